Source: an optimization exercise on an open RTL-to-GDS flow (aim: small area). Production flows keep margins and buffers that such runs may drop. RTL that was checked went through simulation tests only; none was proved equivalent to the original. Order is by start time. A run may have started before the one above it ended, and the first run may already hold edits. Some runs may be left out. An edit can pass the tests and still lose a function that they never use. Function not checked in run 2: the RTL went through the layout flow alone. Power figures rest on the tool's default switching activity, not on a simulated workload.

$ cat constraint.sdc
create_clock -name core_clock -period 7.0 [get_ports {clock}]
set_input_delay 1.4000 -clock core_clock [delete_from_list [all_inputs] [get_ports {clock}]]
set_output_delay 1.4000 -clock core_clock [all_outputs]
set_load 0.01 [all_outputs]
$ cat design.v
module stack(d_in, d_out, push, pop, reset, empty, full, clock);
input [15:0]  d_in;
input push, pop, reset, clock;
output reg empty, full;  
output reg [15:0] d_out;
reg [15:0] stack_mem[0:63];  
reg  [6:0] SP;  
integer i;
always @ (posedge clock)
begin
    if (reset==1) begin
			SP       = 7'b1000000;  
			empty    = SP[6];  
			full     = 1'b0;  
			d_out  = 4'h0;
      for (i=0;i<64;i=i+1) begin
			stack_mem[i]= 0;  
      end
     end
  else if (reset==0) begin
			full = SP ? 0:1;
			empty  = SP[6];
			d_out = 16'h0000;
    if (full == 1'b0 && push == 1'b1) begin  
       SP            = SP-1'b1;  
       full          = SP ? 0:1;  
       empty         = SP[6];
       stack_mem[SP[5:0]] = d_in;  
     end
   else if (empty == 1'b0 && pop == 1'b1) begin  
       d_out  = stack_mem[SP[5:0]];  
       stack_mem[SP[5:0]] = 0;  
       SP  = SP+1;  
       full  = SP? 0:1;  
       empty  = SP[6];  
    end
   else;
  end
  else;
 end
endmodule
$ cat config.mk
export PLATFORM = sky130hd
export DESIGN_NAME = stack
export DESIGN_NICKNAME = stack
export VERILOG_FILES = /design/flow/design.v
export SDC_FILE = /design/flow/constraint.sdc
export NUM_CORES = 8
export LEC_CHECK = 0
export CAP_MARGIN = 30
export CORE_MARGIN = 2
export CORE_UTILIZATION = 40
export SLEW_MARGIN = 40
$ cat run.sh
#!/bin/bash
# synth_recipe.tcl (not shown) runs the flow's synth.tcl, then flattens the netlist and writes it again
# the make line also repeats each setting of config.mk as NAME=value (left out here)
make -C /OpenROAD-flow-scripts/flow DESIGN_CONFIG=/design/flow/config.mk WORK_HOME=/design/flow/orfs CLKGATE_MAP_FILE= SYNTH_SCRIPT=/design/flow/synth_recipe.tcl finish
==> results of run 1 <==
-- sequential cells by signal, indices dropped and copies added (netlist names) --
register	count
stack_mem	1024
d_out	16
SP	7
empty	1
full	1
-- worst paths after layout --
path | from | to | slack (ns) | cells past startpoint
setup / recovery | SP[1] | stack_mem[2][9] | 1.42 | 12
hold / removal | stack_mem[43][7] | stack_mem[43][7] | 0.47 | 1
setup reg to reg | SP[1] | stack_mem[2][9] | 1.42 | 12
hold reg to reg | stack_mem[43][7] | stack_mem[43][7] | 0.47 | 1
-- layer usage --
metal / routed length [microns] / vias up / GRT usage
li1: - / 18000 / -
met1: 96100 / 21500 / 0.487
met2: 98700 / 2870 / 0.530
met3: 25800 / 790 / 0.0832
met4: 19300 / 18 / 0.240
met5: 117 / - / 0
-- area by class of cell --
| cell class | count | area (sq um) | share of cell area |
|---|---|---|---|
| Sequential cell | 1049 | 21000 | 0.367 |
| Tap cell | 1637 | 2050 | 0.0358 |
| Timing Repair Buffer | 278 | 2600 | 0.0455 |
| Clock buffer | 154 | 3200 | 0.0559 |
| Inverter | 13 | 48.8 | 0.000853 |
| Multi-Input combinational cell | 3547 | 27600 | 0.482 |
| Clock inverter | 50 | 742 | 0.0130 |
| Antenna cell | 3 | 7.51 | 0.000131 |
-- placed cells by master (no fill, tap or decap), types with 60 or more instances in the layout --
master,netlist,final
clkbuf_16,0,111
dfxtp_1,1049,1045
nand2b_1,987,987
nand2_1,188,172
o21ai_0,63,60
a22oi_1,433,433
buf_4,28,199
a21oi_1,64,61
nand4_1,68,68
nor2_1,136,73
mux2i_1,979,979
-- cells by family (layout without fill, tap and decap cells) --
| kind of cell | count (synthesis) | count (layout) | share of synthesized area |
|---|---|---|---|
| adders and majority gates | 6 | 6 | 0.00150 |
| buffers and inverters | 471 | 495 | 0.0436 |
| other | 0 | 3 | 0 |
| xor gates and xnor gates | 10 | 10 | 0.00175 |
| DFF | 1049 | 1049 | 0.420 |
| muxes | 980 | 980 | 0.196 |
| and+or+nand+nor | 1700 | 1700 | 0.199 |
| AOI/OAI and AO/OA | 851 | 851 | 0.137 |
-- power by group --
group          switching, uW  internal (uW)  leakage [uW]  total (uW)
Clock                   2670           3750       0.00194        6420
Combinational           7660           3610        0.0125       11300
Sequential               743           7110       0.00851        7850
-- worst max-delay path, cell delays in order, from the launching register on --
cell       delay (ns)
dfxtp_1          0.74
inv_1            0.18
ha_1             0.23
buf_4            0.22
nor3_2           0.58
buf_4            0.35
o32a_1           0.21
nand4_1          0.29
or3_1            0.87
nor2_2           0.71
o2bb2ai_4        0.31
buf_4            0.55
mux2i_1          0.24
-- stage by stage --
step | cells | worst slack, ns | hold WS [ns] | cell area [sq um] | power, uW
detailed placement | 6520 | 1.49 | 0.447 | 53100 | 18700
global placement | 6496 | 1.32 | 0.445 | 52600 | 18400
finish | 6731 | 1.42 | 0.467 | 57200 | 25500
CTS | 6724 | 1.52 | 0.465 | 57100 | 25000
global route | 6728 | 1.30 | 0.476 | 57200 | 25700
floorplan | 5067 | 3.17 | 0.432 | 50000 | 13800
==> impl_metrics.env, run 1 <==
export IMPL_yosysWarnings=2
export IMPL_nets=5026
export IMPL_finalHoldViolations=0
export IMPL_synth_edf_count=0
export IMPL_leakage_uw=0.0229
export IMPL_drt_iter0_drc=6901
export IMPL_final_util=0.462
export IMPL_worstPathRequired_ns=7.66
export IMPL_fmax_mhz=179
export IMPL_post_drt_wl_per_cell_microns=35.7
export IMPL_power_density_nw_per_um2=447
export IMPL_netlist_instances=5067
export IMPL_ant_nets=0
export IMPL_drv_cap=0
export IMPL_grt_max_degree=171
export IMPL_cts_clk_slew_worst_paths_ns=0.06
export IMPL_synth_commonest_cells="1049 x dfxtp_1, 987 x nand2b_1, 979 x mux2i_1"
export IMPL_synthMostInstantiatedCell="dfxtp_1"
export IMPL_num_fill_cells=11600
export IMPL_endpoint_kind="flop"
export IMPL_portBuffers=37
export IMPL_num_io_pins=38
export IMPL_antenna_found_initial=22
export IMPL_grtUsageTotal=0.366
export IMPL_skew_ns=0.0723
export IMPL_relSlewSlack=0.357
export IMPL_place_detailed_hpwl_mm=152
export IMPL_yosys_register_bits=1049
export IMPL_synth_area_sq_um=50000
export IMPL_initial_core_util=0.404
export IMPL_die_w_microns=357
export IMPL_worst_ep_arrival_time_ns=6.24
export IMPL_ys_seq_area_frac=0.420
export IMPL_crit_type="reg -> reg"
export IMPL_period_needed_ns=5.58
export IMPL_crit_fanout=22
export IMPL_post_route_cells_drive_above_1_share=0.124
export IMPL_die_h_microns=357
export IMPL_dr_pass1_iters=7
export IMPL_place_congestion=0.981
export IMPL_clk_latency_ns=0.77
export IMPL_start_kind="flop"
export IMPL_tightestPinTransition_ns=0.964
export IMPL_min_path_type="reg -> reg"
export IMPL_routed_wl_mm=240
export IMPL_synth_fp_nets=5093
export IMPL_cts_hold_buffers=0
export IMPL_post_cts_buffers=0
export IMPL_synth_top_area_share=0.420
export IMPL_synth_area_leaders="dfxtp_1 42%, mux2i_1 20%, nand2b_1 12%"
export IMPL_rsz0062_at_grt="no"
export IMPL_ir_drop_mv=0.294
export IMPL_cts_tree="yes"
export IMPL_yosysTopAreaCell="dfxtp_1"
export IMPL_synth_cell_type_count=106
export IMPL_ctsResizeCount=0
export IMPL_synth_area_per_cell_sq_um=9.86
export IMPL_ctsRootBufferMaster="clkbuf_16"
export IMPL_finalCritPeriodShare=0.797
export IMPL_final_max_slew_violation_count=0
export IMPL_grt_overflow_total=0
export IMPL_cts_sinks=1049
export IMPL_async_reset_ff_frac=0
export IMPL_cts_max_path_buffers=3
export IMPL_fin_setup_tns_ns=0
export IMPL_vias=43200
export IMPL_dieArea_sq_um=128000
export IMPL_coreArea_sq_um=124000
export IMPL_first_global_vias=40800
export IMPL_rows=129
export IMPL_cts_buffers=111
export IMPL_syn2layout_area_growth_pct=14.5
export IMPL_status="timing/DRC/antenna clean"
export IMPL_h_tree_depth=3
export IMPL_routed_via_density=6.42
export IMPL_drc=0
export IMPL_setup_viol=0
export IMPL_grt_pass1_wl_mm=329
export IMPL_synthFlopType="dfxtp_1"
==> inputs of run 2 (changes only) <==
==> design.v (replaced) <==
module stack(d_in, d_out, push, pop, reset, empty, full, clock);
input  [15:0] d_in;
input         push, pop, reset, clock;
output reg    empty, full;
output reg [15:0] d_out;
reg  [6:0]    n;           
reg           ph;          
reg  [1023:0] st;          
wire push_ok = push & ~full & ~reset;
wire pop_ok  = pop & ~empty & ~push_ok;
wire [6:0] m = reset ? 7'd0 : n - {6'd0, pop_ok};
wire [15:0] wdat = ~(d_in ^ {16{~ph}});
wire [15:0] c_even = (push_ok & ~n[0]) ? wdat : 16'hffff;
wire [15:0] c_odd  = (push_ok &  n[0]) ? wdat : 16'hffff;
wire [6:0] n_next = n + {6'd0, push_ok} - {6'd0, pop_ok};
integer j;
reg [15:0] rd;
always @(*) begin
    rd = 16'h0000;
    for (j = 0; j < 64; j = j + 1)
        if (m[5:0] == j) rd = st[16*j +: 16];
end
genvar g;
generate
    for (g = 0; g < 64; g = g + 1) begin : row
        wire r = ({1'b0, m} <= g);
        wire [15:0] c = (g % 2 == 0) ? c_even : c_odd;
        always @(posedge clock)
            st[16*g +: 16] <= ~(st[16*g +: 16] | ({16{r}} & c));
    end
endgenerate
always @(posedge clock) begin
    if (reset) begin
        n     <= 7'd0;
        ph    <= 1'b0;
        empty <= 1'b1;
        full  <= 1'b0;
        d_out <= 16'h0000;
    end else begin
        n     <= n_next;
        ph    <= ~ph;
        empty <= (n_next == 7'd0);
        full  <= n_next[6];
        d_out <= pop_ok ? (rd ^ {16{ph}}) : 16'h0000;
    end
end
endmodule
==> run 2 against run 1 <==
  * Critical path depth increased by 7
  * Routed wire length decreased by 17%
  * Still clean on timing, DRC and antenna
  * Clock skew decreased by 0.040 ns
  * Flip-flop and latch count unchanged
  * Highest routed layer unchanged
==> impl_metrics.env, run 2 <==
export IMPL_status="timing/DRC/antenna clean"
export IMPL_cp_num_buf_inv=5
export IMPL_synthMostInstantiatedCell="a21oi_1"
export IMPL_ir_drop_mv=0.271
export IMPL_cts_tree="yes"
export IMPL_antenna_found_initial=4
export IMPL_multi_input_area_sq_um=16400
export IMPL_largest_register_ffs=1024
export IMPL_synth_area_sq_um=38400
export IMPL_routed_via_density=6.77
export IMPL_critPathSlowestCell="a2111oi_1"
export IMPL_crit_path_max_incr_delay_ns=0.66
export IMPL_post_route_cells_drive_above_1_share=0.168
export IMPL_power_density_nw_per_um2=583
export IMPL_reg2reg_slack_ns=1.08
export IMPL_cp_depth=19
export IMPL_rows=113
export IMPL_post_cts_buffers=0
export IMPL_grt_pass1_wl_mm=277
export IMPL_crit_fanout=11
export IMPL_nets=4405
export IMPL_drt_iter0_drc=6562
export IMPL_rsz0062_at_grt="no"
export IMPL_cts_max_path_buffers=3
export IMPL_cts_hold_buffers=0
export IMPL_place_congestion=1.06
export IMPL_grtUsageTotal=0.390
export IMPL_seqCellArea_sq_um=21000
export IMPL_intPower_uw=15900
export IMPL_cts_clk_slew_worst_paths_ns=0.06
export IMPL_crit_family="compound AO/OA/AOI/OAI gates"
export IMPL_design_area_sq_um=46500
export IMPL_finalCritPeriodShare=0.944
export IMPL_ctsRootBufferMaster="clkbuf_16"
export IMPL_coreArea_sq_um=95200
export IMPL_r2r_cells=19
export IMPL_synth_edf_count=0
export IMPL_synth_commonest_cells="1190 x a21oi_1, 1049 x dfxtp_1, 260 x clkbuf_1"
export IMPL_pwr_share_clk=0.228
export IMPL_placed_cell_area_sq_um=42600
export IMPL_synth_top_area_share=0.547
export IMPL_ys_seq_area_frac=0.547
export IMPL_synth_cell_type_count=95
export IMPL_drv_cap=0
export IMPL_start_kind="input pin"
export IMPL_dr_pass1_iters=8
export IMPL_cts_buffers=110
export IMPL_fin_setup_tns_ns=0
export IMPL_die_w_microns=314
export IMPL_fmax_mhz=151
export IMPL_initial_core_util=0.404
export IMPL_relSlewSlack=0.361
export IMPL_instances_no_fill=5732
export IMPL_finalHoldViolations=0
export IMPL_clk_latency_ns=0.73
export IMPL_vias=38800
export IMPL_hold_ws_ns=0.401
export IMPL_die_h_microns=314
export IMPL_drc=0
export IMPL_leakage_uw=0.0182
export IMPL_portBuffers=37
export IMPL_place_inst=5520
export IMPL_grt_overflow_total=0
export IMPL_min_path_type="reg -> reg"
export IMPL_power_switching_uw=11200
export IMPL_ctsResizeCount=0
export IMPL_async_reset_ff_frac=0
export IMPL_num_io_pins=38
export IMPL_synth_area_leaders="dfxtp_1 55%, a21oi_1 16%, a221oi_1 2.6%"
export IMPL_setup_viol=0
export IMPL_skew_ns=0.0322
export IMPL_yosysWarnings=1
export IMPL_num_fill_cells=8881
export IMPL_netlist_instances=4128
export IMPL_routed_wl_mm=199
export IMPL_crit_chain="clkdlybuf4s50_1, nand2b_1, a21oi_1, ha_1, ha_1, buf_4, nor3b_2, o211ai_1, buf_4, nor4_2, buf_4, nand2_1, and3_1, a2111oi_1, buf_4, o21ai_0, a21oi_1, a22oi_1, mux2i_1"
export IMPL_p_seq_frac=0.376
export IMPL_synthFlopType="dfxtp_1"
export IMPL_startpoint="pop"
export IMPL_cts_sinks=1049
export IMPL_swShare=0.415
export IMPL_crit_type="in -> reg"
export IMPL_period_needed_ns=6.61
export IMPL_worstPathRequired_ns=7.60
export IMPL_yosysTopAreaCell="dfxtp_1"
export IMPL_grt_max_degree=55
export IMPL_dieArea_sq_um=98500
export IMPL_ant_nets=0
export IMPL_worst_ep_arrival_time_ns=7.21
export IMPL_post_drt_wl_per_cell_microns=34.7
export IMPL_yosys_register_bits=1049
export IMPL_final_max_slew_violation_count=0
export IMPL_place_detailed_hpwl_mm=135
export IMPL_reg2reg_to="d_out[4]"
export IMPL_tightestPinTransition_ns=0.954
export IMPL_h_tree_depth=3
export IMPL_reg2reg_from="full"
export IMPL_synth_fp_nets=4164
export IMPL_mostFrequentLayoutCells="1185 x a21oi_1, 1048 x dfxtp_1, 409 x buf_4, 215 x nor2_1, 147 x nand2_1"
export IMPL_final_common_cell="a21oi_1"
export IMPL_p_comb_frac=0.396
export IMPL_endpoint="d_out[4]"
export IMPL_first_global_vias=36000
export IMPL_power_uw=27100
export IMPL_holdPathStages=1
export IMPL_endpoint_kind="flop"
export IMPL_synth_area_per_cell_sq_um=9.31
export IMPL_syn2layout_area_growth_pct=21.1
export IMPL_cpMostUsedCell="buf_4"
-- run 2: worst min-delay path by stage --
stage          startpoint       to
6_report          st[418]  st[418]
5_1_grt           st[524]  st[524]
4_1_cts           st[418]  st[418]
3_5_place_dp      st[284]  st[284]
3_3_place_gp      st[166]  st[166]
2_1_floorplan     st[588]  st[588]
-- run 2: cell type report --
cell class	count	share of cell area
antenna	4	0.000215
clock buffer	159	0.0700
clock inverter	47	0.0125
inverter	21	0.00169
multi-input combinational	2731	0.353
sequential	1049	0.452
tap	1265	0.0340
timing repair buffer	456	0.0769
-- run 2: metrics by stage --
step / setup slack (ns) / utilization
after detailed placement: -0.190 / 0.448
final: 0.394 / 0.489
after floorplan: 0.962 / -
after global routing: 0.248 / 0.489
after global placement: -0.115 / 0.447
after CTS: 0.482 / 0.488
-- run 2: power groups by stage --
stage | sequential (uW) | combinational, uW | clock [uW]
after floorplan | 9810 | 5570 | 0
final | 10200 | 10700 | 6190
after detailed placement | 10200 | 10200 | 0
after CTS | 10100 | 10200 | 6190
after global placement | 10200 | 10000 | 0
after global routing | 10400 | 11100 | 6440
-- run 2: metal layers --
layer	up-vias	global-route usage	wire, microns
met2	3222	0.545	79900
met4	6	0.236	14200
li1	16100	-	-
met3	738	0.136	28700
met5	-	0	35
met1	18800	0.515	76000
-- run 2: cell families after synthesis --
| kind of cell | after synthesis | synth area share |
|---|---|---|
| compound gates | 1950 | 0.307 |
| flops | 1049 | 0.547 |
| simple gates | 719 | 0.0924 |
| buf+inv | 348 | 0.0366 |
| xor+xnor | 25 | 0.00638 |
| mux | 21 | 0.00547 |
| fa+ha+maj | 16 | 0.00541 |
==> inputs of run 3 (changes only) <==
==> design.v (replaced) <==
module stack(d_in, d_out, push, pop, reset, empty, full, clock);
input  [15:0] d_in;
input         push, pop, reset, clock;
output reg    empty, full;
output reg [15:0] d_out;
reg  [6:0]    n;           
reg           ph;          
reg  [1023:0] st;          
wire push_ok = push & ~full & ~reset;
wire pop_ok  = pop & ~empty & ~reset & (~push | full);
wire [6:0] n_next = n + {6'd0, push_ok} - {6'd0, pop_ok};
wire [6:0] m = n - {6'd0, pop_ok};
wire [8:0] m_hlt, m_heq;    
wire [7:0] m_lle;           
genvar k, l, g, b;
generate
    for (k = 0; k < 8; k = k + 1) begin : mh
        assign m_hlt[k] = reset | (~m[6] & (m[5:3] < k));
        assign m_heq[k] = ~m[6] & (m[5:3] == k);
    end
    for (l = 0; l < 8; l = l + 1) begin : ml
        assign m_lle[l] = (m[2:0] <= l);
    end
endgenerate
wire [8:0] n_hoh;           
wire [7:0] n_loh;           
generate
    for (k = 0; k < 8; k = k + 1) begin : nh
        assign n_hoh[k] = ~n[6] & (n[5:3] == k);
    end
    assign n_hoh[8] = n[6];
    for (l = 0; l < 8; l = l + 1) begin : nl
        assign n_loh[l] = (n[2:0] == l);
    end
endgenerate
wire [63:0] r, sel;
generate
    for (g = 0; g < 64; g = g + 1) begin : dec
        assign r[g]   = m_hlt[g / 8] | (m_heq[g / 8] & m_lle[g % 8]);
        assign sel[g] = n_hoh[(g + 1) / 8] & n_loh[(g + 1) % 8];
    end
endgenerate
wire [15:0] wdat = d_in ^ {16{ph}};
wire [15:0] c_even = ~{16{push_ok & ~n[0]}} | wdat;
wire [15:0] c_odd  = ~{16{push_ok &  n[0]}} | wdat;
generate
    for (g = 0; g < 64; g = g + 1) begin : row
        wire [15:0] c = (g % 2 == 0) ? c_even : c_odd;
        always @(posedge clock)
            st[16*g +: 16] <= ~(st[16*g +: 16] | ({16{r[g]}} & c));
    end
endgenerate
wire [15:0] rd;
generate
    for (b = 0; b < 16; b = b + 1) begin : rcol
        wire [21:0] grp;    
        for (k = 0; k < 21; k = k + 1) begin : rg
            assign grp[k] = ~((sel[3*k]   & st[16*(3*k)   + b]) |
                              (sel[3*k+1] & st[16*(3*k+1) + b]) |
                              (sel[3*k+2] & st[16*(3*k+2) + b]));
        end
        assign grp[21] = ~(sel[63] & st[16*63 + b]);
        assign rd[b] = ~&grp;
    end
endgenerate
always @(posedge clock) begin
    if (reset) begin
        n     <= 7'd0;
        ph    <= 1'b0;
        empty <= 1'b1;
        full  <= 1'b0;
        d_out <= 16'h0000;
    end else begin
        n     <= n_next;
        ph    <= ~ph;
        empty <= (n_next == 7'd0);
        full  <= n_next[6];
        d_out <= pop_ok ? (rd ^ {16{ph}}) : 16'h0000;
    end
end
endmodule
==> flow/run.sh (new file) <==
#!/bin/bash
# Own layout flow: the standard ORFS flow (standard.sh) with
#  - synthesis mapped by an area-oriented ABC script (registers unchanged:
#    same synth script, only the combinational mapping script differs),
#  - small port buffers, and a clock tree of small clock buffers without
#    dummy loads.
set -euo pipefail
W=$(pwd)
F=$W/flow

# synthesis script: the standard flow's synth_recipe.tcl, sourcing a copy of ORFS's
# synth.tcl whose abc call uses flow/abc_area.script
sed "s|log_cmd abc {\*}\$abc_args|set abc_args [lreplace \$abc_args 1 1 $F/abc_area.script]; log_cmd abc {*}\$abc_args|" \
    "$FLOW_HOME/scripts/synth.tcl" > "$W/own_synth.tcl"
grep -q "abc_area.script\]; log_cmd abc" "$W/own_synth.tcl"
sed "s|source \$::env(SCRIPTS_DIR)/synth.tcl|source $W/own_synth.tcl|" synth_recipe.tcl > "$W/own_synth_recipe.tcl"
grep -q "own_synth.tcl" "$W/own_synth_recipe.tcl"

CTS=$(cat "$F/cts_args.txt")

bash standard.sh \
    SYNTH_SCRIPT="$W/own_synth_recipe.tcl" \
    BUFFER_PORTS_ARGS="-buffer_cell sky130_fd_sc_hd__buf_1" \
    CTS_ARGS="$CTS" \
    finish > "$W/flow_make.log" 2>&1
==> flow/abc_area.script (new file) <==
&get -n
&st
&dch
&nf -R 1000
&put
topo
stime -c
==> flow/cts_args.txt (new file) <==
-sink_clustering_enable -repair_clock_nets -dont_use_dummy_load -buf_list sky130_fd_sc_hd__clkbuf_4 -sink_clustering_size 8 -sink_clustering_max_diameter 40
==> standard.sh (new file) <==
#!/bin/bash
# synth_recipe.tcl (not shown) runs the flow's synth.tcl, then flattens the netlist and writes it again
# the make line also repeats each setting of config.mk as NAME=value (left out here)
make -C /OpenROAD-flow-scripts/flow DESIGN_CONFIG=/design/flow/config.mk WORK_HOME=/design/flow/orfs CLKGATE_MAP_FILE= SYNTH_SCRIPT=/design/flow/synth_recipe.tcl "${@:-finish}"
==> config.mk (replaced) <==
export PLATFORM = sky130hd
export DESIGN_NAME = stack
export DESIGN_NICKNAME = stack
export VERILOG_FILES = /design/flow/design.v
export SDC_FILE = /design/flow/constraint.sdc
export NUM_CORES = 8
export LEC_CHECK = 0
export CAP_MARGIN = 20
export CORE_MARGIN = 2
export CORE_UTILIZATION = 60
export GPL_TIMING_DRIVEN = 0
export SLEW_MARGIN = 20
removed: run.sh
==> run 3 against run 2 <==
  * Clock-buffer cell count fell by 4
  * Total power fell by 31%
  * Setup slack got worse by 0.12 ns
  * Critical path depth fell by 3
  * Die area fell by 44%
  * First-iteration DRC count fell by 23%
  * Clock skew rose by 0.068 ns
  * Routed wire length fell by 43%
  * Final cell count fell by 33%
  * Core utilization rose by 20 points
  * Critical path type unchanged
  * Largest power group is now registers
==> impl_metrics.env, run 3 <==
export IMPL_worstPathRequired_ns=7.92
export IMPL_power_switching_uw=7130
export IMPL_tightestPinTransition_ns=1.18
export IMPL_ctsRootBufferMaster="clkbuf_4"
export IMPL_clk_latency_ns=1.07
export IMPL_num_fill_cells=3881
export IMPL_p_seq_frac=0.523
export IMPL_swShare=0.381
export IMPL_dr_pass1_iters=10
export IMPL_crit_fanout=19
export IMPL_antenna_found_initial=6
export IMPL_place_congestion=0.945
export IMPL_hold_ws_ns=0.409
export IMPL_synthMostInstantiatedCell="a21oi_1"
export IMPL_portBuffers=37
export IMPL_netlist_instances=2863
export IMPL_setup_viol=0
export IMPL_syn2layout_area_growth_pct=13.2
export IMPL_worst_ep_arrival_time_ns=7.65
export IMPL_crit_family="compound AO/OA/AOI/OAI gates"
export IMPL_synth_edf_count=0
export IMPL_synth_mux_area_fraction=0
export IMPL_post_route_cells_drive_above_1_share=0.131
export IMPL_place_detailed_hpwl_mm=76.9
export IMPL_post_cts_buffers=0
export IMPL_ir_drop_mv=0.272
export IMPL_cts_hold_buffers=0
export IMPL_rows=84
export IMPL_endpoint_kind="flop"
export IMPL_die_h_microns=235
export IMPL_grt_overflow_total=0
export IMPL_synth_top_area_share=0.656
export IMPL_die_w_microns=235
export IMPL_grt_max_degree=20
export IMPL_yosys_register_bits=1049
export IMPL_fmax_mhz=149
export IMPL_nets=3176
export IMPL_layout_setup_ws_ns=0.270
export IMPL_async_reset_ff_frac=0
export IMPL_leakage_uw=0.0135
export IMPL_synth_area_per_cell_sq_um=11.2
export IMPL_critPathSlowestCell="a21oi_4"
export IMPL_wl_met2_mm=49.9
export IMPL_cts_max_path_buffers=3
export IMPL_synth_simple_gate_area_frac=0.0471
export IMPL_cts_tree="yes"
export IMPL_synth_top_family_by_area="compound AO/OA/AOI/OAI gates"
export IMPL_mostFrequentLayoutCells="1048 x dfxtp_1, 1027 x a21oi_1, 336 x a222oi_1, 155 x clkbuf_4, 81 x nand4_1"
export IMPL_post_drt_wl_per_cell_microns=29.8
export IMPL_routed_wl_mm=114
export IMPL_routed_via_density=7.30
export IMPL_drt_iter0_drc=5043
export IMPL_ys_seq_area_frac=0.656
export IMPL_drc=0
export IMPL_synthFlopType="dfxtp_1"
export IMPL_start_kind="input pin"
export IMPL_place_ws_ns=-2.05
export IMPL_synth_area_sq_um=32000
export IMPL_grt_pass1_wl_mm=167
export IMPL_wl_met1_mm=41.9
export IMPL_final_max_slew_violation_count=0
export IMPL_fin_setup_tns_ns=0
export IMPL_power_uw=18700
export IMPL_vias=28000
export IMPL_cts_clk_slew_worst_paths_ns=0.08
export IMPL_grtUsageTotal=0.400
export IMPL_initial_core_util=0.608
export IMPL_coreArea_sq_um=52700
export IMPL_h_tree_depth=4
export IMPL_p_comb_frac=0.319
export IMPL_status="timing/DRC/antenna clean"
export IMPL_synth_fp_nets=2900
export IMPL_synth_compound_area_frac=0.277
export IMPL_yosysTopAreaCell="dfxtp_1"
export IMPL_place_inst=3670
export IMPL_synth_commonest_cells="1064 x a21oi_1, 1049 x dfxtp_1, 336 x a222oi_1"
export IMPL_finalHoldViolations=0
export IMPL_finalCritPeriodShare=0.961
export IMPL_ant_nets=0
export IMPL_cts_sinks=1049
export IMPL_relSlewSlack=0.207
export IMPL_yosysWarnings=1
export IMPL_crit_type="in -> reg"
export IMPL_crit_path_max_incr_delay_ns=0.70
export IMPL_synth_xor_area_share=0.0123
export IMPL_cts_buffers=155
export IMPL_min_path_type="reg -> reg"
export IMPL_final_common_cell="dfxtp_1"
export IMPL_pwr_share_clk=0.157
export IMPL_seqCellArea_sq_um=21000
export IMPL_routed_top_layer="met5"
export IMPL_synthAdderAreaFrac=0.00688
export IMPL_first_global_vias=27100
export IMPL_synth_cell_type_count=23
export IMPL_skew_ns=0.101
export IMPL_intPower_uw=11600
export IMPL_largest_register_ffs=1024
export IMPL_crit_chain="buf_1, clkinvlp_4, nand3b_1, a21o_1, clkinv_1, ha_1, ha_1, nand2_1, xnor2_1, nand2_1, a31oi_4, nand2_2, a21oi_4, o21ai_2, buf_6, a21oi_1"
export IMPL_multi_input_area_sq_um=11500
export IMPL_synth_area_leaders="dfxtp_1 66%, a21oi_1 17%, a222oi_1 11%"
export IMPL_drv_cap=0
export IMPL_rsz0062_at_grt="no"
export IMPL_period_needed_ns=6.73
export IMPL_cp_num_buf_inv=4
export IMPL_power_density_nw_per_um2=516
export IMPL_dieArea_sq_um=55200
export IMPL_instances_no_fill=3833
export IMPL_num_io_pins=38
export IMPL_dr_wl_met3_mm=14.6
run 3: cell count changes after synthesis, sizes merged, moves of 83 or more:
| cell | change |
|---|---|
| o21ai | -115 |
| a21oi | -126 |
| nor3 | -83 |
| nand2 | -106 |
| a222oi | +325 |
| clkbuf | -260 |
| a221oi | -112 |
| nor2 | -118 |
run 3: final timing paths:
path,cells after the start,to,startpoint,slack [ns]
worst min register to register,1,st[348],st[348],0.41
worst max register to register,14,st[863],full,1.55
worst max-delay path,16,st[863],reset,0.27
worst min-delay path,1,st[348],st[348],0.41
run 3: per-stage QoR:
| step | cell area, sq um | util |
|---|---|---|
| floorplan | 32000 | - |
| global placement | 33000 | 0.627 |
| detailed placement | 35000 | 0.664 |
| CTS | 36200 | 0.687 |
| global route | 36200 | 0.688 |
| finish | 36200 | 0.688 |
run 3: what timing repair did:
item | 4_1_cts | 5_1_grt
pin swaps | 0 | 0
gates resized for setup | 5 | 4
setup endpoints to repair | 331 | 147
run 3: power groups by stage:
stage / clock, uW / combinational (uW) / sequential, uW
6_report: 2940 / 5970 / 9780
4_1_cts: 2960 / 5790 / 9700
3_5_place_dp: 0 / 5780 / 9800
5_1_grt: 3210 / 6370 / 9970
2_1_floorplan: 0 / 3320 / 9490
3_3_place_gp: 0 / 4940 / 9670
run 3: cell families (layout without fill, tap and decap cells):
logic type / Yosys count / after routing
flops: 1049 / 1049
other cells: 0 / 8
compound gates: 1432 / 1432
xor+xnor: 45 / 45
buf+inv: 13 / 287
simple gates: 307 / 307
fa+ha+maj: 17 / 17
run 3: routing by layer:
layer,vias to the layer above,GRT usage
met5,-,0
met4,6,0.265
met3,434,0.127
met2,2074,0.601
met1,13500,0.496
li1,12000,-
run 3: area by class of cell:
cell class	count	share of cell area
antenna	8	0.000552
clock buffer	155	0.0321
inverter	13	0.00145
multi-input combinational	1801	0.318
sequential	1049	0.579
tap	688	0.0238
timing repair buffer	119	0.0445
==> inputs of run 4 (changes only) <==
==> flow/cts_args.txt (replaced) <==
-sink_clustering_enable -repair_clock_nets -dont_use_dummy_load -buf_list sky130_fd_sc_hd__clkbuf_8 -sink_clustering_size 14 -sink_clustering_max_diameter 50
==> run 4 against run 3 <==
  * Worst hold slack is essentially flat
  * Clock skew down 0.062 ns
  * Die area stayed put
  * Flip-flop and latch count stayed put
  * Sequential share of layout area is 0.10 points lower
  * Largest power group unchanged
  * Combinational power hardly changed
==> impl_metrics.env, run 4 <==
export IMPL_status="timing/DRC/antenna clean"
export IMPL_nets=3112
export IMPL_min_path_type="reg -> reg"
export IMPL_ir_drop_mv=0.280
export IMPL_synth_top_area_share=0.656
export IMPL_routed_wl_mm=113
export IMPL_syn2layout_area_growth_pct=13.4
export IMPL_ant_nets=0
export IMPL_cts_max_path_buffers=3
export IMPL_endpoint_kind="flop"
export IMPL_cts_tree="yes"
export IMPL_ys_seq_area_frac=0.656
export IMPL_routed_via_density=7.36
export IMPL_synth_edf_count=0
export IMPL_skew_ns=0.0389
export IMPL_place_ws_ns=-2.05
export IMPL_hold_ws_ns=0.408
export IMPL_vias=27700
export IMPL_synth_compound_area_frac=0.277
export IMPL_synth_commonest_cells="1064 x a21oi_1, 1049 x dfxtp_1, 336 x a222oi_1"
export IMPL_cts_sinks=1049
export IMPL_cts_hold_buffers=0
export IMPL_netlist_instances=2863
export IMPL_crit_fanout=19
export IMPL_r2r_cells=13
export IMPL_synthAdderAreaFrac=0.00688
export IMPL_use_met2=0.596
export IMPL_antenna_found_initial=7
export IMPL_hold_path_endpoint="st[957]"
export IMPL_reg2reg_from="full"
export IMPL_final_util=0.690
export IMPL_synth_fp_nets=2900
export IMPL_grtUsageTotal=0.393
export IMPL_use_met1=0.496
export IMPL_synth_xor_area_share=0.0123
export IMPL_setup_viol=0
export IMPL_drt_iter0_drc=5292
export IMPL_worstPathRequired_ns=7.62
export IMPL_holdPathStages=1
export IMPL_mostFrequentLayoutCells="1048 x dfxtp_1, 1027 x a21oi_1, 336 x a222oi_1, 89 x clkbuf_8, 81 x nand4_1"
export IMPL_dieArea_sq_um=55200
export IMPL_initial_core_util=0.608
export IMPL_coreArea_sq_um=52700
export IMPL_reg2reg_to="st[214]"
export IMPL_tightestPinTransition_ns=1.29
export IMPL_reg2reg_slack_ns=1.58
export IMPL_yosys_register_bits=1049
export IMPL_drv_cap=0
export IMPL_layout_setup_ws_ns=0.257
export IMPL_h_tree_depth=3
export IMPL_place_detailed_hpwl_mm=76.9
export IMPL_portBuffers=37
export IMPL_grt_pass1_wl_mm=165
export IMPL_num_io_pins=38
export IMPL_synth_area_per_cell_sq_um=11.2
export IMPL_cts_buffers=89
export IMPL_die_w_microns=235
export IMPL_die_h_microns=235
export IMPL_post_drt_wl_per_cell_microns=30.0
export IMPL_synth_cell_type_count=23
export IMPL_synth_area_leaders="dfxtp_1 66%, a21oi_1 17%, a222oi_1 11%"
export IMPL_relSlewSlack=0.135
export IMPL_grt_busiest_layer="met2"
export IMPL_period_needed_ns=6.74
export IMPL_yosysTopAreaCell="dfxtp_1"
export IMPL_worst_ep_arrival_time_ns=7.37
export IMPL_async_reset_ff_frac=0
export IMPL_first_global_vias=26500
export IMPL_power_density_nw_per_um2=516
export IMPL_synth_simple_gate_area_frac=0.0471
export IMPL_cts_clk_slew_worst_paths_ns=0.08
export IMPL_crit_type="in -> reg"
export IMPL_synthMostInstantiatedCell="a21oi_1"
export IMPL_post_route_cells_drive_above_1_share=0.112
export IMPL_place_congestion=0.945
export IMPL_final_common_cell="dfxtp_1"
export IMPL_worstHoldStart="st[957]"
export IMPL_gr_usage_met3=0.111
export IMPL_start_kind="input pin"
export IMPL_yosysWarnings=1
export IMPL_leakage_uw=0.0135
export IMPL_clk_latency_ns=0.71
export IMPL_synth_area_sq_um=32000
export IMPL_synth_top_family_by_area="compound AO/OA/AOI/OAI gates"
export IMPL_largest_register_ffs=1024
export IMPL_rows=84
export IMPL_final_max_slew_violation_count=0
export IMPL_ctsRootBufferMaster="clkbuf_8"
export IMPL_drc=0
export IMPL_finalHoldViolations=0
export IMPL_fmax_mhz=148
export IMPL_grt_max_degree=20
export IMPL_finalCritPeriodShare=0.963
export IMPL_synth_mux_area_fraction=0
export IMPL_dr_pass1_iters=11
export IMPL_synthFlopType="dfxtp_1"
export IMPL_grt_overflow_total=0
export IMPL_rsz0062_at_grt="no"
==> run 4: cell counts after synthesis <==
No cell type changed its count.
==> run 4: power by group <==
group	switching (uW)	internal, uW	leakage, uW	total, uW
Clock	1850	1140	0.000640	2990
Sequential	1290	8490	0.00871	9780
Combinational	3900	2070	0.00413	5970
Total	7040	11700	0.0135	18700
==> run 4: cell type report <==
class,instances,area [sq um]
sequential,1049,21000
inverter,13,50.0
timing repair buffer,121,1640
multi-input combinational,1801,11500
fill,3823,16300
antenna,2,5.00
clock buffer,89,1220
tap,688,861
==> run 4: how the worst max path moves through the flow <==
stage / from / end / slack [ns] / depth (start not counted)
2_1_floorplan: reset / st[768] / 1.26 / 14
3_3_place_gp: reset / st[825] / -2.13 / 14
3_5_place_dp: reset / st[894] / -2.05 / 15
4_1_cts: reset / st[894] / 0.09 / 15
5_1_grt: reset / st[214] / 0.01 / 16
6_report: reset / st[713] / 0.26 / 16
==> run 4: cells by family (layout without fill, tap and decap cells) <==
family | Yosys count | after routing
buf+inv | 13 | 223
fa+ha+maj | 17 | 17
simple gates | 307 | 307
other cells | 0 | 2
xor+xnor | 45 | 45
compound gates | 1432 | 1432
flops | 1049 | 1049
==> run 4: metrics by stage <==
step | cell area [sq um] | TNS [ns] | instances | power [uW]
finish | 36300 | 0 | 3763 | 18700
CTS | 36200 | 0 | 3759 | 18500
global placement | 33000 | -930.57 | 3588 | 14600
detailed placement | 35000 | -758.53 | 3670 | 15600
global route | 36300 | 0 | 3761 | 19600
floorplan | 32000 | 0 | 2863 | 12800
==> run 4: worst max-delay path, cell delays in order <==
cell,delay [ns]
buf_1,0.64
clkinv_2,0.48
nand3b_1,0.26
a21o_1,0.63
clkinv_1,0.17
ha_1,0.24
ha_1,0.26
nand2_1,0.18
xnor2_1,0.30
nand2_1,0.20
a31oi_4,0.65
nand2_2,0.56
nor2_2,0.61
a21oi_2,0.32
buf_6,0.27
a21oi_1,0.15
==> run 4: layer usage <==
| metal | wire [microns] | share of wire |
|---|---|---|
| met1 | 41700 | 0.37 |
| met4 | 7680 | 0.068 |
| met5 | 71 | 0.00063 |
| met2 | 49500 | 0.44 |
| met3 | 13900 | 0.12 |
==> run 4: repair_timing <==
| action | in CTS | in global routing |
|---|---|---|
| pin swaps | 0 | 0 |
| resized for setup | 6 | 3 |
| setup buffers | 0 | 2 |
| setup endpoints to repair | 548 | 179 |
| gates cloned | 0 | 0 |
==> inputs of run 5 (changes only) <==
==> flow/cts_args.txt (replaced) <==
-sink_clustering_enable -repair_clock_nets -dont_use_dummy_load -buf_list sky130_fd_sc_hd__clkbuf_4 -sink_clustering_size 8 -sink_clustering_max_diameter 40
--- a/config.mk
+++ b/config.mk
@@ -8,5 +8,4 @@
 export CAP_MARGIN = 20
 export CORE_MARGIN = 2
 export CORE_UTILIZATION = 60
-export GPL_TIMING_DRIVEN = 0
 export SLEW_MARGIN = 20
==> run 5 against run 4 <==
  * Die area is the same
  * Largest cell class unchanged
  * Clock power shrank 3%
  * Highest routed layer unchanged
  * Global-route usage grew 1.1 points
  * First-iteration DRC count grew 3.7%
  * Total power shrank 2.4%
  * Sequential share of layout area grew 1.8 points
  * Still clean
  * Clock skew grew 0.043 ns
  * Register-to-register slack gained 0.62 ns
  * Critical endpoint is now d_out[11]
  * Worst hold slack gained 0.0018 ns
  * Via count grew 1.3%
  * Core utilization shrank 2.1 points
  * Synthesized area is the same
  * Critical path type is now reg -> reg
==> impl_metrics.env, run 5 <==
export IMPL_relSlewSlack=0.217
export IMPL_synth_cell_type_count=23
export IMPL_synth_commonest_cells="1064 x a21oi_1, 1049 x dfxtp_1, 336 x a222oi_1"
export IMPL_portBuffers=37
export IMPL_drt_iter0_drc=5487
export IMPL_drc=0
export IMPL_initial_core_util=0.608
export IMPL_nets=3204
export IMPL_grtUsageTotal=0.404
export IMPL_routed_wl_mm=115
export IMPL_critPathSlowestCell="nor4_1"
export IMPL_ctsRootBufferMaster="clkbuf_4"
export IMPL_die_w_microns=235
export IMPL_r2r_cells=10
export IMPL_cts_sinks=1049
export IMPL_synthMostInstantiatedCell="a21oi_1"
export IMPL_post_route_cells_drive_above_1_share=0.102
export IMPL_largest_register_ffs=1024
export IMPL_layout_setup_ws_ns=2.20
export IMPL_finalCritPeriodShare=0.686
export IMPL_synth_area_leaders="dfxtp_1 66%, a21oi_1 17%, a222oi_1 11%"
export IMPL_synth_fp_nets=2900
export IMPL_power_uw=18300
export IMPL_finalHoldViolations=0
export IMPL_design_area_sq_um=35200
export IMPL_multi_input_area_sq_um=11100
export IMPL_place_ws_ns=1.33
export IMPL_grt_max_degree=34
export IMPL_synth_area_sq_um=32000
export IMPL_num_io_pins=38
export IMPL_routed_via_density=7.27
export IMPL_synth_top_family_by_area="compound AO/OA/AOI/OAI gates"
export IMPL_mostFrequentLayoutCells="1063 x a21oi_1, 1048 x dfxtp_1, 336 x a222oi_1, 152 x clkbuf_4, 113 x buf_4"
export IMPL_dieArea_sq_um=55200
export IMPL_crit_type="reg -> reg"
export IMPL_synth_compound_area_frac=0.277
export IMPL_fmax_mhz=208
export IMPL_antenna_found_initial=6
export IMPL_grt_overflow_total=0
export IMPL_syn2layout_area_growth_pct=9.89
export IMPL_netlist_instances=2863
export IMPL_crit_fanout=12
export IMPL_place_congestion=0.981
export IMPL_synth_top_area_share=0.656
export IMPL_rsz0062_at_grt="no"
export IMPL_leakage_uw=0.0133
export IMPL_final_max_slew_violation_count=0
export IMPL_cts_tree="yes"
export IMPL_vias=28100
export IMPL_crit_path_max_incr_delay_ns=1.12
export IMPL_async_reset_ff_frac=0
export IMPL_drv_cap=0
export IMPL_place_detailed_hpwl_mm=69.6
export IMPL_ys_seq_area_frac=0.656
export IMPL_final_common_cell="a21oi_1"
export IMPL_ctsResizeCount=0
export IMPL_synthAdderAreaFrac=0.00688
export IMPL_coreArea_sq_um=52700
export IMPL_synth_xor_area_share=0.0123
export IMPL_setup_viol=0
export IMPL_synth_edf_count=0
export IMPL_cts_hold_buffers=0
export IMPL_fin_setup_tns_ns=0
export IMPL_first_global_vias=27100
export IMPL_crit_chain="clkinv_1, nand3_1, nor2_1, buf_4, a222oi_1, nand4_1, nor4_1, nand4_1, xnor2_1, nor2_1"
export IMPL_cts_max_path_buffers=3
export IMPL_holdPathStages=1
export IMPL_yosysWarnings=1
export IMPL_tightestPinTransition_ns=1.17
export IMPL_ant_nets=0
export IMPL_dr_pass1_iters=13
export IMPL_placed_cell_area_sq_um=34000
export IMPL_endpoint_kind="flop"
export IMPL_power_density_nw_per_um2=520
export IMPL_post_drt_wl_per_cell_microns=29.8
export IMPL_synth_area_per_cell_sq_um=11.2
export IMPL_post_cts_buffers=0
export IMPL_die_h_microns=235
export IMPL_h_tree_depth=4
export IMPL_num_fill_cells=4136
export IMPL_synthFlopType="dfxtp_1"
export IMPL_start_kind="flop"
export IMPL_cts_buffers=152
export IMPL_worst_ep_arrival_time_ns=5.71
export IMPL_period_needed_ns=4.80
export IMPL_skew_ns=0.0823
export IMPL_yosysTopAreaCell="dfxtp_1"
export IMPL_rows=84
export IMPL_status="timing/DRC/antenna clean"
export IMPL_ir_drop_mv=0.243
export IMPL_worstPathRequired_ns=7.91
export IMPL_seqCellArea_sq_um=21000
export IMPL_min_path_type="reg -> reg"
export IMPL_clk_latency_ns=1.04
export IMPL_yosys_register_bits=1049
export IMPL_cts_clk_slew_worst_paths_ns=0.09
export IMPL_synth_simple_gate_area_frac=0.0471
export IMPL_grt_pass1_wl_mm=168
export IMPL_synth_mux_area_fraction=0
==> run 5: changes by cell type in the layout (fill, tap and decap cells not counted), sizes merged <==
cell and delta:
buf +29, clkbuf +63, diode +4
==> run 5: critical path: cells and delay by family (launching register included) <==
family / cells / cell delay [ns]
compound gates: 1 / 0.36
xor+xnor: 1 / 0.29
buf+inv: 2 / 0.64
flops: 1 / 0.58
simple gates: 6 / 2.84
==> run 5: cells by family after synthesis <==
logic type | count (synthesis)
AOI/OAI and AO/OA | 1432
DFF | 1049
and+or+nand+nor | 307
xor gates and xnor gates | 45
adders and majority gates | 17
buffers and inverters | 13
==> run 5: through the flow <==
step                      instances  hold WS (ns)   util
after detailed placement       3701         0.398  0.646
final                          3859         0.410  0.668
after CTS                      3853         0.409  0.667
after global placement         3701         0.395  0.645
after global routing           3858         0.416  0.668
after floorplan                2863         0.388      -
==> run 5: cell type report <==
| type | instances | area share |
|---|---|---|
| Antenna cell | 6 | 0.000427 |
| Clock buffer | 152 | 0.0324 |
| Inverter | 13 | 0.00139 |
| Multi-Input combinational cell | 1801 | 0.317 |
| Sequential cell | 1049 | 0.597 |
| Tap cell | 688 | 0.0245 |
| Timing Repair Buffer | 150 | 0.0280 |
==> run 5: final timing paths <==
kind / from / endpoint / slack [ns]
worst max-delay path: n[2] / d_out[11] / 2.20
worst min-delay path: st[549] / st[549] / 0.41
worst max register to register: n[2] / d_out[11] / 2.20
worst min register to register: st[549] / st[549] / 0.41
==> run 5: routing by layer <==
layer | vias to the layer above | GRT usage | wire length [microns]
li1 | 12000 | - | -
met1 | 13500 | 0.519 | 43400
met5 | - | 0 | 52
met3 | 433 | 0.109 | 13700
met2 | 2036 | 0.599 | 49700
met4 | 8 | 0.267 | 7950
==> run 5: power by group <==
part / internal, uW / switching (uW)
clock network: 999 / 1910
logic: 1940 / 3660
registers: 8500 / 1300
total: 11400 / 6860
==> inputs of run 6 (changes only) <==
--- a/flow/run.sh
+++ b/flow/run.sh
@@ -5,6 +5,7 @@
 #  - small port buffers, and a clock tree of small clock buffers without
 #    dummy loads.
 set -euo pipefail
+export UPSIZE_FO=10
 W=$(pwd)
 F=$W/flow
 
@@ -22,4 +23,5 @@
     SYNTH_SCRIPT="$W/own_synth_recipe.tcl" \
     BUFFER_PORTS_ARGS="-buffer_cell sky130_fd_sc_hd__buf_1" \
     CTS_ARGS="$CTS" \
+    PRE_GLOBAL_PLACE_TCL="$F/pre_gpl.tcl" \
     finish > "$W/flow_make.log" 2>&1
==> flow/pre_gpl.tcl (new file) <==
# size up the drivers of high-fanout nets (row selects, write buses) so
# that placement does not need to buffer them
set n 0
foreach inst [get_cells *] {
  set cell [get_property $inst ref_name]
  if {![regexp {^sky130_fd_sc_hd__(nor2|nand2|a21oi|o21ai|nor2b|nand2b|and2|or2|a21o|o21a|xnor2|xor2|inv|clkinv)_(0|1)$} $cell -> base drv]} continue
  foreach pin [get_pins -of_objects $inst -filter "direction==output"] {
    set net [get_nets -of_objects $pin]
    set fo [llength [get_pins -of_objects $net -filter "direction==input"]]
    if {$fo >= $::env(UPSIZE_FO)} {
      replace_cell $inst sky130_fd_sc_hd__${base}_2
      incr n
    }
  }
}
puts "pre_gpl: upsized $n drivers"
==> run 6 against run 5 <==
  * Still clean on timing, DRC and antenna
  * Clock power is 1% higher
  * Register-to-register slack worse by 0.15 ns
  * Die area stayed put
  * Clock-buffer cell count is 1 higher
  * Critical path depth is 6 higher
  * Flip-flop and latch count stayed put
  * Largest cell class unchanged
  * Largest power group unchanged
  * Highest routed layer unchanged
==> impl_metrics.env, run 6 <==
export IMPL_status="timing/DRC/antenna clean"
export IMPL_grt_max_degree=34
export IMPL_final_common_cell="dfxtp_1"
export IMPL_ys_seq_area_frac=0.656
export IMPL_cts_sinks=1049
export IMPL_antenna_found_initial=8
export IMPL_drv_cap=0
export IMPL_ir_drop_mv=0.258
export IMPL_post_drt_wl_per_cell_microns=30.5
export IMPL_vias=27800
export IMPL_tightestPinTransition_ns=1.22
export IMPL_start_kind="input pin"
export IMPL_synth_area_per_cell_sq_um=11.2
export IMPL_place_congestion=0.973
export IMPL_grt_pass1_wl_mm=169
export IMPL_synth_commonest_cells="1064 x a21oi_1, 1049 x dfxtp_1, 336 x a222oi_1"
export IMPL_largest_register_ffs=1024
export IMPL_relSlewSlack=0.181
export IMPL_h_tree_depth=4
export IMPL_place_inst=3599
export IMPL_drc=0
export IMPL_layout_setup_ws_ns=1.98
export IMPL_crit_path_max_incr_delay_ns=0.92
export IMPL_rsz0062_at_grt="no"
export IMPL_finalHoldViolations=0
export IMPL_initial_core_util=0.608
export IMPL_place_ws_ns=1.08
export IMPL_cp_num_buf_inv=4
export IMPL_routed_via_density=7.40
export IMPL_post_cts_buffers=0
export IMPL_ant_nets=0
export IMPL_min_path_type="reg -> reg"
export IMPL_hold_ws_ns=0.409
export IMPL_clk_latency_ns=1.04
export IMPL_endpoint_kind="flop"
export IMPL_yosys_register_bits=1049
export IMPL_skew_ns=0.0719
export IMPL_setup_viol=0
export IMPL_cts_max_path_buffers=3
export IMPL_post_route_cells_drive_above_1_share=0.110
export IMPL_crit_fanout=19
export IMPL_synthMostInstantiatedCell="a21oi_1"
export IMPL_dr_pass1_iters=10
export IMPL_crit_family="compound AO/OA/AOI/OAI gates"
export IMPL_crit_chain="buf_1, clkinv_2, nand3b_1, a21o_2, clkinv_1, ha_1, ha_1, nand2_1, xnor2_1, nand2_1, a31oi_2, buf_4, nand2_2, a21oi_2, nand2_2, a21oi_1"
export IMPL_grtUsageTotal=0.404
export IMPL_rows=84
export IMPL_num_io_pins=38
export IMPL_critPathSlowestCell="a21oi_2"
export IMPL_power_density_nw_per_um2=522
export IMPL_seqCellArea_sq_um=21000
export IMPL_mostFrequentLayoutCells="1048 x dfxtp_1, 1028 x a21oi_1, 336 x a222oi_1, 153 x clkbuf_4, 81 x nand4_1"
export IMPL_yosysWarnings=1
export IMPL_worstPathRequired_ns=7.93
export IMPL_drt_iter0_drc=4689
export IMPL_netlist_instances=2863
export IMPL_synth_fp_nets=2900
export IMPL_multi_input_area_sq_um=11500
export IMPL_crit_type="in -> reg"
export IMPL_cts_tree="yes"
export IMPL_die_w_microns=235
export IMPL_synth_top_area_share=0.656
export IMPL_synth_area_leaders="dfxtp_1 66%, a21oi_1 17%, a222oi_1 11%"
export IMPL_routed_wl_mm=115
export IMPL_die_h_microns=235
export IMPL_dieArea_sq_um=55200
export IMPL_final_util=0.661
export IMPL_async_reset_ff_frac=0
export IMPL_synth_cell_type_count=23
export IMPL_final_max_slew_violation_count=0
export IMPL_fmax_mhz=199
export IMPL_nets=3104
export IMPL_syn2layout_area_growth_pct=8.66
export IMPL_coreArea_sq_um=52700
export IMPL_worst_ep_arrival_time_ns=5.94
export IMPL_grt_overflow_total=0
export IMPL_instances_no_fill=3758
export IMPL_place_detailed_hpwl_mm=69.5
export IMPL_cts_clk_slew_worst_paths_ns=0.08
export IMPL_ctsRootBufferMaster="clkbuf_4"
export IMPL_cts_hold_buffers=0
export IMPL_leakage_uw=0.0128
export IMPL_fin_setup_tns_ns=0
export IMPL_period_needed_ns=5.02
export IMPL_synth_area_sq_um=32000
export IMPL_finalCritPeriodShare=0.717
export IMPL_first_global_vias=26800
export IMPL_synth_edf_count=0
export IMPL_cts_buffers=153
export IMPL_num_fill_cells=4180
export IMPL_ctsResizeCount=0
export IMPL_synthFlopType="dfxtp_1"
export IMPL_portBuffers=37
export IMPL_yosysTopAreaCell="dfxtp_1"
run 6: per-layer routing:
metal | track usage | up-vias | wire, microns
met4 | 0.261 | 8 | 7490
met2 | 0.591 | 2101 | 49200
met3 | 0.114 | 405 | 14600
met1 | 0.526 | 13400 | 43300
met5 | 0 | - | 56
li1 | - | 11900 | -
run 6: metrics by stage:
step                instance area [sq um]  total power (uW)
global placement                    33600             14800
floorplan                           32000             12800
global route                        34800             19000
CTS                                 34800             17900
detailed placement                  33600             15100
finish                              34800             18200
run 6: worst paths after layout:
| path | slack, ns | end | cells after the start | start |
|---|---|---|---|---|
| setup / recovery | 1.98 | st[884] | 16 | reset |
| hold / removal | 0.41 | st[944] | 1 | st[944] |
| setup reg to reg | 2.05 | st[884] | 14 | full |
| hold reg to reg | 0.41 | st[944] | 1 | st[944] |
run 6: worst register-to-register path, cell delays in order (launching register included):
cell      delay (ns)
dfxtp_1         0.45
clkinv_1        0.24
a21o_2          0.42
clkinv_1        0.10
ha_1            0.16
ha_1            0.25
nand2_1         0.14
xnor2_1         0.33
nand2_1         0.14
a31oi_2         0.19
buf_4           0.29
nand2_2         0.33
a21oi_2         0.93
nand2_2         0.63
a21oi_1         0.32
run 6: area by class of cell:
type	count	area share
Clock buffer	153	0.0330
Multi-Input combinational cell	1801	0.330
Antenna cell	5	0.000359
Timing Repair Buffer	49	0.00694
Inverter	13	0.00144
Tap cell	688	0.0247
Sequential cell	1049	0.603
run 6: power by group:
part | internal, uW | leakage [uW] | total, uW | switching (uW)
Combinational | 1730 | 0.00342 | 5450 | 3720
Sequential | 8500 | 0.00871 | 9770 | 1280
Clock | 1010 | 0.000704 | 2940 | 1940
Total | 11200 | 0.0128 | 18200 | 6930
run 6: kinds of logic (layout without fill, tap and decap cells):
logic type               count (synthesis)  in the layout  share of synthesized area
buffers and inverters                   13            215                    0.00152
adder cells (fa/ha/maj)                 17             17                    0.00687
AND/OR/NAND/NOR                        307            307                     0.0471
flip-flops                            1049           1049                      0.656
other                                    0              5                          0
XOR/XNOR                                45             45                     0.0123
AO/OA/AOI/OAI                         1432           1432                      0.277
==> inputs of run 7 (changes only) <==
==> flow/cts_args.txt (replaced) <==
-sink_clustering_enable -repair_clock_nets -dont_use_dummy_load -buf_list sky130_fd_sc_hd__clkbuf_4 -sink_clustering_size 10 -sink_clustering_max_diameter 40
==> run 7 against run 6 <==
  * Synthesized area unchanged
  * Synthesized cell count unchanged
  * Routed wire length is 0.11% lower
  * First-iteration DRC count decreased by 0.41%
  * Critical endpoint is now d_out[10]
  * Non-clock buffer count unchanged
  * Setup slack lost 0.093 ns
  * Register-to-register slack worse by 0.16 ns
  * Cell area down 0.37%
  * Largest power group unchanged
  * Critical path type is now reg -> reg
==> impl_metrics.env, run 7 <==
export IMPL_synth_area_per_cell_sq_um=11.2
export IMPL_place_detailed_hpwl_mm=69.5
export IMPL_rows=84
export IMPL_post_route_cells_drive_above_1_share=0.104
export IMPL_num_io_pins=38
export IMPL_drc=0
export IMPL_synth_fp_nets=2900
export IMPL_synthMostInstantiatedCell="a21oi_1"
export IMPL_routed_via_density=7.39
export IMPL_crit_fanout=16
export IMPL_synthFlopType="dfxtp_1"
export IMPL_initial_core_util=0.608
export IMPL_yosysWarnings=1
export IMPL_synth_commonest_cells="1064 x a21oi_1, 1049 x dfxtp_1, 336 x a222oi_1"
export IMPL_syn2layout_area_growth_pct=8.25
export IMPL_ys_seq_area_frac=0.656
export IMPL_crit_path_max_incr_delay_ns=1.19
export IMPL_cts_hold_buffers=0
export IMPL_final_max_slew_violation_count=0
export IMPL_dieArea_sq_um=55200
export IMPL_cp_num_buf_inv=1
export IMPL_netlist_instances=2863
export IMPL_grt_max_degree=34
export IMPL_endpoint_kind="flop"
export IMPL_period_needed_ns=5.11
export IMPL_mostFrequentLayoutCells="1048 x dfxtp_1, 1028 x a21oi_1, 336 x a222oi_1, 134 x clkbuf_4, 81 x nand4_1"
export IMPL_ctsRootBufferMaster="clkbuf_4"
export IMPL_skew_ns=0.0966
export IMPL_rsz0062_at_grt="no"
export IMPL_setup_viol=0
export IMPL_cts_buffers=134
export IMPL_post_cts_buffers=0
export IMPL_grtUsageTotal=0.403
export IMPL_cts_tree="yes"
export IMPL_synth_top_area_share=0.656
export IMPL_crit_chain="clkinv_1, nand3_1, nor2_2, a222oi_1, nand4_1, nor4_1, nand4_1, xnor2_1, nor2_1"
export IMPL_worst_ep_arrival_time_ns=6.06
export IMPL_fin_setup_tns_ns=0
export IMPL_tightestPinTransition_ns=1.29
export IMPL_place_congestion=0.973
export IMPL_finalCritPeriodShare=0.730
export IMPL_drt_iter0_drc=4670
export IMPL_yosysTopAreaCell="dfxtp_1"
export IMPL_synth_area_leaders="dfxtp_1 66%, a21oi_1 17%, a222oi_1 11%"
export IMPL_synth_edf_count=0
export IMPL_fmax_mhz=196
export IMPL_portBuffers=37
export IMPL_nets=3085
export IMPL_leakage_uw=0.0127
export IMPL_cts_sinks=1049
export IMPL_dr_pass1_iters=10
export IMPL_placed_cell_area_sq_um=33600
export IMPL_first_global_vias=26600
export IMPL_design_area_sq_um=34700
export IMPL_vias=27700
export IMPL_hold_ws_ns=0.410
export IMPL_finalHoldViolations=0
export IMPL_die_w_microns=235
export IMPL_synth_area_sq_um=32000
export IMPL_h_tree_depth=4
export IMPL_coreArea_sq_um=52700
export IMPL_min_path_type="reg -> reg"
export IMPL_cts_max_path_buffers=3
export IMPL_drv_cap=0
export IMPL_relSlewSlack=0.132
export IMPL_power_density_nw_per_um2=519
export IMPL_cts_clk_slew_worst_paths_ns=0.11
export IMPL_antenna_found_initial=7
export IMPL_yosys_register_bits=1049
export IMPL_largest_register_ffs=1024
export IMPL_critPathSlowestCell="nor4_1"
export IMPL_clk_latency_ns=1.08
export IMPL_synth_cell_type_count=23
export IMPL_worstPathRequired_ns=7.94
export IMPL_ir_drop_mv=0.274
export IMPL_reg2reg_slack_ns=1.89
export IMPL_die_h_microns=235
export IMPL_start_kind="flop"
export IMPL_async_reset_ff_frac=0
export IMPL_ctsResizeCount=0
export IMPL_grt_overflow_total=0
export IMPL_grt_pass1_wl_mm=168
export IMPL_ant_nets=0
export IMPL_crit_type="reg -> reg"
export IMPL_routed_wl_mm=114
export IMPL_final_common_cell="dfxtp_1"
export IMPL_cpMostUsedCell="nand4_1"
export IMPL_crit_family="simple AND/OR/NAND/NOR gates"
export IMPL_status="timing/DRC/antenna clean"
export IMPL_post_drt_wl_per_cell_microns=30.6
-- run 7: cell families after synthesis --
logic type / count (synthesis) / synth area share
AO/OA/AOI/OAI: 1432 / 0.277
XOR/XNOR: 45 / 0.0123
adder cells (fa/ha/maj): 17 / 0.00687
buffers and inverters: 13 / 0.00152
flip-flops: 1049 / 0.656
AND/OR/NAND/NOR: 307 / 0.0471
-- run 7: power by group --
part           leakage, uW  total, uW  internal [uW]  switching [uW]
combinational      0.00342       5450           1730            3720
sequential         0.00871       9780           8490            1280
clock             0.000617       2790            883            1900
total               0.0127      18000          11100            6910
-- run 7: path summary, 6_finish.rpt --
check                              from   endpoint  depth (start not counted)
worst max-delay path               n[2]  d_out[10]                          9
worst min-delay path            st[624]    st[624]                          1
worst max register to register     n[2]  d_out[10]                          9
worst min register to register  st[624]    st[624]                          1
-- run 7: routing by layer --
layer | part of all wire | routed length [microns] | track usage | vias to the layer above
met1 | 0.38 | 43900 | 0.523 | 13500
met5 | 0.0011 | 126 | 0 | -
met4 | 0.067 | 7620 | 0.255 | 10
met2 | 0.43 | 49400 | 0.592 | 1927
li1 | - | - | - | 11800
met3 | 0.12 | 13400 | 0.118 | 409
-- run 7: stage by stage --
stage	total power, uW	util	instances	worst slack, ns
global route	18900	0.658	3741	1.82
floorplan	12800	-	2863	1.26
detailed placement	15100	0.639	3599	1.08
finish	18000	0.659	3744	1.89
CTS	17800	0.658	3733	2.18
global placement	14800	0.639	3599	1.24
-- run 7: final cells by class --
cell class	instances	area, sq um
Tap cell	688	861
Timing Repair Buffer	49	241
Clock buffer	134	1010
Fill cell	4213	18000
Inverter	13	50.0
Antenna cell	10	25.0
Sequential cell	1049	21000
Multi-Input combinational cell	1801	11500
-- run 7: worst register-to-register path, cell delays in order (launching register included) --
cell	delay, ns
dfxtp_1	0.57
clkinv_1	0.34
nand3_1	0.64
nor2_2	0.33
a222oi_1	0.79
nand4_1	0.56
nor4_1	1.19
nand4_1	0.30
xnor2_1	0.25
nor2_1	0.06
==> inputs of run 8 (changes only) <==
==> design.v (replaced) <==
module stack(d_in, d_out, push, pop, reset, empty, full, clock);
input  [15:0] d_in;
input         push, pop, reset, clock;
output reg    empty;
output        full;
output reg [15:0] d_out;
reg  [6:0]   n;            
reg  [1:0]   p;            
reg          tc;           
reg          infl;         
reg  [15:0]  T;            
reg  [15:0]  W;            
reg  [503:0] sa, sb;       
assign full = n[6];
wire pu  = push & ~n[6] & ~reset;                   
wire po  = pop & ~empty & ~reset & (~push | n[6]);  
wire wr1 = pu & ~empty & ~tc;                       
wire wr2 = infl & ~reset;                           
wire [6:0] m = (reset | empty) ? 7'd0 : n - 7'd1 - {6'd0, infl} + {6'd0, tc & ~po};
wire [1:0] f1 = n[1:0] - 2'd1;
wire [1:0] f2 = n[1:0] - 2'd2;
wire [7:0] gT, gW;
genvar i, j, q;
generate
    for (i = 0; i < 8; i = i + 1) begin : enc
        assign gT[i] = (p[0] ? T[2*i] : T[2*i+1]) ^ p[1];
        assign gW[i] = (p[0] ? W[2*i] : W[2*i+1]) ^ p[1];
    end
endgenerate
wire [7:0] c [0:3];
generate
    for (q = 0; q < 4; q = q + 1) begin : bus
        wire s1 = wr1 & (f1 == q);
        wire s2 = wr2 & (f2 == q);
        assign c[q] = ~(({8{s1}} & ~gT) | ({8{s2}} & ~gW));
    end
endgenerate
wire [8:0] hoh;
wire [7:0] loh;
generate
    for (q = 0; q < 8; q = q + 1) begin : oh
        assign hoh[q] = ~n[6] & (n[5:3] == q);
        assign loh[q] = (n[2:0] == q);
    end
endgenerate
assign hoh[8] = n[6];
wire [62:0] r, sel;
generate
    for (j = 0; j < 63; j = j + 1) begin : row
        assign r[j]   = ({1'b0, m} <= j);
        assign sel[j] = hoh[(j + 2) / 8] & loh[(j + 2) % 8];
        always @(posedge clock) begin
            sa[8*j +: 8] <= ~(sb[8*j +: 8] | ({8{r[j]}} & c[j % 4]));
            sb[8*j +: 8] <= sa[8*j +: 8];
        end
    end
endgenerate
wire [15:0] rab;           
generate
    for (i = 0; i < 16; i = i + 1) begin : rcol
        wire [62:0] col;
        for (j = 0; j < 63; j = j + 1) begin : cj
            assign col[j] = (i < 8) ? sa[8*j + i] : sb[8*j + i - 8];
        end
        wire [20:0] grp;    
        for (q = 0; q < 21; q = q + 1) begin : rg
            assign grp[q] = ~((sel[3*q]   & col[3*q]) |
                              (sel[3*q+1] & col[3*q+1]) |
                              (sel[3*q+2] & col[3*q+2]));
        end
        assign rab[i] = ~&grp;
    end
endgenerate
wire [7:0] ra = rab[7:0];
wire [7:0] rb = rab[15:8];
wire [15:0] rdw;
generate
    for (i = 0; i < 8; i = i + 1) begin : dec
        assign rdw[2*i]   = (p[0] ? rb[i] : ra[i]) ^ p[1];
        assign rdw[2*i+1] = (p[0] ? ra[i] : rb[i]) ^ p[1] ^ p[0];
    end
endgenerate
wire [6:0] n_next = n + {6'd0, pu} - {6'd0, po};
always @(posedge clock) begin
    W <= T;
    if (pu)
        T <= d_in;
    else if (po)
        T <= infl ? W : rdw;
    if (reset) begin
        n     <= 7'd0;
        p     <= 2'd0;
        tc    <= 1'b0;
        infl  <= 1'b0;
        empty <= 1'b1;
        d_out <= 16'h0000;
    end else begin
        n     <= n_next;
        p     <= p + 2'd1;
        tc    <= pu ? 1'b0 : (po ? (n != 7'd1) : tc);
        infl  <= wr1;
        empty <= (n_next == 7'd0);
        d_out <= po ? T : 16'h0000;
    end
end
endmodule
==> run 8 against run 7 <==
  * Still clean on timing, DRC and antenna
  * Routed wire length shrank 5.8%
  * Sequential share of layout area up 3.7 points
  * Fmax decreased by 7.8%
  * Synthesized area decreased by 3.9%
  * Die area is 3.8% lower
  * Non-clock buffer count grew 39
  * Largest power group unchanged
==> impl_metrics.env, run 8 <==
export IMPL_min_path_type="reg -> reg"
export IMPL_drc=0
export IMPL_dr_wl_met3_mm=12.7
export IMPL_yosysWarnings=1
export IMPL_wl_met2_mm=45.7
export IMPL_num_fill_cells=4009
export IMPL_hold_ws_ns=0.315
export IMPL_routed_wl_mm=108
export IMPL_coreArea_sq_um=51000
export IMPL_routed_via_density=7.22
export IMPL_clk_latency_ns=1.03
export IMPL_post_drt_wl_per_cell_microns=31.8
export IMPL_place_inst=3249
export IMPL_power_uw=16300
export IMPL_holdPathStages=0
export IMPL_worst_ep_arrival_time_ns=6.24
export IMPL_crit_fanout=16
export IMPL_netlist_instances=2483
export IMPL_die_h_microns=231
export IMPL_first_global_vias=23300
export IMPL_fmax_mhz=180
export IMPL_cts_max_path_buffers=3
export IMPL_dr_pass1_iters=15
export IMPL_start_kind="flop"
export IMPL_place_congestion=0.963
export IMPL_seqCellArea_sq_um=21500
export IMPL_final_common_cell="dfxtp_1"
export IMPL_cpMostUsedCell="o21ai_0"
export IMPL_synth_cell_type_count=28
export IMPL_yosys_register_bits=1068
export IMPL_portBuffers=37
export IMPL_multi_input_area_sq_um=9540
export IMPL_drt_iter0_drc=5043
export IMPL_worstHoldStart="sa[88]"
export IMPL_grt_pass1_wl_mm=155
export IMPL_post_route_cells_drive_above_1_share=0.106
export IMPL_finalHoldViolations=0
export IMPL_reg2reg_from="n[1]"
export IMPL_die_w_microns=231
export IMPL_grt_overflow_total=0
export IMPL_ctsRootBufferMaster="clkbuf_4"
export IMPL_routed_top_layer="met5"
export IMPL_cts_buffers=133
export IMPL_synth_edf_count=16
export IMPL_cts_sinks=1068
export IMPL_fin_setup_tns_ns=0
export IMPL_instances_no_fill=3386
export IMPL_leakage_uw=0.0124
export IMPL_ant_nets=0
export IMPL_synth_area_sq_um=30800
export IMPL_async_reset_ff_frac=0
export IMPL_synth_commonest_cells="1052 x dfxtp_1, 571 x a21oi_1, 336 x a222oi_1"
export IMPL_mostFrequentLayoutCells="1050 x dfxtp_1, 571 x a21oi_1, 336 x a222oi_1, 134 x clkbuf_4, 65 x nor2_2"
export IMPL_initial_core_util=0.604
export IMPL_synthMostInstantiatedCell="dfxtp_1"
export IMPL_crit_type="reg -> reg"
export IMPL_ir_drop_mv=0.255
export IMPL_setup_viol=0
export IMPL_reg2reg_to="T[5]"
export IMPL_vias=24400
export IMPL_place_detailed_hpwl_mm=70.3
export IMPL_critPathSlowestCell="nor4_1"
export IMPL_grt_max_degree=43
export IMPL_power_density_nw_per_um2=486
export IMPL_crit_chain="clkinv_1, nand3_1, nor2_2, a222oi_1, nand4_1, nor4_1, and3_1, nand2_1, o21ai_0, xnor2_1, nor2_1, a21oi_1, o21ai_0"
export IMPL_period_needed_ns=5.54
export IMPL_synthFlopType="dfxtp_1"
export IMPL_ys_seq_area_frac=0.700
export IMPL_syn2layout_area_growth_pct=8.84
export IMPL_final_util=0.657
export IMPL_skew_ns=0.125
export IMPL_relSlewSlack=0.210
export IMPL_cts_tree="yes"
export IMPL_ctsResizeCount=0
export IMPL_yosysTopAreaCell="dfxtp_1"
export IMPL_hold_path_endpoint="sb[88]"
export IMPL_crit_path_max_incr_delay_ns=1.05
export IMPL_synth_area_leaders="dfxtp_1 68%, a222oi_1 11%, a21oi_1 9.3%"
export IMPL_rows=83
export IMPL_worstPathRequired_ns=7.70
export IMPL_wl_met1_mm=42.9
export IMPL_cts_clk_slew_worst_paths_ns=0.11
export IMPL_num_io_pins=38
export IMPL_reg2reg_slack_ns=1.46
export IMPL_r2r_cells=13
export IMPL_tightestPinTransition_ns=1.18
export IMPL_dieArea_sq_um=53200
export IMPL_drv_cap=0
export IMPL_finalCritPeriodShare=0.792
export IMPL_grtUsageTotal=0.401
export IMPL_nets=2744
export IMPL_endpoint_kind="flop"
export IMPL_status="timing/DRC/antenna clean"
export IMPL_final_max_slew_violation_count=0
export IMPL_h_tree_depth=4
export IMPL_post_cts_buffers=0
export IMPL_synth_fp_nets=2521
export IMPL_cts_hold_buffers=0
export IMPL_synth_top_area_share=0.684
export IMPL_antenna_found_initial=4
export IMPL_rsz0062_at_grt="no"
export IMPL_synth_area_per_cell_sq_um=12.4
## run 8: worst max-delay path by stage
stage                     cells past startpoint  endpoint   from  slack (ns)
after floorplan                              14   sa[128]  reset        2.55
after global placement                       16   sa[174]  reset        1.43
after detailed placement                     16   sa[171]  reset        1.30
after global routing                         13      T[5]   n[1]        1.48
final                                        13      T[5]   n[1]        1.46
after CTS                                    13      T[5]   n[1]        1.67
## run 8: cell type report
class | instances | area share
sequential | 1068 | 0.643
multi-input combinational | 1402 | 0.285
clock buffer | 133 | 0.0298
tap | 680 | 0.0254
timing repair buffer | 88 | 0.0158
inverter | 13 | 0.00149
antenna | 2 | 0.000149
## run 8: power by group
group	leakage (uW)	internal [uW]	switching, uW	total [uW]
clock	0.000612	877	1890	2770
combinational	0.00293	1090	2440	3530
sequential	0.00883	8610	1360	9970
## run 8: logic make-up (layout without fill, tap and decap cells)
logic type	after synthesis	after routing	synth area share
other	0	2	0
flip-flops	1068	1068	0.700
adder cells (fa/ha/maj)	18	18	0.00780
AO/OA/AOI/OAI	978	978	0.216
AND/OR/NAND/NOR	339	339	0.0547
multiplexers	24	24	0.00780
XOR/XNOR	43	43	0.0122
buffers and inverters	13	234	0.00158
## run 8: critical path: cells and delay by family (launching register included)
family | cells | cell delay, ns
simple gates | 7 | 3.23
compound gates | 4 | 0.88
flops | 1 | 0.63
buf+inv | 1 | 0.33
xor+xnor | 1 | 0.15
## run 8: per-layer routing
layer / global-route usage / vias to the layer above
li1: - / 10300
met1: 0.559 / 12000
met2: 0.572 / 1755
met3: 0.0881 / 348
met4: 0.240 / 2
met5: 0 / -
## run 8: stage by stage
step | area (sq um) | setup WS, ns
2_1_floorplan | 30800 | 2.55
3_3_place_gp | 32500 | 1.43
3_5_place_dp | 32500 | 1.30
4_1_cts | 33500 | 1.67
5_1_grt | 33500 | 1.48
6_report | 33500 | 1.46
==> inputs of run 9 (changes only) <==
--- a/design.v
+++ b/design.v
@@ -9,7 +9,7 @@
 reg          tc;           
 reg          infl;         
 reg  [15:0]  T;            
-reg  [15:0]  W;            
+reg  [7:0]   W;            
 reg  [503:0] sa, sb;       
 assign full = n[6];
 wire pu  = push & ~n[6] & ~reset;                   
@@ -24,7 +24,7 @@
 generate
     for (i = 0; i < 8; i = i + 1) begin : enc
         assign gT[i] = (p[0] ? T[2*i] : T[2*i+1]) ^ p[1];
-        assign gW[i] = (p[0] ? W[2*i] : W[2*i+1]) ^ p[1];
+        assign gW[i] = (p[0] ? ~T[2*i+1] : T[2*i]) ^ p[1];
     end
 endgenerate
 wire [7:0] c [0:3];
@@ -32,7 +32,7 @@
     for (q = 0; q < 4; q = q + 1) begin : bus
         wire s1 = wr1 & (f1 == q);
         wire s2 = wr2 & (f2 == q);
-        assign c[q] = ~(({8{s1}} & ~gT) | ({8{s2}} & ~gW));
+        assign c[q] = ~(({8{s1}} & ~gT) | ({8{s2}} & ~W));
     end
 endgenerate
 wire [8:0] hoh;
@@ -72,7 +72,7 @@
     end
 endgenerate
 wire [7:0] ra = rab[7:0];
-wire [7:0] rb = rab[15:8];
+wire [7:0] rb = infl ? W : rab[15:8];
 wire [15:0] rdw;
 generate
     for (i = 0; i < 8; i = i + 1) begin : dec
@@ -82,11 +82,11 @@
 endgenerate
 wire [6:0] n_next = n + {6'd0, pu} - {6'd0, po};
 always @(posedge clock) begin
-    W <= T;
+    W <= gW;
     if (pu)
         T <= d_in;
     else if (po)
-        T <= infl ? W : rdw;
+        T <= rdw;
     if (reset) begin
         n     <= 7'd0;
         p     <= 2'd0;
==> run 9 against run 8 <==
  * Via count fell by 0.55%
  * Non-clock buffer count rose by 9
  * Global-route usage barely moved
  * First-iteration DRC count decreased by 9.5%
  * Highest routed layer unchanged
  * Flip-flop and latch count shrank 8
  * Combinational power up 2%
  * Sequential power hardly changed
  * Setup slack improved by 0.18 ns
  * Routed wire length shrank 0.34%
  * Cell area down 0.32%
  * Die area decreased by 0.58%
  * Clock skew fell by 0.031 ns
==> impl_metrics.env, run 9 <==
export IMPL_endpoint_kind="flop"
export IMPL_synth_area_sq_um=30600
export IMPL_crit_type="reg -> reg"
export IMPL_ctsRootBufferMaster="clkbuf_4"
export IMPL_worstPathRequired_ns=7.70
export IMPL_ant_nets=0
export IMPL_grt_pass1_wl_mm=155
export IMPL_routed_wl_mm=107
export IMPL_crit_fanout=16
export IMPL_synth_top_area_share=0.683
export IMPL_die_w_microns=230
export IMPL_fin_setup_tns_ns=0
export IMPL_finalCritPeriodShare=0.766
export IMPL_skew_ns=0.0934
export IMPL_initial_core_util=0.609
export IMPL_mostFrequentLayoutCells="1042 x dfxtp_1, 573 x a21oi_1, 324 x a222oi_1, 135 x clkbuf_4, 88 x nor2_1"
export IMPL_fmax_mhz=186
export IMPL_power_density_nw_per_um2=489
export IMPL_drc=0
export IMPL_ir_drop_mv=0.289
export IMPL_yosysWarnings=1
export IMPL_synth_area_leaders="dfxtp_1 68%, a222oi_1 11%, a21oi_1 9.9%"
export IMPL_p_comb_frac=0.220
export IMPL_cts_max_path_buffers=3
export IMPL_startpoint="n[2]"
export IMPL_tightestPinTransition_ns=1.24
export IMPL_async_reset_ff_frac=0
export IMPL_vias=24300
export IMPL_dr_pass1_iters=12
export IMPL_reg2reg_from="n[2]"
export IMPL_power_uw=16300
export IMPL_synthMostInstantiatedCell="dfxtp_1"
export IMPL_ctsResizeCount=0
export IMPL_worstHoldStart="sa[148]"
export IMPL_finalHoldViolations=0
export IMPL_placed_cell_area_sq_um=32400
export IMPL_syn2layout_area_growth_pct=9.13
export IMPL_p_seq_frac=0.611
export IMPL_rsz0062_at_grt="no"
export IMPL_setup_viol=0
export IMPL_place_congestion=1.01
export IMPL_dieArea_sq_um=52800
export IMPL_intPower_uw=10600
export IMPL_place_detailed_hpwl_mm=70.0
export IMPL_synth_commonest_cells="1044 x dfxtp_1, 606 x a21oi_1, 324 x a222oi_1"
export IMPL_final_common_cell="dfxtp_1"
export IMPL_portBuffers=37
export IMPL_routed_top_layer="met5"
export IMPL_routed_via_density=7.15
export IMPL_ys_seq_area_frac=0.698
export IMPL_cts_hold_buffers=0
export IMPL_cts_buffers=134
export IMPL_synth_edf_count=16
export IMPL_die_h_microns=230
export IMPL_critPathSlowestCell="a2111oi_0"
export IMPL_dr_wl_met3_mm=12.6
export IMPL_place_inst=3259
export IMPL_post_route_cells_drive_above_1_share=0.110
export IMPL_post_drt_wl_per_cell_microns=31.6
export IMPL_worst_ep_arrival_time_ns=6.06
export IMPL_relSlewSlack=0.166
export IMPL_num_io_pins=38
export IMPL_yosys_register_bits=1060
export IMPL_wl_met1_mm=41.3
export IMPL_synth_fp_nets=2529
export IMPL_nets=2762
export IMPL_period_needed_ns=5.36
export IMPL_swShare=0.350
export IMPL_drv_cap=0
export IMPL_instances_no_fill=3399
export IMPL_status="timing/DRC/antenna clean"
export IMPL_grt_max_degree=51
export IMPL_pwr_share_clk=0.169
export IMPL_final_max_slew_violation_count=0
export IMPL_synth_area_per_cell_sq_um=12.3
export IMPL_synthFlopType="dfxtp_1"
export IMPL_design_area_sq_um=33400
export IMPL_start_kind="flop"
export IMPL_crit_path_max_incr_delay_ns=0.81
export IMPL_power_switching_uw=5710
export IMPL_crit_chain="clkinv_1, nand3_1, nor2_2, a222oi_1, nand4_1, or4_1, a2111oi_0, buf_4, nand2_1, o21ai_0, xnor2_1, a21oi_1"
export IMPL_h_tree_depth=4
export IMPL_min_path_type="reg -> reg"
export IMPL_cts_clk_slew_worst_paths_ns=0.10
export IMPL_drt_iter0_drc=4565
export IMPL_grt_overflow_total=0
export IMPL_rows=82
export IMPL_wl_met2_mm=45.8
export IMPL_yosysTopAreaCell="dfxtp_1"
export IMPL_antenna_found_initial=7
export IMPL_grtUsageTotal=0.401
export IMPL_post_cts_buffers=0
export IMPL_leakage_uw=0.0125
export IMPL_first_global_vias=23800
export IMPL_cts_sinks=1060
export IMPL_cts_tree="yes"
export IMPL_synth_cell_type_count=33
export IMPL_netlist_instances=2491
export IMPL_coreArea_sq_um=50300
export IMPL_clk_latency_ns=1.07
## run 9: critical path: cells and delay by family (launching register included)
| family | cells | cell delay, ns |
|---|---|---|
| AOI/OAI and AO/OA | 4 | 1.65 |
| xor gates and xnor gates | 1 | 0.16 |
| buffers and inverters | 2 | 0.52 |
| DFF | 1 | 0.46 |
| and+or+nand+nor | 5 | 2.26 |
## run 9: worst paths after layout
kind / end / slack [ns] / depth (start not counted)
max: T[1] / 1.64 / 12
min: sb[148] / 0.31 / 0
max reg2reg: T[1] / 1.64 / 12
min reg2reg: sb[148] / 0.31 / 0
## run 9: power groups by stage
| stage | Combinational [uW] | Sequential (uW) | Clock (uW) |
|---|---|---|---|
| after floorplan | 1990 | 9570 | 0 |
| after global placement | 3340 | 9890 | 0 |
| after detailed placement | 3440 | 9990 | 0 |
| after CTS | 3460 | 9890 | 2760 |
| after global routing | 3790 | 10200 | 3030 |
| final | 3590 | 9970 | 2760 |
## run 9: kinds of logic (layout without fill, tap and decap cells)
group | count (synthesis) | after routing | share of synthesized area
DFF | 1060 | 1060 | 0.698
AOI/OAI and AO/OA | 981 | 981 | 0.216
and+or+nand+nor | 353 | 353 | 0.0558
xor gates and xnor gates | 43 | 43 | 0.0123
muxes | 24 | 24 | 0.00785
adders and majority gates | 18 | 18 | 0.00785
buffers and inverters | 12 | 243 | 0.00147
other | 0 | 5 | 0
## run 9: final cells by class
cell class / count / area [sq um]
diodes: 5 / 12.5
clock buffers: 134 / 1010
fillers: 3868 / 16900
inverters: 12 / 46.3
multi-input cells: 1419 / 9530
flip-flops and latches: 1060 / 21400
well taps: 672 / 841
repair buffers: 97 / 589
## run 9: through the flow
stage          setup WS [ns]  hold slack [ns]  utilization
3_5_place_dp            1.17            0.335        0.644
3_3_place_gp            1.32            0.331        0.644
4_1_cts                 1.75            0.302        0.664
2_1_floorplan           2.48            0.327            -
6_report                1.64            0.313        0.665
5_1_grt                 1.58            0.315        0.664
## run 9: layer usage
layer,GRT usage,vias up
met2,0.582,1694
met5,0,-
met4,0.274,4
li1,-,10300
met1,0.520,11900
met3,0.115,385
==> inputs of run 10 (changes only) <==
--- a/config.mk
+++ b/config.mk
@@ -7,5 +7,5 @@
 export LEC_CHECK = 0
 export CAP_MARGIN = 20
 export CORE_MARGIN = 2
-export CORE_UTILIZATION = 60
+export CORE_UTILIZATION = 70
 export SLEW_MARGIN = 20
==> run 10 against run 9 <==
  * Setup slack gained 0.022 ns
  * Total power down 0.62%
  * Core utilization rose by 11 points
  * Global-route usage rose by 5.0 points
  * Fmax grew 0.41%
  * Via count increased by 1.2%
  * Cell area down 0.76%
  * Critical path type unchanged
  * Largest power group unchanged
==> impl_metrics.env, run 10 <==
export IMPL_finalHoldViolations=0
export IMPL_tightestPinTransition_ns=1.31
export IMPL_synth_cell_type_count=33
export IMPL_h_tree_depth=4
export IMPL_min_path_type="reg -> reg"
export IMPL_fmax_mhz=187
export IMPL_routed_via_density=7.48
export IMPL_synth_area_leaders="dfxtp_1 68%, a222oi_1 11%, a21oi_1 9.9%"
export IMPL_portBuffers=37
export IMPL_dr_pass1_iters=10
export IMPL_drc=0
export IMPL_skew_ns=0.0911
export IMPL_cts_max_path_buffers=3
export IMPL_num_fill_cells=2797
export IMPL_synth_top_area_share=0.683
export IMPL_cts_tree="yes"
export IMPL_status="timing/DRC/antenna clean"
export IMPL_post_route_cells_drive_above_1_share=0.101
export IMPL_yosysTopAreaCell="dfxtp_1"
export IMPL_ctsRootBufferMaster="clkbuf_4"
export IMPL_synth_area_per_cell_sq_um=12.3
export IMPL_drv_cap=0
export IMPL_initial_core_util=0.711
export IMPL_first_global_vias=23800
export IMPL_clk_latency_ns=1.05
export IMPL_synth_commonest_cells="1044 x dfxtp_1, 606 x a21oi_1, 324 x a222oi_1"
export IMPL_routed_wl_mm=103
export IMPL_ctsResizeCount=0
export IMPL_synth_compound_area_frac=0.216
export IMPL_hold_ws_ns=0.275
export IMPL_yosys_register_bits=1060
export IMPL_synth_edf_count=16
export IMPL_yosysWarnings=1
export IMPL_setup_viol=0
export IMPL_cts_hold_buffers=0
export IMPL_relSlewSlack=0.128
export IMPL_synth_top_family_by_area="compound AO/OA/AOI/OAI gates"
export IMPL_post_drt_wl_per_cell_microns=31.4
export IMPL_die_h_microns=213
export IMPL_grt_overflow_total=0
export IMPL_fin_setup_tns_ns=0
export IMPL_ant_nets=0
export IMPL_ys_seq_area_frac=0.698
export IMPL_cts_sinks=1060
export IMPL_leakage_uw=0.0124
export IMPL_worstPathRequired_ns=7.72
export IMPL_die_w_microns=213
export IMPL_place_detailed_hpwl_mm=68.3
export IMPL_rsz0062_at_grt="no"
export IMPL_final_common_cell="dfxtp_1"
export IMPL_synthAdderAreaFrac=0.00785
export IMPL_nets=2736
export IMPL_multi_input_area_sq_um=9580
export IMPL_syn2layout_area_growth_pct=8.31
export IMPL_power_density_nw_per_um2=489
export IMPL_final_util=0.770
export IMPL_finalCritPeriodShare=0.763
export IMPL_endpoint_kind="flop"
export IMPL_grt_max_degree=51
export IMPL_synth_mux_area_fraction=0.00785
export IMPL_grtUsageTotal=0.451
export IMPL_synth_fp_nets=2529
export IMPL_vias=24600
export IMPL_synth_simple_gate_area_frac=0.0558
export IMPL_start_kind="flop"
export IMPL_power_uw=16200
export IMPL_synth_area_sq_um=30600
export IMPL_worst_ep_arrival_time_ns=6.06
export IMPL_rows=76
export IMPL_final_max_slew_violation_count=0
export IMPL_num_io_pins=38
export IMPL_synthMostInstantiatedCell="dfxtp_1"
export IMPL_async_reset_ff_frac=0
export IMPL_crit_type="reg -> reg"
export IMPL_period_needed_ns=5.34
export IMPL_synthFlopType="dfxtp_1"
export IMPL_synth_xor_area_share=0.0123
export IMPL_netlist_instances=2491
export IMPL_ir_drop_mv=0.308
export IMPL_coreArea_sq_um=43100
export IMPL_seqCellArea_sq_um=21400
export IMPL_post_cts_buffers=0
export IMPL_mostFrequentLayoutCells="1042 x dfxtp_1, 574 x a21oi_1, 324 x a222oi_1, 131 x clkbuf_4, 88 x nor2_1"
export IMPL_grt_pass1_wl_mm=148
export IMPL_dieArea_sq_um=45400
export IMPL_drt_iter0_drc=5349
export IMPL_place_congestion=1.03
export IMPL_antenna_found_initial=10
export IMPL_cts_clk_slew_worst_paths_ns=0.11
export IMPL_crit_fanout=16
export IMPL_cts_buffers=131
[run 10: cell counts after synthesis]
Identical to the previous run, type by type.
[run 10: where the power goes]
group / switching, uW / internal (uW) / total [uW]
clock network: 1870 / 865 / 2730
logic: 2390 / 1080 / 3480
registers: 1430 / 8580 / 10000
total: 5690 / 10500 / 16200
[run 10: cells by family (layout without fill, tap and decap cells)]
| kind of cell | Yosys count | in the layout |
|---|---|---|
| flops | 1060 | 1060 |
| mux | 24 | 24 |
| other cells | 0 | 7 |
| compound gates | 981 | 981 |
| buf+inv | 12 | 217 |
| xor+xnor | 43 | 43 |
| simple gates | 353 | 353 |
| fa+ha+maj | 18 | 18 |
[run 10: critical path: stages, from the launching register on]
cell	delay [ns]
dfxtp_1	0.54
nor2_1	0.17
nand2_1	0.64
nor2_2	0.34
a222oi_1	0.74
nand4_1	0.55
or4_1	0.80
a2111oi_0	0.78
mux2i_1	0.20
xnor2_1	0.21
a21oi_1	0.09
[run 10: area by class of cell]
cell class	instances	share of cell area
Sequential cell	1060	0.645
Multi-Input combinational cell	1419	0.289
Clock buffer	131	0.0297
Tap cell	585	0.0221
Timing Repair Buffer	74	0.0126
Inverter	12	0.00140
Antenna cell	7	0.000528
[run 10: final timing paths]
kind / startpoint / endpoint / slack (ns) / cells after the start
setup / recovery: n[1] / T[14] / 1.66 / 10
hold / removal: sa[377] / sb[377] / 0.27 / 0
setup reg to reg: n[1] / T[14] / 1.66 / 10
hold reg to reg: sa[377] / sb[377] / 0.27 / 0
[run 10: per-layer routing]
| layer | wire [microns] | track usage | vias up |
|---|---|---|---|
| met2 | 43400 | 0.646 | 1991 |
| li1 | - | - | 10300 |
| met5 | 44 | 0 | - |
| met3 | 13400 | 0.136 | 470 |
| met1 | 37500 | 0.568 | 11900 |
| met4 | 8910 | 0.362 | 8 |
[run 10: per-stage QoR]
step           setup WS (ns)  instance area, sq um  cells
2_1_floorplan           2.48                 30600   2491
3_3_place_gp            1.46                 32200   3150
3_5_place_dp            1.29                 32200   3150
4_1_cts                 1.87                 33100   3281
5_1_grt                 1.48                 33100   3284
6_report                1.66                 33200   3288
==> inputs of run 11 (changes only) <==
--- a/design.v
+++ b/design.v
@@ -3,10 +3,11 @@
 input         push, pop, reset, clock;
 output reg    empty;
 output        full;
-output reg [15:0] d_out;
+output [15:0] d_out;
 reg  [6:0]   n;            
 reg  [1:0]   p;            
 reg          tc;           
+reg          lp;           
 reg          infl;         
 reg  [15:0]  T;            
 reg  [7:0]   W;            
@@ -48,7 +49,7 @@
 generate
     for (j = 0; j < 63; j = j + 1) begin : row
         assign r[j]   = ({1'b0, m} <= j);
-        assign sel[j] = hoh[(j + 2) / 8] & loh[(j + 2) % 8];
+        assign sel[j] = hoh[(j + 1) / 8] & loh[(j + 1) % 8];
         always @(posedge clock) begin
             sa[8*j +: 8] <= ~(sb[8*j +: 8] | ({8{r[j]}} & c[j % 4]));
             sb[8*j +: 8] <= sa[8*j +: 8];
@@ -72,7 +73,7 @@
     end
 endgenerate
 wire [7:0] ra = rab[7:0];
-wire [7:0] rb = infl ? W : rab[15:8];
+wire [7:0] rb = rab[15:8];
 wire [15:0] rdw;
 generate
     for (i = 0; i < 8; i = i + 1) begin : dec
@@ -80,12 +81,13 @@
         assign rdw[2*i+1] = (p[0] ? ra[i] : rb[i]) ^ p[1] ^ p[0];
     end
 endgenerate
+assign d_out = {16{lp}} & T;
 wire [6:0] n_next = n + {6'd0, pu} - {6'd0, po};
 always @(posedge clock) begin
     W <= gW;
     if (pu)
         T <= d_in;
-    else if (po)
+    else if (po & tc)
         T <= rdw;
     if (reset) begin
         n     <= 7'd0;
@@ -93,14 +95,14 @@
         tc    <= 1'b0;
         infl  <= 1'b0;
         empty <= 1'b1;
-        d_out <= 16'h0000;
+        lp    <= 1'b0;
     end else begin
         n     <= n_next;
         p     <= p + 2'd1;
         tc    <= pu ? 1'b0 : (po ? (n != 7'd1) : tc);
         infl  <= wr1;
         empty <= (n_next == 7'd0);
-        d_out <= po ? T : 16'h0000;
+        lp    <= po;
     end
 end
 endmodule
==> run 11 against run 10 <==
  * Via count decreased by 0.53%
  * Critical endpoint is now sa[280]
  * Still clean on timing, DRC and antenna
  * First-iteration DRC count decreased by 1.5%
  * Synthesized cell count decreased by 1.1%
  * Non-clock buffer count increased by 8
  * Clock power decreased by 5%
  * Flip-flop and latch count decreased by 15
  * Highest routed layer unchanged
  * Worst hold slack improved by 0.0098 ns
  * Critical path depth increased by 3
==> impl_metrics.env, run 11 <==
export IMPL_status="timing/DRC/antenna clean"
export IMPL_post_cts_buffers=0
export IMPL_swShare=0.350
export IMPL_reg2reg_to="T[1]"
export IMPL_final_common_cell="dfxtp_1"
export IMPL_finalCritPeriodShare=0.793
export IMPL_yosysWarnings=1
export IMPL_vias=24500
export IMPL_drt_iter0_drc=5269
export IMPL_synthMostInstantiatedCell="dfxtp_1"
export IMPL_clk_latency_ns=0.97
export IMPL_cts_max_path_buffers=3
export IMPL_start_kind="input pin"
export IMPL_finalHoldViolations=0
export IMPL_cts_tree="yes"
export IMPL_portBuffers=37
export IMPL_crit_fanout=16
export IMPL_fmax_mhz=180
export IMPL_initial_core_util=0.705
export IMPL_post_drt_wl_per_cell_microns=32.1
export IMPL_grtUsageTotal=0.463
export IMPL_synthFlopType="dfxtp_1"
export IMPL_dieArea_sq_um=44900
export IMPL_synth_cell_type_count=28
export IMPL_min_path_type="reg -> reg"
export IMPL_synth_commonest_cells="1029 x dfxtp_1, 586 x a21oi_1, 336 x a222oi_1"
export IMPL_nets=2706
export IMPL_die_h_microns=212
export IMPL_worst_ep_arrival_time_ns=6.43
export IMPL_p_comb_frac=0.213
export IMPL_synth_fp_nets=2502
export IMPL_fin_setup_tns_ns=0
export IMPL_intPower_uw=10300
export IMPL_period_needed_ns=5.55
export IMPL_antenna_found_initial=5
export IMPL_routed_via_density=7.51
export IMPL_h_tree_depth=3
export IMPL_synth_area_leaders="dfxtp_1 68%, a222oi_1 11%, a21oi_1 9.7%"
export IMPL_place_congestion=1.01
export IMPL_rows=76
export IMPL_holdPathStages=0
export IMPL_cts_sinks=1045
export IMPL_power_switching_uw=5530
export IMPL_cts_buffers=120
export IMPL_hold_path_endpoint="sb[418]"
export IMPL_synth_area_sq_um=30200
export IMPL_power_density_nw_per_um2=483
export IMPL_post_route_cells_drive_above_1_share=0.102
export IMPL_die_w_microns=212
export IMPL_netlist_instances=2464
export IMPL_worstHoldStart="sa[418]"
export IMPL_hold_ws_ns=0.285
export IMPL_ant_nets=0
export IMPL_grt_pass1_wl_mm=150
export IMPL_routed_wl_mm=105
export IMPL_reg2reg_slack_ns=2.00
export IMPL_endpoint_kind="flop"
export IMPL_grt_overflow_total=0
export IMPL_ctsRootBufferMaster="clkbuf_4"
export IMPL_ys_seq_area_frac=0.697
export IMPL_grt_max_degree=51
export IMPL_first_global_vias=23500
export IMPL_drv_cap=0
export IMPL_mostFrequentLayoutCells="1027 x dfxtp_1, 552 x a21oi_1, 336 x a222oi_1, 120 x clkbuf_4, 70 x nor2_1"
export IMPL_synth_area_per_cell_sq_um=12.3
export IMPL_drc=0
export IMPL_syn2layout_area_growth_pct=8.15
export IMPL_tightestPinTransition_ns=1.18
export IMPL_ir_drop_mv=0.284
export IMPL_skew_ns=0.0977
export IMPL_coreArea_sq_um=42900
export IMPL_yosys_register_bits=1045
export IMPL_rsz0062_at_grt="no"
export IMPL_leakage_uw=0.0121
export IMPL_setup_viol=0
export IMPL_synth_edf_count=16
export IMPL_relSlewSlack=0.207
export IMPL_num_io_pins=38
export IMPL_dr_pass1_iters=13
export IMPL_cts_clk_slew_worst_paths_ns=0.10
export IMPL_r2r_cells=12
export IMPL_cts_hold_buffers=0
export IMPL_final_max_slew_violation_count=0
export IMPL_pwr_share_clk=0.164
export IMPL_crit_type="in -> reg"
export IMPL_reg2reg_from="n[1]"
export IMPL_worstPathRequired_ns=7.88
export IMPL_yosysTopAreaCell="dfxtp_1"
export IMPL_p_seq_frac=0.623
export IMPL_async_reset_ff_frac=0
export IMPL_synth_top_area_share=0.681
export IMPL_ctsResizeCount=0
export IMPL_place_detailed_hpwl_mm=67.5
[run 11: changes by cell type in the layout (fill, tap and decap cells not counted), moves of 13 or more]
cell / change
o21ai_0: +18
nand2_1: +13
nor2_1: -18
a21oi_1: -22
dfxtp_1: -15
and3_1: +14
[run 11: worst max-delay path: stages]
cell     delay (ns)
buf_1          0.54
nor2_1         0.26
nand3_1        0.24
nand2_1        0.13
fa_1           0.44
o21ai_0        0.34
nand2_1        0.14
and3_1         0.20
nor3_1         0.63
o21ai_0        0.57
nor2_1         0.74
a21oi_1        0.48
a21oi_1        0.31
[run 11: cell families (layout without fill, tap and decap cells)]
| logic type | after synthesis | after routing | share of synthesized area |
|---|---|---|---|
| muxes | 16 | 16 | 0.00530 |
| adders and majority gates | 18 | 18 | 0.00795 |
| DFF | 1045 | 1045 | 0.697 |
| xor gates and xnor gates | 43 | 43 | 0.0125 |
| and+or+nand+nor | 357 | 357 | 0.0582 |
| buffers and inverters | 12 | 214 | 0.00149 |
| other | 0 | 5 | 0 |
| AOI/OAI and AO/OA | 973 | 973 | 0.217 |
[run 11: final cells by class]
cell class / instances / area [sq um]
flip-flops and latches: 1045 / 21100
fillers: 2880 / 10200
multi-input cells: 1407 / 9440
clock buffers: 120 / 901
well taps: 585 / 732
repair buffers: 82 / 485
inverters: 12 / 45.0
diodes: 5 / 12.5
[run 11: worst max-delay path by stage]
| stage | from | end | cells past startpoint |
|---|---|---|---|
| after CTS | reset | sa[86] | 15 |
| final | reset | sa[280] | 13 |
| after detailed placement | reset | sa[81] | 15 |
| after global placement | reset | sa[150] | 15 |
| after floorplan | reset | sa[200] | 14 |
| after global routing | reset | sa[261] | 13 |
[run 11: routing by layer]
metal / vias to the layer above / share of wire / track usage
met2: 2095 / 0.41 / 0.665
li1: 10200 / - / -
met1: 11700 / 0.35 / 0.568
met5: - / 0.00046 / 0
met3: 516 / 0.14 / 0.160
met4: 6 / 0.095 / 0.371
[run 11: stage by stage]
| stage | total power [uW] | util | cells | area, sq um | setup WS (ns) |
|---|---|---|---|---|---|
| finish | 15800 | 0.762 | 3256 | 32700 | 1.45 |
| detailed placement | 13000 | 0.741 | 3130 | 31800 | 0.934 |
| global placement | 12800 | 0.740 | 3128 | 31700 | 1.14 |
| global route | 16400 | 0.762 | 3256 | 32700 | 1.29 |
| CTS | 15500 | 0.762 | 3250 | 32700 | 1.93 |
| floorplan | 11400 | - | 2464 | 30200 | 2.63 |
[run 11: power groups by stage]
stage               clock (uW)  sequential (uW)  combinational, uW
CTS                       2580             9740               3220
floorplan                    0             9410               1950
global route              2810            10000               3540
finish                    2590             9840               3370
detailed placement           0             9850               3200
global placement             0             9720               3070
==> inputs of run 12 (changes only) <==
==> flow/cts_args.txt (replaced) <==
-sink_clustering_enable -repair_clock_nets -dont_use_dummy_load -buf_list sky130_fd_sc_hd__clkbuf_4 -sink_clustering_size 10 -sink_clustering_max_diameter 50
--- a/config.mk
+++ b/config.mk
@@ -7,5 +7,5 @@
 export LEC_CHECK = 0
 export CAP_MARGIN = 20
 export CORE_MARGIN = 2
-export CORE_UTILIZATION = 70
+export CORE_UTILIZATION = 75
 export SLEW_MARGIN = 20
==> run 12 against run 11 <==
  * Core utilization increased by 5.8 points
  * Via count increased by 2.3%
  * Critical endpoint is now T[11]
  * Final cell count decreased by 2.3%
  * Sequential share of layout area increased by 0.21 points
  * Flip-flop and latch count unchanged
  * Highest routed layer unchanged
  * Synthesized area unchanged
  * Combinational power increased by 2%
  * Largest cell class unchanged
  * Worst hold slack improved by 0.0020 ns
  * Clock power about the same
==> impl_metrics.env, run 12 <==
export IMPL_place_detailed_hpwl_mm=68.4
export IMPL_yosys_register_bits=1045
export IMPL_routed_via_density=7.86
export IMPL_period_needed_ns=5.42
export IMPL_synthFlopType="dfxtp_1"
export IMPL_dr_pass1_iters=17
export IMPL_cts_buffers=115
export IMPL_initial_core_util=0.761
export IMPL_skew_ns=0.114
export IMPL_mostFrequentLayoutCells="1027 x dfxtp_1, 553 x a21oi_1, 336 x a222oi_1, 115 x clkbuf_4, 71 x nor2_1"
export IMPL_critPathSlowestCell="nor4_1"
export IMPL_drv_cap=0
export IMPL_nets=2691
export IMPL_cts_tree="yes"
export IMPL_seqCellArea_sq_um=21100
export IMPL_crit_fanout=16
export IMPL_place_congestion=1.05
export IMPL_start_kind="flop"
export IMPL_cp_num_buf_inv=1
export IMPL_synth_commonest_cells="1029 x dfxtp_1, 586 x a21oi_1, 336 x a222oi_1"
export IMPL_rsz0062_at_grt="no"
export IMPL_min_path_type="reg -> reg"
export IMPL_synth_area_sq_um=30200
export IMPL_grt_max_degree=51
export IMPL_cts_clk_slew_worst_paths_ns=0.11
export IMPL_cts_sinks=1045
export IMPL_multi_input_area_sq_um=9510
export IMPL_ir_drop_mv=0.339
export IMPL_ctsResizeCount=0
export IMPL_crit_family="simple AND/OR/NAND/NOR gates"
export IMPL_synthMostInstantiatedCell="dfxtp_1"
export IMPL_num_fill_cells=2325
export IMPL_rows=73
export IMPL_placed_cell_area_sq_um=31700
export IMPL_finalHoldViolations=0
export IMPL_synth_fp_nets=2502
export IMPL_status="timing/DRC/antenna clean"
export IMPL_design_area_sq_um=32600
export IMPL_async_reset_ff_frac=0
export IMPL_post_drt_wl_per_cell_microns=33.0
export IMPL_die_w_microns=205
export IMPL_ys_seq_area_frac=0.697
export IMPL_finalCritPeriodShare=0.774
export IMPL_coreArea_sq_um=39700
export IMPL_clk_latency_ns=0.99
export IMPL_yosysWarnings=1
export IMPL_relSlewSlack=0.146
export IMPL_final_common_cell="dfxtp_1"
export IMPL_yosysTopAreaCell="dfxtp_1"
export IMPL_final_max_slew_violation_count=0
export IMPL_worst_ep_arrival_time_ns=6.09
export IMPL_crit_type="reg -> reg"
export IMPL_synth_area_leaders="dfxtp_1 68%, a222oi_1 11%, a21oi_1 9.7%"
export IMPL_worstPathRequired_ns=7.67
export IMPL_ctsRootBufferMaster="clkbuf_4"
export IMPL_grt_overflow_total=0
export IMPL_endpoint_kind="flop"
export IMPL_synth_cell_type_count=28
export IMPL_fmax_mhz=185
export IMPL_crit_path_max_incr_delay_ns=1.15
export IMPL_drc=0
export IMPL_syn2layout_area_growth_pct=7.80
export IMPL_grtUsageTotal=0.494
export IMPL_setup_viol=0
export IMPL_leakage_uw=0.0120
export IMPL_cts_hold_buffers=0
export IMPL_die_h_microns=205
export IMPL_post_cts_buffers=0
export IMPL_cts_max_path_buffers=3
export IMPL_synth_top_area_share=0.681
export IMPL_synth_area_per_cell_sq_um=12.3
export IMPL_ant_nets=0
export IMPL_netlist_instances=2464
export IMPL_drt_iter0_drc=6150
export IMPL_tightestPinTransition_ns=1.28
export IMPL_fin_setup_tns_ns=0
export IMPL_num_io_pins=38
export IMPL_routed_wl_mm=105
export IMPL_portBuffers=37
export IMPL_synth_edf_count=16
export IMPL_h_tree_depth=3
export IMPL_dieArea_sq_um=41900
export IMPL_vias=25000
export IMPL_antenna_found_initial=6
export IMPL_power_density_nw_per_um2=487
export IMPL_post_route_cells_drive_above_1_share=0.0969
export IMPL_grt_pass1_wl_mm=151
export IMPL_crit_chain="clkinv_1, nand2_1, nor2_2, a222oi_1, nand4_1, nor4_1, and3_1, nand2_1, o21ai_0, xnor2_1, o21ai_0"
export IMPL_first_global_vias=23400
[run 12: final cells by class]
type,instances,area share
tap,525,0.0202
antenna,4,0.000307
timing repair buffer,72,0.0129
inverter,12,0.00138
clock buffer,115,0.0265
multi-input combinational,1407,0.292
sequential,1045,0.647
[run 12: power breakdown]
group	total (uW)	leakage [uW]	internal (uW)	switching [uW]
Combinational	3450	0.00288	1030	2420
Sequential	9870	0.00864	8450	1430
Clock	2560	0.000529	750	1810
Total	15900	0.0120	10200	5650
[run 12: path summary, 6_finish.rpt]
kind / slack [ns] / end / cells after the start / from
hold reg to reg: 0.29 / sb[182] / 0 / sa[182]
setup reg to reg: 1.58 / T[11] / 11 / n[2]
hold / removal: 0.29 / sb[182] / 0 / sa[182]
setup / recovery: 1.58 / T[11] / 11 / n[2]
[run 12: cell families after synthesis]
family / share of synthesized area
and+or+nand+nor: 0.0582
DFF: 0.697
muxes: 0.00530
buffers and inverters: 0.00149
adders and majority gates: 0.00795
AOI/OAI and AO/OA: 0.217
xor gates and xnor gates: 0.0125
[run 12: per-layer routing]
| metal | up-vias | track usage | wire, microns |
|---|---|---|---|
| met4 | 6 | 0.292 | 7320 |
| met2 | 2498 | 0.655 | 41100 |
| li1 | 10100 | - | - |
| met5 | - | 0 | 112 |
| met3 | 499 | 0.214 | 18600 |
| met1 | 11900 | 0.666 | 37800 |
[run 12: per-stage QoR]
step / setup WS (ns) / hold slack (ns) / utilization / std cells / total power [uW]
2_1_floorplan: 2.63 / 0.330 / - / 2464 / 11400
3_3_place_gp: 1.36 / 0.331 / 0.797 / 3060 / 12800
3_5_place_dp: 1.15 / 0.335 / 0.797 / 3060 / 13100
4_1_cts: 2.09 / 0.287 / 0.819 / 3175 / 15500
5_1_grt: 1.67 / 0.282 / 0.820 / 3177 / 16300
6_report: 1.58 / 0.287 / 0.820 / 3180 / 15900
==> inputs of run 13 (changes only) <==
--- a/flow/run.sh
+++ b/flow/run.sh
@@ -2,8 +2,12 @@
 # Own layout flow: the standard ORFS flow (standard.sh) with
 #  - synthesis mapped by an area-oriented ABC script (registers unchanged:
 #    same synth script, only the combinational mapping script differs),
+#  - drivers of high-fanout nets sized up before global placement
+#    (pre_gpl.tcl), so timing-driven placement buffers fewer nets,
 #  - small port buffers, and a clock tree of small clock buffers without
-#    dummy loads.
+#    dummy loads (cts_args.txt).
+# Every tool's output goes to the ORFS logs under orfs/logs and to
+# flow_make.log in the work folder.
 set -euo pipefail
 export UPSIZE_FO=10
 W=$(pwd)
==> run 13 against run 12 <==
  * Still clean on timing, DRC and antenna
  * Register-to-register slack barely moved
  * Flip-flop and latch count did not move
  * Global-route usage did not move
  * Core utilization did not move
  * Via count did not move
  * Setup slack did not move
  * Clock-buffer cell count did not move
  * Routed wire length did not move
  * Total power did not move
  * Fmax did not move
  * Die area did not move
  * Sequential power barely moved
  * Highest routed layer unchanged
==> impl_metrics.env, run 13 <==
export IMPL_tightestPinTransition_ns=1.28
export IMPL_finalHoldViolations=0
export IMPL_synth_fp_nets=2502
export IMPL_place_detailed_hpwl_mm=68.4
export IMPL_die_w_microns=205
export IMPL_rows=73
export IMPL_ir_drop_mv=0.339
export IMPL_worst_ep_arrival_time_ns=6.09
export IMPL_portBuffers=37
export IMPL_grt_max_degree=51
export IMPL_min_path_type="reg -> reg"
export IMPL_synth_cell_type_count=28
export IMPL_clk_latency_ns=0.99
export IMPL_final_max_slew_violation_count=0
export IMPL_worstPathRequired_ns=7.67
export IMPL_grt_pass1_wl_mm=151
export IMPL_vias=25000
export IMPL_p_comb_frac=0.217
export IMPL_place_congestion=1.05
export IMPL_pwr_share_clk=0.161
export IMPL_rsz0062_at_grt="no"
export IMPL_cts_sinks=1045
export IMPL_h_tree_depth=3
export IMPL_synth_area_sq_um=30200
export IMPL_synth_edf_count=16
export IMPL_dr_pass1_iters=17
export IMPL_routed_wl_mm=105
export IMPL_ant_nets=0
export IMPL_cts_tree="yes"
export IMPL_drv_cap=0
export IMPL_swShare=0.356
export IMPL_synth_area_leaders="dfxtp_1 68%, a222oi_1 11%, a21oi_1 9.7%"
export IMPL_routed_via_density=7.86
export IMPL_yosysWarnings=1
export IMPL_ctsResizeCount=0
export IMPL_drt_iter0_drc=6150
export IMPL_cts_clk_slew_worst_paths_ns=0.11
export IMPL_mostFrequentLayoutCells="1027 x dfxtp_1, 553 x a21oi_1, 336 x a222oi_1, 115 x clkbuf_4, 71 x nor2_1"
export IMPL_period_needed_ns=5.42
export IMPL_first_global_vias=23400
export IMPL_post_drt_wl_per_cell_microns=33.0
export IMPL_netlist_instances=2464
export IMPL_dieArea_sq_um=41900
export IMPL_fmax_mhz=185
export IMPL_power_density_nw_per_um2=487
export IMPL_power_switching_uw=5650
export IMPL_async_reset_ff_frac=0
export IMPL_yosysTopAreaCell="dfxtp_1"
export IMPL_grtUsageTotal=0.494
export IMPL_fin_setup_tns_ns=0
export IMPL_leakage_uw=0.0120
export IMPL_post_cts_buffers=0
export IMPL_ctsRootBufferMaster="clkbuf_4"
export IMPL_final_common_cell="dfxtp_1"
export IMPL_relSlewSlack=0.146
export IMPL_cts_buffers=115
export IMPL_endpoint_kind="flop"
export IMPL_start_kind="flop"
export IMPL_num_io_pins=38
export IMPL_coreArea_sq_um=39700
export IMPL_die_h_microns=205
export IMPL_initial_core_util=0.761
export IMPL_setup_viol=0
export IMPL_syn2layout_area_growth_pct=7.80
export IMPL_design_area_sq_um=32600
export IMPL_drc=0
export IMPL_p_seq_frac=0.622
export IMPL_hold_ws_ns=0.287
export IMPL_synth_area_per_cell_sq_um=12.3
export IMPL_finalCritPeriodShare=0.774
export IMPL_skew_ns=0.114
export IMPL_intPower_uw=10200
export IMPL_cts_hold_buffers=0
export IMPL_crit_type="reg -> reg"
export IMPL_antenna_found_initial=6
export IMPL_grt_overflow_total=0
export IMPL_nets=2691
export IMPL_status="timing/DRC/antenna clean"
export IMPL_synthFlopType="dfxtp_1"
export IMPL_placed_cell_area_sq_um=31700
export IMPL_crit_fanout=16
export IMPL_synthMostInstantiatedCell="dfxtp_1"
export IMPL_yosys_register_bits=1045
export IMPL_post_route_cells_drive_above_1_share=0.0969
export IMPL_synth_commonest_cells="1029 x dfxtp_1, 586 x a21oi_1, 336 x a222oi_1"
export IMPL_cts_max_path_buffers=3
export IMPL_synth_top_area_share=0.681
export IMPL_ys_seq_area_frac=0.697
-- run 13: cell counts in the layout (fill, tap and decap cells not counted) --
No cell type changed its count.
-- run 13: worst paths after layout --
kind | from | endpoint | slack, ns | cells past startpoint
setup / recovery | n[2] | T[11] | 1.58 | 11
hold / removal | sa[182] | sb[182] | 0.29 | 0
hold reg to reg | sa[182] | sb[182] | 0.29 | 0
setup reg to reg | n[2] | T[11] | 1.58 | 11
-- run 13: area by class of cell --
type | count | area, sq um
antenna | 4 | 10.0
sequential | 1045 | 21100
timing repair buffer | 72 | 422
clock buffer | 115 | 863
inverter | 12 | 45.0
fill | 2325 | 7150
tap | 525 | 657
multi-input combinational | 1407 | 9510
-- run 13: worst max-delay path, stage by stage (launching register included) --
cell	delay, ns
dfxtp_1	0.50
clkinv_1	0.29
nand2_1	0.86
nor2_2	0.35
a222oi_1	0.67
nand4_1	0.50
nor4_1	1.15
and3_1	0.35
nand2_1	0.07
o21ai_0	0.15
xnor2_1	0.15
o21ai_0	0.09
-- run 13: layer usage --
layer  track usage  share of wire  up-vias
li1              -              -    10100
met1         0.666           0.36    11900
met2         0.655           0.39     2498
met3         0.214           0.18      499
met4         0.292          0.070        6
met5             0         0.0011        -
-- run 13: power by group through the flow --
| stage | Sequential [uW] | Clock, uW | Combinational, uW |
|---|---|---|---|
| 3_5_place_dp | 9860 | 0 | 3210 |
| 3_3_place_gp | 9690 | 0 | 3070 |
| 6_report | 9870 | 2560 | 3450 |
| 5_1_grt | 10000 | 2730 | 3570 |
| 4_1_cts | 9760 | 2510 | 3230 |
| 2_1_floorplan | 9410 | 0 | 1950 |
-- run 13: per-stage QoR --
stage / setup WS [ns] / power, uW / util / std cells
finish: 1.58 / 15900 / 0.820 / 3180
floorplan: 2.63 / 11400 / - / 2464
CTS: 2.09 / 15500 / 0.819 / 3175
detailed placement: 1.15 / 13100 / 0.797 / 3060
global placement: 1.36 / 12800 / 0.797 / 3060
global route: 1.67 / 16300 / 0.820 / 3177
-- run 13: cell families after synthesis --
group,synth area share
DFF,0.697
xor gates and xnor gates,0.0125
muxes,0.00530
buffers and inverters,0.00149
AOI/OAI and AO/OA,0.217
and+or+nand+nor,0.0582
adders and majority gates,0.00795

## port drivers added, routing unchanged
The flow's constraints put no driver on any port. The routed layouts listed below were extracted and timed again, unchanged, in two steps. Step 1 sets driving cells, clkbuf_16 on the clock port and buf_2 on the other inputs (assumed; they add their load-dependent delay and slew). Step 2 moves the port delays by t, midway between the first and last clock arrival at a register: inputs arrive t later, outputs are due t later. That takes back most of the time a late clock gives input paths. a / b / c = ideal ports / drivers / drivers and shift; a / b = the first two.
run | shift t [ns] | setup slack, ns | worst setup path at the end
run 1 | 0.809 | 1.420 / 1.420 / 1.420 | register to register
run 2 | 0.776 | 0.394 / 0.439 / -0.336 | input to register
run 3 | 1.080 | 0.270 / 0.212 / -0.868 | input to register
run 4 | 0.754 | 0.257 / 0.182 / -0.572 | input to register
run 5 | 1.062 | 2.195 / 2.195 / 1.187 | input to register
run 6 | 1.062 | 1.982 / 1.926 / 0.864 | input to register
run 7 | 1.086 | 1.889 / 1.889 / 0.880 | input to register
run 8 | 1.026 | 1.459 / 1.459 / 1.217 | input to register
run 9 | 1.079 | 1.638 / 1.638 / 0.828 | input to register
run 10 | 1.060 | 1.660 / 1.660 / 1.126 | input to register
run 11 | 0.983 | 1.452 / 1.482 / 0.499 | input to register
run 12 | 0.995 | 1.582 / 1.582 / 0.857 | input to register
run 13 | 0.995 | 1.582 / 1.582 / 0.857 | input to register
With both steps, setup timing fails in run 2, run 3 and run 4, where it was met with ideal ports. The setup slack of run 3, which loses most, moves by -0.058 ns with the drivers and by -1.138 ns with both steps.
